What follows belongs to an exercise in optimizing a design on an open flow for small area; a production flow would make more cautious choices.
At most, simulation tests tie the RTL to the original design; equivalence was not proved.
The runs stand in the order in which they began. Some may have run side by side, so a run need not build on the results above it, and the first need not be the original design.
Some runs may be left out. An edit can pass the tests and still lose a function that they never use.
Only the layout flow was run in runs 1 and 13; the RTL was not checked for function there.
The clock cells of runs 5 to 7 and 10 to 15 come from the design's own scripts or RTL, not from TritonCTS.
The flow treats the clock pin as an ideal source. Dropping or thinning the clock tree relies on that and would not hold on a real chip.
Power and IR drop assume default switching activity.

==> flow/config.mk <==
export PLATFORM = sky130hd
export DESIGN_NAME = block_break
export DESIGN_NICKNAME = block_break
export VERILOG_FILES = /design/flow/design.v
export SDC_FILE = /design/flow/constraint.sdc
export NUM_CORES = 4
export LEC_CHECK = 0
export CAP_MARGIN = 20
export CORE_MARGIN = 2
export CORE_UTILIZATION = 40
export SLEW_MARGIN = 20
==> flow/constraint.sdc <==
create_clock -name core_clock -period 20.0 [get_ports {CLOCK_50}]
set_input_delay 4.0000 -clock core_clock [delete_from_list [all_inputs] [get_ports {CLOCK_50}]]
set_output_delay 4.0000 -clock core_clock [all_outputs]
set_load 0.01 [all_outputs]
==> flow/design.v <==
module block_break (CLOCK_50, reset, SW, KEY,
 VGA_R, VGA_G, VGA_B, VGA_BLANK_N, VGA_CLK,
 VGA_HS, VGA_VS, VGA_SYNC_N);
	input CLOCK_50, reset;
	input [2:0] KEY, SW;
	output [7:0] VGA_R, VGA_G, VGA_B;
	output VGA_BLANK_N, VGA_CLK, VGA_HS, VGA_VS, VGA_SYNC_N;
	reg pe;           
	reg [9:0] h;      
	reg [8:0] v;      
	reg [9:0] apx;    
	reg [9:0] mpx;    
	reg [8:0] mpy;    
	reg [7:0] col;    
	wire h_end = h[9] & h[8] & (&h[4:0]);                  
	wire game_en = pe & h[9] & ~h[7] & (&h[6:1]) & ~h[0]   
	               & (&v[8:5]);                            
	wire idle = mpy[8] & mpy[7] & mpy[6];
	wire hit = (mpy == 9'd99) & (mpx <= 10'd600);
	always @(posedge CLOCK_50 or posedge reset)
		if (reset) pe <= 1'b1;
		else pe <= ~pe;
	always @(posedge CLOCK_50 or posedge reset)
		if (reset) h <= 10'd799;
		else if (pe) h <= h_end ? 10'd0 : h + 10'd1;
	always @(posedge CLOCK_50 or posedge reset)
		if (reset) v <= 9'd511;
		else if (pe & h_end) v <= v + 9'd1;
	always @(posedge CLOCK_50 or posedge reset)
		if (reset) apx <= 10'd340;
		else if (game_en) begin
			if (~KEY[0]) begin
				if (~(apx[9] & apx[7] & apx[4] & apx[1] & apx[0])) apx <= apx + 10'd1;
			end else if (~KEY[1]) begin
				if (apx != 10'd20) apx <= apx - 10'd1;
			end
		end
	always @(posedge CLOCK_50 or posedge reset)
		if (reset) mpy[8:6] <= 3'b111;
		else if (game_en) begin
			if (idle) begin
				if (~KEY[2]) mpy[8:6] <= 3'b110;
			end else mpy[8:6] <= mpy[8:6] - {2'b00, mpy[5:0] == 6'd0};
		end
	always @(posedge CLOCK_50)
		if (game_en) begin
			if (idle) begin
				if (~KEY[2]) begin mpy[5:0] <= 6'b010000; mpx <= apx; end
			end else mpy[5:0] <= mpy[5:0] - 6'd1;
		end
	always @(posedge CLOCK_50 or posedge reset)
		if (reset) col <= 8'hB0;
		else if (game_en & hit & (col != 8'h00)) col <= col - 8'h01;
	wire hvis = ~(h[9] & (h[8] | h[7]));                    
	wire [4:0] ad = v[5:0] - 6'd16;
	wire arow = (v >= 9'd400) & (v <= 9'd420);
	wire [10:0] adx = {1'b0, h} - {1'b0, apx};
	wire airplane = arow & ($signed(adx) <= $signed({6'd0, ad})) & ($signed(adx) >= -$signed({6'd0, ad}));
	wire [8:0] mdv = v - mpy;
	wire mrow = ~idle & (mdv <= 9'd6);
	wire [10:0] mdx = {1'b0, h} - {1'b0, mpx};
	wire missile = mrow & ($signed(mdx) <= $signed({8'd0, mdv[2:0]})) & ($signed(mdx) >= -$signed({8'd0, mdv[2:0]}));
	assign VGA_R = {{4{hvis & airplane}}, 4'h0};
	assign VGA_B = {{4{hvis & missile}}, 4'h0};
	assign VGA_G = (hvis & (v <= 9'd100)) ? col : 8'h00;
	assign VGA_HS = ~((h >= 10'd659) & (h <= 10'd755));
	assign VGA_VS = ~((v == 9'd493) | (v == 9'd494));
	assign VGA_BLANK_N = VGA_HS & VGA_VS;
	assign VGA_CLK = pe;
	assign VGA_SYNC_N = 1'b0;
endmodule
==> flow/run.sh <==
#!/bin/bash
# synth_recipe.tcl (not shown) runs the flow's synth.tcl, then flattens the netlist and writes it again
# the make line also repeats each setting of config.mk as NAME=value (left out here)
make -C /OpenROAD-flow-scripts/flow DESIGN_CONFIG=/design/flow/config.mk WORK_HOME=/design/flow/orfs CLKGATE_MAP_FILE= SYNTH_SCRIPT=/design/flow/synth_recipe.tcl finish
==> results.sh, run 1 <==
export IMPL_status="complete, no violations"
export IMPL_leakage_nw=2.514
export IMPL_max_stage_delay_ns=0.63
export IMPL_area_delta_synth_final_pct=12.15
export IMPL_ys_flop_type="dfstp_2"
export IMPL_peakVddDrop_v=0.00002706
export IMPL_num_antenna_cells=0
export IMPL_root_buffer="clkbuf_16"
export IMPL_r2r_start="v[5]"
export IMPL_r2r_cells=6
export IMPL_grt_use_met3_pct=3.620
export IMPL_rsz0062_at_grt="no"
export IMPL_worstSetupPathType="flop to primary output"
export IMPL_clk_latency_ns=0.33
export IMPL_cts_clk_slew_worst_paths_ns=0.06
export IMPL_powerDensity_nw_per_um2=51.52
export IMPL_grt_pass1_vias=4111
export IMPL_grt_pass1_wl_um=19890
export IMPL_cts_hold_buffers=0
export IMPL_timing_rr_end="apx[8]"
export IMPL_nFillCells=1260
export IMPL_hp_class="flop to flop"
export IMPL_ant_nets=0
export IMPL_finalSetupTns_ns=0
export IMPL_htree_levels=3
export IMPL_antenna_found_initial=0
export IMPL_fin_crit_ns=8.799
export IMPL_cp_end_kind="primary output"
export IMPL_fin_ws_ns=11.20
export IMPL_clock_sinks=57
export IMPL_crit_path_max_fanout=7
export IMPL_syn_area_per_cell_um2=8.845
export IMPL_fin_skew_ns=0.008567
export IMPL_vias_per_cell=5.392
export IMPL_use_met2_pct=30.89
export IMPL_ioPinCount=37
export IMPL_arrival_ns=4.80
export IMPL_grt_busiest_layer="met2"
export IMPL_tightest_slew_ns=0.7689
export IMPL_die_x_um=118.6
export IMPL_core_um2=12720
export IMPL_finalHoldViolCount=0
export IMPL_path_common_cell="inv_1"
export IMPL_synthTopCellsByCount="ha_1 (79), inv_1 (57), nor2_1 (46)"
export IMPL_yosysMostFrequentCell="ha_1"
export IMPL_drt_iter0_drc=194
export IMPL_async_flop_share_pct=71.93
export IMPL_yosys_area_top_type="ha_1"
export IMPL_slew_violations=0
export IMPL_synthTopCellsByArea="ha_1 (19%), dfstp_2 (14%), edfxtp_1 (9.1%)"
export IMPL_drtPass1Iterations=5
export IMPL_grt_overflow_total=0
export IMPL_wire_per_inst_um=15.03
export IMPL_routed_wl_um=11920
export IMPL_pre_cts_slack_ns=11.53
export IMPL_die_height_um=118.6
export IMPL_grt_util_met1_pct=21.62
export IMPL_port_buffers=24
export IMPL_initial_core_util_pct=41.30
export IMPL_cts_buffers=9
export IMPL_nNetsFinal=707
export IMPL_critPathCapture="VGA_B[4]"
export IMPL_r2r_slack_ns=17.39
export IMPL_slew_headroom_pct=48.74
export IMPL_period_share_pct=43.99
export IMPL_vias=4276
export IMPL_crit_path_cell_trace="inv_1, ha_1, inv_1, fa_1, inv_1, ha_1, nor2b_1, o21ai_0, a32oi_1, or3_1, or4_1, or3_1, a2111oi_2, clkdlybuf4s50_1"
export IMPL_grt_start_max_net_pins=42
export IMPL_ctsResizeCount=0
export IMPL_final_util_pct=46.31
export IMPL_synth_area_um2=5254
export IMPL_worst_ep_required_time_ns=16.00
export IMPL_startpoint_type="flop"
export IMPL_place_area_um2=5612
export IMPL_gp_congestion=0.8103
export IMPL_route_detailed_drc=0
export IMPL_synth_top_cell_area_share_pct=18.81
export IMPL_critical_path_top_delay_family="simple AND/OR/NAND/NOR gates"
export IMPL_rows=41
export IMPL_cts_tree="built"
export IMPL_drive_gt1_share_pct=8.696
export IMPL_synth_edf_count=16
export IMPL_grt_total_usage_pct=17.52
export IMPL_final_area_um2=5892
export IMPL_yosysUniqueCellTypes=63
export IMPL_postSynthCellCount=594
export IMPL_die_area_um2=14070
export IMPL_yosys_warnings=1
export IMPL_place_hpwl_um=9277
export IMPL_cp_num_cells=14
export IMPL_crit_start="v[0]"
export IMPL_clk_path_buf_depth=2
export IMPL_synth_seq_area_share_pct=29.32
export IMPL_ys_ff_latch=57
export IMPL_clock_fmax_ghz=0.1137
export IMPL_maxCapViolCount=0
export IMPL_setup_viol=0
export IMPL_post_cts_buffers=0
export IMPL_crit_buf_inv=4
export IMPL_crit_slowest_cell="clkdlybuf4s50_1"
export IMPL_hold_depth=1
[flip-flops by register name (all words and copies together), names as in the netlist]
register and count:
h 10, pe 1, mpy 9, v 9, mpx 10, apx 10, col 8
[layout by cell type, fill, tap and decap left out, types with 4 or more instances in the layout]
cell,count
ha_1,79
inv_1,57
nor2_1,46
nand2_1,40
o21ai_0,32
xnor2_1,29
dfstp_2,27
nor3_1,26
a21oi_1,25
clkdlybuf4s50_1,24
xor2_1,21
edfxtp_1,16
nand3_1,14
dfrtp_1,14
and2_1,13
and3_1,10
o21a_1,9
conb_1,9
clkbuf_16,9
nor2b_1,7
or3_1,7
nand4_1,6
nor4_1,6
a21o_1,6
nand2b_1,5
or2_2,5
o211ai_1,5
o2111ai_1,5
a31oi_1,5
o31ai_1,4
a211oi_1,4
fa_1,4
[how the worst min path moves through the flow]
stage | end | startpoint
after floorplan | col[6] | col[6]
final | col[6] | col[6]
after detailed placement | col[6] | col[6]
after CTS | col[6] | col[6]
after global placement | col[6] | col[6]
after global routing | col[7] | col[7]
[cells by family (layout without fill, tap and decap cells)]
| logic type | count (synthesis) | in the layout | synth area share, % |
|---|---|---|---|
| adder cells (fa/ha/maj) | 83 | 83 | 20.34 |
| AO/OA/AOI/OAI | 123 | 123 | 15.81 |
| buffers and inverters | 80 | 99 | 6.787 |
| flip-flops | 57 | 57 | 29.32 |
| XOR/XNOR | 50 | 50 | 8.335 |
| multiplexers | 2 | 2 | 0.4286 |
| AND/OR/NAND/NOR | 198 | 198 | 18.91 |
| other | 1 | 9 | 0.07138 |
[layout make-up]
class / count / area [µm²] / share of cell area (%)
multi-input combinational: 465 / 3387 / 57.49
sequential: 57 / 1540 / 26.14
timing repair buffer: 26 / 255.2 / 4.332
clock buffer: 11 / 232.7 / 3.950
tap: 172 / 215.2 / 3.653
inverter: 57 / 214.0 / 3.631
clock inverter: 5 / 47.55 / 0.8070
[metal layers]
| layer | vias to the layer above | wire length, µm |
|---|---|---|
| met1 | 2029 | 5378 |
| met4 | 0 | 174 |
| met5 | - | 0 |
| li1 | 2134 | - |
| met3 | 17 | 502 |
| met2 | 96 | 5864 |
[report_power, final]
part | switching (mW) | internal [mW] | total [mW]
logic | 0.0173 | 0.0126 | 0.0299
clock network | 0.0545 | 0.0951 | 0.150
registers | 0.00234 | 0.122 | 0.124
total | 0.0741 | 0.229 | 0.304
[metrics by stage]
step / hold WS (ns) / instances / total power, mW
2_1_floorplan: 0.4566 / 602 / 0.1493
3_3_place_gp: 0.4716 / 777 / 0.1548
3_5_place_dp: 0.4838 / 777 / 0.1559
4_1_cts: 0.4913 / 793 / 0.3058
5_1_grt: 0.5152 / 793 / 0.3151
6_report: 0.4855 / 793 / 0.3035
==> inputs of run 2 (changes only) <==
--- a/flow/design.v
+++ b/flow/design.v
@@ -9,6 +9,6 @@
 	reg [9:0] h;      
 	reg [8:0] v;      
-	reg [9:0] apx;    
-	reg [9:0] mpx;    
+	reg [9:0] ca;     
+	reg [9:0] cm;     
 	reg [8:0] mpy;    
 	reg [7:0] col;    
@@ -17,5 +17,11 @@
 	               & (&v[8:5]);                            
 	wire idle = mpy[8] & mpy[7] & mpy[6];
-	wire hit = (mpy == 9'd99) & (mpx <= 10'd600);
+	wire fire = game_en & idle & ~KEY[2];
+	wire at_right = ca[9] & ca[8] & ~ca[4] & ~ca[2];       
+	wire at_left = ca[9] & ca[6] & ca[5] & ca[3] & ca[1];  
+	wire mv_right = game_en & ~KEY[0] & ~at_right;
+	wire mv_left = game_en & KEY[0] & ~KEY[1] & ~at_left;
+	wire m_le600 = ~(cm[9] & cm[8]) & (cm >= 10'd37);      
+	wire hit = (mpy == 9'd99) & m_le600;
 	always @(posedge CLOCK_50 or posedge reset)
 		if (reset) pe <= 1'b1;
@@ -27,13 +33,14 @@
 		if (reset) v <= 9'd511;
 		else if (pe & h_end) v <= v + 9'd1;
+	wire [1:0] ca_k = mv_right ? 2'd0 : mv_left ? 2'd2 : 2'd1;
+	wire [10:0] ca_s = ca + ca_k;
+	wire ca_wrap = ca[9] & ca[8] & (&ca[4:1]) & (ca[0] ? ca_k != 2'd0 : ca_k == 2'd2);
 	always @(posedge CLOCK_50 or posedge reset)
-		if (reset) apx <= 10'd340;
-		else if (game_en) begin
-			if (~KEY[0]) begin
-				if (~(apx[9] & apx[7] & apx[4] & apx[1] & apx[0])) apx <= apx + 10'd1;
-			end else if (~KEY[1]) begin
-				if (apx != 10'd20) apx <= apx - 10'd1;
-			end
-		end
+		if (reset) ca <= 10'd459;
+		else if (pe) ca <= ca_wrap ? {9'd0, ca[0] & ca_k[1]} : ca_s[9:0];
+	wire cm_end = cm[9] & cm[8] & (&cm[4:0]);
+	always @(posedge CLOCK_50)
+		if (fire) cm <= ca;
+		else if (pe) cm <= cm_end ? 10'd0 : cm + 10'd1;
 	always @(posedge CLOCK_50 or posedge reset)
 		if (reset) mpy[8:6] <= 3'b111;
@@ -46,5 +53,5 @@
 		if (game_en) begin
 			if (idle) begin
-				if (~KEY[2]) begin mpy[5:0] <= 6'b010000; mpx <= apx; end
+				if (~KEY[2]) mpy[5:0] <= 6'b010000;
 			end else mpy[5:0] <= mpy[5:0] - 6'd1;
 		end
@@ -53,12 +60,13 @@
 		else if (game_en & hit & (col != 8'h00)) col <= col - 8'h01;
 	wire hvis = ~(h[9] & (h[8] | h[7]));                    
-	wire [4:0] ad = v[5:0] - 6'd16;
 	wire arow = (v >= 9'd400) & (v <= 9'd420);
-	wire [10:0] adx = {1'b0, h} - {1'b0, apx};
-	wire airplane = arow & ($signed(adx) <= $signed({6'd0, ad})) & ($signed(adx) >= -$signed({6'd0, ad}));
+	wire [4:0] ad = v[5:0] - 6'd16;                         
+	wire [5:0] ahs = ca[4:0] + ad;
+	wire airplane = arow & (((ca[9:5] == 5'd0) & (ca[4:0] <= ad)) | (ca[9] & ca[8] & ahs[5]));
 	wire [8:0] mdv = v - mpy;
-	wire mrow = ~idle & (mdv <= 9'd6);
-	wire [10:0] mdx = {1'b0, h} - {1'b0, mpx};
-	wire missile = mrow & ($signed(mdx) <= $signed({8'd0, mdv[2:0]})) & ($signed(mdx) >= -$signed({8'd0, mdv[2:0]}));
+	wire mrow = ~idle & (mdv <= 9'd6);                      
+	wire [2:0] md = mdv[2:0];
+	wire missile = mrow & (((cm[9:3] == 7'd0) & (cm[2:0] < md)) |
+	                       (cm[9] & cm[8] & cm[4] & cm[3] & (~cm[2:0] <= md)));
 	assign VGA_R = {{4{hvis & airplane}}, 4'h0};
 	assign VGA_B = {{4{hvis & missile}}, 4'h0};
--- a/flow/config.mk
+++ b/flow/config.mk
@@ -9,3 +9,6 @@
 export CORE_MARGIN = 2
 export CORE_UTILIZATION = 40
+export CTS_BUF_LIST = sky130_fd_sc_hd__clkbuf_4
+export CTS_CLUSTER_DIAMETER = 100
+export CTS_CLUSTER_SIZE = 30
 export SLEW_MARGIN = 20
==> results.sh, run 2 <==
export IMPL_powerDensity_nw_per_um2=56.24
export IMPL_yosysUniqueCellTypes=64
export IMPL_wl_met1_um=4329
export IMPL_fin_crit_ns=8.221
export IMPL_root_buffer="clkbuf_4"
export IMPL_port_buffers=24
export IMPL_grt_pass1_vias=3001
export IMPL_place_area_um2=4496
export IMPL_die_x_um=106.5
export IMPL_synthTopCellsByCount="nor2_1 (43), ha_1 (42), nand2_1 (32)"
export IMPL_vias=3201
export IMPL_final_util_pct=45.06
export IMPL_grt_overflow_total=0
export IMPL_die_area_um2=11350
export IMPL_highest_layer="met4"
export IMPL_slew_headroom_pct=55.78
export IMPL_worstSetupPathType="flop to primary output"
export IMPL_startpoint_type="flop"
export IMPL_yosysMostFrequentCell="nor2_1"
export IMPL_arrival_ns=4.22
export IMPL_peakVddDrop_v=0.00004770
export IMPL_period_share_pct=41.10
export IMPL_wl_met3_um=201
export IMPL_ys_ff_latch=57
export IMPL_finalHoldViolCount=0
export IMPL_final_common_cell="nor2_1"
export IMPL_r2r_cells=9
export IMPL_synth_area_um2=4204
export IMPL_tightest_slew_ns=0.6633
export IMPL_mostFrequentLayoutCells="nor2_1 (43), ha_1 (42), nand2_1 (32)"
export IMPL_cp_end_kind="primary output"
export IMPL_initial_core_util_pct=40.91
export IMPL_fin_skew_ns=0.01756
export IMPL_grt_total_usage_pct=16.19
export IMPL_grt_pass1_wl_um=14500
export IMPL_drt_iter0_drc=146
export IMPL_clock_sinks=57
export IMPL_cts_clk_slew_worst_paths_ns=0.11
export IMPL_num_antenna_cells=0
export IMPL_place_hpwl_um=6427
export IMPL_final_area_um2=4631
export IMPL_clock_fmax_ghz=0.1216
export IMPL_synth_edf_count=16
export IMPL_reg_top3="ca: 10 flops, cm: 10 flops, h: 10 flops"
export IMPL_async_flop_share_pct=71.93
export IMPL_grt_start_max_net_pins=42
export IMPL_synth_seq_area_share_pct=36.70
export IMPL_hp_class="flop to flop"
export IMPL_cts_tree="built"
export IMPL_finalSetupTns_ns=0
export IMPL_ioPinCount=37
export IMPL_area_delta_synth_final_pct=10.15
export IMPL_vias_per_cell=5.317
export IMPL_rsz0062_at_grt="no"
export IMPL_crit_path_max_fanout=8
export IMPL_syn_area_per_cell_um2=9.490
export IMPL_htree_levels=3
export IMPL_die_height_um=106.5
export IMPL_status="complete, no violations"
export IMPL_nNetsFinal=513
export IMPL_ys_flop_type="dfstp_2"
export IMPL_wire_per_inst_um=14.49
export IMPL_post_cts_buffers=0
export IMPL_cts_hold_buffers=0
export IMPL_slew_violations=0
export IMPL_ctsResizeCount=0
export IMPL_setup_viol=0
export IMPL_yosys_warnings=1
export IMPL_route_detailed_drc=0
export IMPL_worst_ep_required_time_ns=16.00
export IMPL_postSynthCellCount=443
export IMPL_drive_gt1_share_pct=12.23
export IMPL_met2RoutedLength_um=4010
export IMPL_rows=37
export IMPL_clk_latency_ns=0.41
export IMPL_synthTopCellsByArea="dfstp_2 (18%), ha_1 (13%), edfxtp_1 (11%)"
export IMPL_hold_depth=1
export IMPL_maxCapViolCount=0
export IMPL_ant_nets=0
export IMPL_r2r_slack_ns=16.48
export IMPL_drtPass1Iterations=4
export IMPL_cts_buffers=9
export IMPL_clk_path_buf_depth=2
export IMPL_yosys_area_top_type="dfstp_2"
export IMPL_leakage_nw=1.902
export IMPL_antenna_found_initial=0
export IMPL_routed_wl_um=8724
export IMPL_synth_top_cell_area_share_pct=18.13
export IMPL_gp_congestion=0.9348
export IMPL_core_um2=10280
## run 2: cell types whose count changed after synthesis, sizes merged, moves of 5 or more
| cell | previous run | this run |
|---|---|---|
| a21o | 8 | 1 |
| a21oi | 25 | 15 |
| ha | 79 | 42 |
| inv | 57 | 31 |
| nand2 | 40 | 32 |
| nand4 | 6 | 13 |
| nor3 | 26 | 11 |
| o2111ai | 5 | 0 |
| o21ai | 32 | 7 |
| or2 | 6 | 1 |
| or3 | 7 | 1 |
| xor2 | 21 | 15 |
## run 2: stage by stage
stage               std cells  total power, mW  hold WS, ns  setup slack, ns
CTS                       602           0.2635       0.5068            11.73
floorplan                 451           0.1691       0.4599            12.86
detailed placement        586           0.1801       0.4887            12.21
global route              602           0.2746       0.5141            11.51
finish                    602           0.2605       0.5045            11.78
global placement          586           0.1775       0.4854            12.34
## run 2: kinds of logic after synthesis
family / share of synthesized area (%)
compound gates: 11.40
xor+xnor: 8.750
fa+ha+maj: 13.45
buf+inv: 6.667
flops: 36.70
mux: 1.815
other cells: 0.08920
simple gates: 21.13
## run 2: power by group
group          internal [mW]  total (mW)  switching, mW
logic                 0.0165      0.0357         0.0192
registers              0.128       0.143         0.0150
clock network         0.0396      0.0819         0.0423
## run 2: critical path: stages, from the launching register on
cell and delay (ns):
dfstp_2 0.62, inv_1 0.13, ha_1 0.22, fa_1 0.41, xor2_1 0.26, ha_1 0.32, o22a_1 0.21, a211oi_1 0.27
o22ai_1 0.11, nor4_1 0.59, clkdlybuf4s50_1 0.66
## run 2: path summary, 6_finish.rpt
| kind | startpoint | endpoint |
|---|---|---|
| min reg2reg | col[7] | col[7] |
| max | v[0] | VGA_B[6] |
| min in group asynchronous | reset | h[5] |
| max reg2reg | pe | ca[6] |
| max in group asynchronous | reset | ca[3] |
| min | col[7] | col[7] |
## run 2: area by class of cell
class	count	area [µm²]
clock buffer	11	82.58
clock inverter	5	46.29
fill	983	5647
inverter	31	116.4
multi-input combinational	336	2417
sequential	57	1543
tap	136	170.2
timing repair buffer	26	255.2
## run 2: metal layers
metal	up-vias	GRT usage [%]
met5	-	0
met4	0	7.328
met3	13	2.759
met2	51	25.41
met1	1545	21.86
li1	1592	-
==> inputs of run 3 (changes only) <==
--- a/flow/config.mk
+++ b/flow/config.mk
@@ -9,6 +9,3 @@
 export CORE_MARGIN = 2
 export CORE_UTILIZATION = 40
-export CTS_BUF_LIST = sky130_fd_sc_hd__clkbuf_4
-export CTS_CLUSTER_DIAMETER = 100
-export CTS_CLUSTER_SIZE = 30
 export SLEW_MARGIN = 20
==> results.sh, run 3 <==
export IMPL_cts_tree="built"
export IMPL_port_buffers=24
export IMPL_seq_area_um2=1543
export IMPL_grt_pass1_wl_um=14520
export IMPL_clock_fmax_ghz=0.1227
export IMPL_clk_latency_ns=0.35
export IMPL_ioPinCount=37
export IMPL_place_hpwl_um=6427
export IMPL_synth_seq_area_share_pct=36.70
export IMPL_gp_congestion=0.9348
export IMPL_nFillCells=976
export IMPL_synthTopCellsByCount="nor2_1 (43), ha_1 (42), nand2_1 (32)"
export IMPL_fin_skew_ns=0.01027
export IMPL_clk_path_buf_depth=2
export IMPL_yosysUniqueCellTypes=64
export IMPL_grt_util_met1_pct=21.85
export IMPL_synth_edf_count=16
export IMPL_synth_area_um2=4204
export IMPL_die_area_um2=11350
export IMPL_wire_per_inst_um=14.51
export IMPL_route_detailed_drc=0
export IMPL_yosys_area_top_type="dfstp_2"
export IMPL_clock_sinks=57
export IMPL_grt_busiest_layer="met2"
export IMPL_worst_ep_required_time_ns=16.00
export IMPL_powerDensity_nw_per_um2=60.57
export IMPL_grt_overflow_total=0
export IMPL_die_height_um=106.5
export IMPL_yosysMostFrequentCell="nor2_1"
export IMPL_multi_input_area_um2=2417
export IMPL_yosys_warnings=1
export IMPL_num_antenna_cells=0
export IMPL_nNetsFinal=513
export IMPL_grt_pass1_vias=2991
export IMPL_async_flop_share_pct=71.93
export IMPL_routed_wl_um=8737
export IMPL_drive_gt1_share_pct=12.02
export IMPL_use_met2_pct=25.46
export IMPL_tightest_slew_ns=0.6618
export IMPL_final_area_um2=4690
export IMPL_finalHoldWorstSlack_ns=0.5000
export IMPL_synthTopCellsByArea="dfstp_2 (18%), ha_1 (13%), edfxtp_1 (11%)"
export IMPL_area_delta_synth_final_pct=11.55
export IMPL_initial_core_util_pct=40.91
export IMPL_slew_violations=0
export IMPL_grt_start_max_net_pins=42
export IMPL_cp_end_kind="primary output"
export IMPL_leakage_nw=1.924
export IMPL_final_util_pct=45.63
export IMPL_period_share_pct=40.74
export IMPL_peakVddDrop_v=0.00004952
export IMPL_post_cts_buffers=0
export IMPL_worstSetupPathType="flop to primary output"
export IMPL_antenna_found_initial=0
export IMPL_crit_path_max_fanout=8
export IMPL_final_common_cell="nor2_1"
export IMPL_ys_ff_latch=57
export IMPL_status="complete, no violations"
export IMPL_maxCapViolCount=0
export IMPL_hp_class="flop to flop"
export IMPL_postSynthCellCount=443
export IMPL_setup_viol=0
export IMPL_fin_crit_ns=8.148
export IMPL_core_um2=10280
export IMPL_power_uw=284.0
export IMPL_reg_top3="ca: 10 flops, cm: 10 flops, h: 10 flops"
export IMPL_die_x_um=106.5
export IMPL_ys_flop_type="dfstp_2"
export IMPL_root_buffer="clkbuf_8"
export IMPL_finalHoldViolCount=0
export IMPL_vias=3183
export IMPL_cts_clk_slew_worst_paths_ns=0.07
export IMPL_grt_total_usage_pct=16.20
export IMPL_syn_area_per_cell_um2=9.490
export IMPL_rows=37
export IMPL_cts_buffers=9
export IMPL_drt_iter0_drc=180
export IMPL_synth_top_cell_area_share_pct=18.13
export IMPL_finalSetupTns_ns=0
export IMPL_mostFrequentLayoutCells="nor2_1 (43), ha_1 (42), nand2_1 (32)"
export IMPL_vias_per_cell=5.287
export IMPL_htree_levels=3
export IMPL_drtPass1Iterations=4
export IMPL_startpoint_type="flop"
export IMPL_slew_headroom_pct=55.88
export IMPL_arrival_ns=4.15
export IMPL_cts_hold_buffers=0
export IMPL_ctsResizeCount=0
export IMPL_rsz0062_at_grt="no"
export IMPL_place_area_um2=4496
export IMPL_ant_nets=0
export IMPL_grt_use_met3_pct=2.575
## run 3: cell counts after synthesis
No cell type changed its count.
## run 3: kinds of logic (layout without fill, tap and decap cells)
logic type	Yosys count	after routing	synth area share [%]
flops	57	57	36.70
mux	7	7	1.815
other cells	1	9	0.08920
compound gates	68	68	11.40
xor+xnor	42	42	8.750
fa+ha+maj	44	44	13.45
simple gates	166	166	21.13
buf+inv	58	73	6.667
## run 3: power by group
part,leakage (nW),internal [mW],switching (mW)
Sequential,0.638,0.128,0.0150
Clock,0.0954,0.0599,0.0452
Combinational,1.19,0.0166,0.0193
Total,1.92,0.205,0.0795
## run 3: per-layer routing
metal	wire [µm]	vias up
met2	3990	54
met3	213	15
li1	-	1590
met5	0	-
met4	198	0
met1	4334	1524
## run 3: layout make-up
class	instances	share of cell area, %
sequential	57	32.90
clock buffer	12	3.095
inverter	31	2.481
clock inverter	4	0.9072
tap	136	3.629
multi-input combinational	336	51.55
timing repair buffer	26	5.443
## run 3: critical path: stages (launching register included)
cell and delay (ns):
dfstp_2 0.61, inv_1 0.13, ha_1 0.22, fa_1 0.41, xor2_1 0.26, ha_1 0.32
o22a_1 0.21, a211oi_1 0.27, o22ai_1 0.11, nor4_1 0.59, clkdlybuf4s50_1 0.66
## run 3: through the flow
step	worst slack [ns]	cells
5_1_grt	11.60	602
4_1_cts	11.82	602
2_1_floorplan	12.86	451
3_5_place_dp	12.21	586
6_report	11.85	602
3_3_place_gp	12.34	586
## run 3: worst paths after layout
| kind | from | endpoint | slack [ns] | depth (start not counted) |
|---|---|---|---|---|
| max | v[0] | VGA_B[6] | 11.85 | 10 |
| max reg2reg | pe | ca[6] | 16.48 | 9 |
| min in group asynchronous | reset | col[3] | 4.09 | 3 |
| max in group asynchronous | reset | ca[1] | 15.53 | 3 |
| min | col[7] | col[7] | 0.50 | 1 |
| min reg2reg | col[7] | col[7] | 0.50 | 1 |
==> inputs of run 4 (changes only) <==
==> flow/flow/run.sh (new file) <==
#!/bin/bash
# Layout flow: the standard flow (standard.sh), with three changes:
#  - synthesis maps the logic with an area-oriented ABC script (flow/area.abc)
#    and without Yosys's full/half-adder extraction; everything else in the
#    synthesis (synth_recipe.tcl, ORFS synth.tcl, flip-flop mapping) is unchanged;
#  - the port buffers are buf_1 cells;
#  - CTS uses a few clkbuf_8 cells and no dummy loads.
set -euo pipefail
F=$(pwd)
rm -rf "$F/scr"
cp -r "$FLOW_HOME/scripts" "$F/scr"
cp "$F/flow/area.abc" "$F/scr/abc_speed.script"
# same synthesis script as the standard flow's, pointed at the copied scripts folder
{
  echo "set ::env(SCRIPTS_DIR) $F/scr"
  echo "set ::env(ADDER_MAP_FILE) {}"
  sed -e "s|\$::env(SCRIPTS_DIR)/synth.tcl|$F/scr/synth.tcl|" synth_recipe.tcl
} > "$F/my_synth.tcl"
sed -e "s|SYNTH_SCRIPT=[^ ]*|SYNTH_SCRIPT=$F/my_synth.tcl|" standard.sh > "$F/my_standard.sh"
bash "$F/my_standard.sh" synth > "$F/synth.log" 2>&1
export BUFFER_PORTS_ARGS="-buffer_cell sky130_fd_sc_hd__buf_1"
export CTS_ARGS="-sink_clustering_enable -repair_clock_nets -dont_use_dummy_load -buf_list sky130_fd_sc_hd__clkbuf_8 -sink_clustering_size 30 -sink_clustering_max_diameter 100"
bash standard.sh > "$F/layout.log" 2>&1
==> flow/flow/area.abc (new file) <==
strash
&get -n
&deepsyn -I 8 -J 50
&put
dch -f
amap
topo
==> flow/standard.sh (new file) <==
#!/bin/bash
# synth_recipe.tcl (not shown) runs the flow's synth.tcl, then flattens the netlist and writes it again
# the make line also repeats each setting of config.mk as NAME=value (left out here)
make -C /OpenROAD-flow-scripts/flow DESIGN_CONFIG=/design/flow/config.mk WORK_HOME=/design/flow/orfs CLKGATE_MAP_FILE= SYNTH_SCRIPT=/design/flow/synth_recipe.tcl "${@:-finish}"
removed: flow/run.sh
==> results.sh, run 4 <==
export IMPL_final_common_cell="nor2_1"
export IMPL_drt_iter0_drc=120
export IMPL_cts_tree="built"
export IMPL_maxCapViolCount=0
export IMPL_area_delta_synth_final_pct=8.258
export IMPL_synth_top_cell_area_share_pct=23.95
export IMPL_initial_core_util_pct=41.18
export IMPL_status="complete, no violations"
export IMPL_arrival_ns=2.92
export IMPL_min_from="col[7]"
export IMPL_crit_start="v[1]"
export IMPL_finalHoldViolCount=0
export IMPL_route_detailed_drc=0
export IMPL_synth_edf_count=16
export IMPL_instances_no_fill=517
export IMPL_cts_clk_slew_worst_paths_ns=0.07
export IMPL_yosysMostFrequentCell="nor2_1"
export IMPL_clock_fmax_ghz=0.1446
export IMPL_port_buffers=24
export IMPL_crit_path_cell_trace="nor2_1, a21oi_1, clkinv_1, nor3_1, nor2_1, o21ai_0, nor2_1, a221oi_1, a211oi_1, a31oi_1, nor3_1, buf_1"
export IMPL_core_um2=7727
export IMPL_async_flop_share_pct=71.93
export IMPL_gp_congestion=0.8291
export IMPL_finalSetupTns_ns=0
export IMPL_fin_ws_ns=13.08
export IMPL_ys_flop_type="dfstp_2"
export IMPL_wire_per_inst_um=12.92
export IMPL_reg_top3="ca: 10 flops, cm: 10 flops, h: 10 flops"
export IMPL_grt_overflow_total=0
export IMPL_cp_end_kind="primary output"
export IMPL_fin_crit_ns=6.917
export IMPL_clock_sinks=57
export IMPL_setup_viol=0
export IMPL_die_area_um2=8684
export IMPL_worst_ep_required_time_ns=16.00
export IMPL_nNetsFinal=425
export IMPL_place_hpwl_um=5114
export IMPL_die_x_um=93.19
export IMPL_fin_skew_ns=0.01978
export IMPL_crit_slowest_cell="dfstp_2"
export IMPL_path_common_cell="nor2_1"
export IMPL_htree_levels=3
export IMPL_yosysUniqueCellTypes=35
export IMPL_grt_pass1_vias=2485
export IMPL_tightest_slew_ns=0.8745
export IMPL_vias=2661
export IMPL_hp_class="flop to flop"
export IMPL_num_antenna_cells=0
export IMPL_rsz0062_at_grt="no"
export IMPL_clk_latency_ns=0.34
export IMPL_finalHoldWorstSlack_ns=0.4569
export IMPL_ys_ff_latch=57
export IMPL_yosys_warnings=1
export IMPL_grt_total_usage_pct=17.20
export IMPL_postSynthCellCount=389
export IMPL_drtPass1Iterations=6
export IMPL_root_buffer="clkbuf_8"
export IMPL_die_height_um=93.19
export IMPL_max_stage_delay_ns=0.61
export IMPL_drive_gt1_share_pct=9.398
export IMPL_post_cts_buffers=0
export IMPL_grt_pass1_wl_um=11580
export IMPL_syn_area_per_cell_um2=8.179
export IMPL_antenna_found_initial=0
export IMPL_worstSetupPathType="flop to primary output"
export IMPL_r2r_start="pe"
export IMPL_ant_nets=0
export IMPL_period_share_pct=34.59
export IMPL_synthTopCellsByArea="dfstp_2 (24%), edfxtp_1 (15%), dfrtp_1 (9.4%)"
export IMPL_ctsResizeCount=0
export IMPL_synthTopCellsByCount="nor2_1 (76), clkinv_1 (65), nand2_1 (34)"
export IMPL_grt_start_max_net_pins=42
export IMPL_mostFrequentLayoutCells="nor2_1 (76), clkinv_1 (65), nand2_1 (34)"
export IMPL_cts_buffers=9
export IMPL_ioPinCount=37
export IMPL_synth_seq_area_share_pct=48.49
export IMPL_startpoint_type="flop"
export IMPL_slew_headroom_pct=41.25
export IMPL_cts_hold_buffers=0
export IMPL_pre_cts_slack_ns=13.46
export IMPL_routed_wl_um=6682
export IMPL_vias_per_cell=5.147
export IMPL_crit_path_max_fanout=8
export IMPL_yosys_area_top_type="dfstp_2"
export IMPL_synth_area_um2=3182
export IMPL_rows=32
export IMPL_dp_cells=508
export IMPL_clk_path_buf_depth=2
export IMPL_slew_violations=0
run 4: cell count changes after synthesis, sizes merged, moves of 15 or more:
cell,delta
xnor2,-27
ha,-42
nor2,+33
xor2,-15
clkinv,+65
inv,-31
o21ai,+20
run 4: path summary, 6_finish.rpt:
check | endpoint | slack [ns] | cells past startpoint
max in group asynchronous | ca[8] | 15.87 | 3
min in group asynchronous | h[7] | 3.74 | 3
setup reg to reg | cm[7] | 16.20 | 9
hold reg to reg | col[7] | 0.46 | 2
hold / removal | col[7] | 0.46 | 2
setup / recovery | VGA_B[5] | 13.08 | 12
run 4: per-stage QoR:
step	utilization, %	cell area (µm²)
global placement	42.97	3321
detailed placement	42.97	3321
finish	44.58	3445
CTS	44.58	3445
global route	44.58	3445
floorplan	-	3212
run 4: routing by layer:
layer  wire, µm  share of wire [%]  GRT usage, %
met1       3340                 50         23.37
met2       2944                 44         26.15
met3        255                3.8         4.674
met4        141                2.1         6.863
met5          0                  0             0
run 4: area by class of cell:
type / count / area, µm²
Inverter: 65 / 244.0
Tap cell: 102 / 127.6
Fill cell: 762 / 4283
Multi-Input combinational cell: 259 / 1309
Sequential cell: 57 / 1543
Clock buffer: 9 / 123.9
Timing Repair Buffer: 25 / 97.59
run 4: critical path: cells and delay by family (launching register included):
| kind | cells | cell delay (ns) |
|---|---|---|
| buffers and inverters | 2 | 0.26 |
| and+or+nand+nor | 5 | 0.56 |
| AOI/OAI and AO/OA | 5 | 1.15 |
| DFF | 1 | 0.61 |
run 4: logic make-up after synthesis:
logic type             Yosys count  share of synthesized area [%]
buffers and inverters           81                          11.33
AND/OR/NAND/NOR                145                          19.15
flip-flops                      57                          48.49
other                            1                         0.1179
AO/OA/AOI/OAI                  105                          20.92
Power of run 4 is not shown: the default activity estimate is doubtful for this run.
==> inputs of run 5 (changes only) <==
--- a/flow/flow/run.sh
+++ b/flow/flow/run.sh
@@ -5,5 +5,6 @@
 #    synthesis (synth_recipe.tcl, ORFS synth.tcl, flip-flop mapping) is unchanged;
 #  - the port buffers are buf_1 cells;
-#  - CTS uses a few clkbuf_8 cells and no dummy loads.
+#  - instead of a CTS tree, the clock port drives one clkbuf_8 per quadrant of
+#    flip-flops (flow/cts_pre.tcl, flow/clkbuf.tcl).
 set -euo pipefail
 F=$(pwd)
@@ -20,4 +21,4 @@
 bash "$F/my_standard.sh" synth > "$F/synth.log" 2>&1
 export BUFFER_PORTS_ARGS="-buffer_cell sky130_fd_sc_hd__buf_1"
-export CTS_ARGS="-sink_clustering_enable -repair_clock_nets -dont_use_dummy_load -buf_list sky130_fd_sc_hd__clkbuf_8 -sink_clustering_size 30 -sink_clustering_max_diameter 100"
+export PRE_CTS_TCL="$F/flow/cts_pre.tcl"
 bash standard.sh > "$F/layout.log" 2>&1
==> flow/flow/clkbuf.tcl (new file) <==
# Clock distribution without CTS: the flip-flops are split into up to four
# groups by quadrant around their centre, and each group gets one clock
# buffer, driven by the clock port.
proc my_clock_buffers { buf_cell } {
  set block [ord::get_db_block]
  set clknet [$block findNet CLOCK_50]
  set sinks {}
  foreach it [$clknet getITerms] { lappend sinks $it }
  set xs 0; set ys 0
  foreach it $sinks {
    set b [[$it getInst] getBBox]
    set xs [expr {$xs + ([$b xMin] + [$b xMax]) / 2}]
    set ys [expr {$ys + ([$b yMin] + [$b yMax]) / 2}]
  }
  set n [llength $sinks]
  set cx [expr {$xs / $n}]; set cy [expr {$ys / $n}]
  array set grp {}
  foreach it $sinks {
    set b [[$it getInst] getBBox]
    set q [expr {(([$b xMin] + [$b xMax]) / 2 >= $cx) + 2 * ((([$b yMin] + [$b yMax]) / 2) >= $cy)}]
    lappend grp($q) $it
  }
  set master [[ord::get_db] findMaster $buf_cell]
  foreach q [lsort [array names grp]] {
    set xs 0; set ys 0
    foreach it $grp($q) {
      set b [[$it getInst] getBBox]
      set xs [expr {$xs + ([$b xMin] + [$b xMax]) / 2}]
      set ys [expr {$ys + ([$b yMin] + [$b yMax]) / 2}]
    }
    set m [llength $grp($q)]
    set inst [odb::dbInst_create $block $master clkbuf_q$q]
    set net [odb::dbNet_create $block clknet_q$q]
    $net setSigType CLOCK
    foreach it $grp($q) { $it disconnect; $it connect $net }
    [$inst findITerm A] connect $clknet
    [$inst findITerm X] connect $net
    $inst setLocation [expr {$xs / $m}] [expr {$ys / $m}]
    $inst setPlacementStatus PLACED
    puts "clock buffer clkbuf_q$q drives $m flip-flops"
  }
}
==> flow/flow/cts_pre.tcl (new file) <==
# Runs in ORFS's cts.tcl just before clock_tree_synthesis: the clock gets one
# clkbuf_8 per quadrant of flip-flops instead of a CTS tree, and the CTS call
# that follows is skipped.
source [file dirname [info script]]/clkbuf.tcl
my_clock_buffers sky130_fd_sc_hd__clkbuf_8
detailed_placement
set_propagated_clock [all_clocks]
rename clock_tree_synthesis {}
proc clock_tree_synthesis { args } { puts "clock_tree_synthesis skipped: clock buffers placed by cts_pre.tcl" }
==> results.sh, run 5 <==
export IMPL_arrival_ns=2.74
export IMPL_ys_ff_latch=57
export IMPL_initial_core_util_pct=41.18
export IMPL_final_common_cell="nor2_1"
export IMPL_tightest_slew_ns=0.8910
export IMPL_synthTopCellsByArea="dfstp_2 (24%), edfxtp_1 (15%), dfrtp_1 (9.4%)"
export IMPL_yosys_warnings=1
export IMPL_area_delta_synth_final_pct=6.095
export IMPL_antenna_found_initial=0
export IMPL_status="complete, no violations"
export IMPL_worstSetupPathType="flop to primary output"
export IMPL_ant_nets=0
export IMPL_die_area_um2=8684
export IMPL_setup_viol=0
export IMPL_min_from="col[7]"
export IMPL_maxCapViolCount=0
export IMPL_synth_seq_area_share_pct=48.49
export IMPL_yosysMostFrequentCell="nor2_1"
export IMPL_ioPinCount=37
export IMPL_slew_headroom_pct=40.14
export IMPL_vias=2611
export IMPL_nNetsFinal=420
export IMPL_place_hpwl_um=5114
export IMPL_drive_gt1_share_pct=8.293
export IMPL_drt_iter0_drc=143
export IMPL_grt_overflow_total=0
export IMPL_reg_top3="ca: 10 flops, cm: 10 flops, h: 10 flops"
export IMPL_nFillCells=774
export IMPL_synth_edf_count=16
export IMPL_grt_total_usage_pct=15.51
export IMPL_synth_area_um2=3182
export IMPL_yosys_area_top_type="dfstp_2"
export IMPL_hp_class="flop to flop"
export IMPL_core_um2=7727
export IMPL_rows=32
export IMPL_clk_latency_ns=0.15
export IMPL_die_x_um=93.19
export IMPL_r2r_start="pe"
export IMPL_post_cts_buffers=0
export IMPL_finalSetupTns_ns=0
export IMPL_syn_area_per_cell_um2=8.179
export IMPL_synth_top_cell_area_share_pct=23.95
export IMPL_fin_crit_ns=6.742
export IMPL_mostFrequentLayoutCells="nor2_1 (76), clkinv_1 (65), nand2_1 (34)"
export IMPL_worst_ep_required_time_ns=16.00
export IMPL_cp_end_kind="primary output"
export IMPL_crit_path_max_fanout=8
export IMPL_cts_hold_buffers=0
export IMPL_grt_pass1_wl_um=11250
export IMPL_startpoint_type="flop"
export IMPL_rsz0062_at_grt="no"
export IMPL_routed_wl_um=6515
export IMPL_die_height_um=93.19
export IMPL_fin_skew_ns=0.01548
export IMPL_clock_fmax_ghz=0.1483
export IMPL_ys_flop_type="dfstp_2"
export IMPL_postSynthCellCount=389
export IMPL_final_util_pct=43.69
export IMPL_gp_congestion=0.8291
export IMPL_vias_per_cell=5.100
export IMPL_async_flop_share_pct=71.93
export IMPL_slew_violations=0
export IMPL_finalHoldViolCount=0
export IMPL_num_antenna_cells=0
export IMPL_grt_pass1_vias=2431
export IMPL_wire_per_inst_um=12.72
export IMPL_crit_start="v[1]"
export IMPL_ctsResizeCount=0
export IMPL_synthTopCellsByCount="nor2_1 (76), clkinv_1 (65), nand2_1 (34)"
export IMPL_drtPass1Iterations=4
export IMPL_grt_start_max_net_pins=42
export IMPL_route_detailed_drc=0
export IMPL_cts_clk_slew_worst_paths_ns=0.10
export IMPL_port_buffers=24
export IMPL_yosysUniqueCellTypes=35
export IMPL_period_share_pct=33.71
## run 5: cell counts after synthesis
Identical to the previous run, type by type.
## run 5: final timing paths
path                            cells after the start  slack, ns        to
worst max-delay path                               12      13.26  VGA_B[5]
worst min-delay path                                2       0.46    col[7]
worst max register to register                      9      16.18     cm[7]
worst min register to register                      2       0.46    col[7]
max in group asynchronous                           3      15.70    mpy[6]
min in group asynchronous                           3       3.91      h[6]
## run 5: routing by layer
layer,GRT usage (%),vias up,wire [µm]
li1,-,1367,-
met1,22.80,1194,3296
met2,25.72,44,2911
met3,1.209,6,203
met4,2.328,0,104
met5,0,-,0
## run 5: cells by family after synthesis
group | Yosys count | synth area share, %
other | 1 | 0.1179
buffers and inverters | 81 | 11.33
AND/OR/NAND/NOR | 145 | 19.15
AO/OA/AOI/OAI | 105 | 20.92
flip-flops | 57 | 48.49
## run 5: critical path, stage by stage, from the launching register on
cell      delay (ns)
dfstp_2         0.63
nor2_1          0.09
a21oi_1         0.20
clkinv_1        0.11
nor3_1          0.22
nor2_1          0.08
o21ai_0         0.46
nor2_1          0.07
a221oi_1        0.22
a211oi_1        0.08
a31oi_1         0.18
nor3_1          0.10
buf_1           0.15
## run 5: final cells by class
type	count	area (µm²)	area share, %
Inverter	65	244.0	7.228
Buffer	4	55.05	1.631
Timing Repair Buffer	25	97.59	2.891
Tap cell	102	127.6	3.781
Multi-Input combinational cell	259	1309	38.77
Sequential cell	57	1543	45.70
## run 5: per-stage QoR
step	hold slack, ns	instances	cell area (µm²)	setup WS [ns]
3_5_place_dp	0.4455	508	3321	13.46
4_1_cts	0.4627	512	3376	13.26
6_report	0.4615	512	3376	13.26
3_3_place_gp	0.4432	508	3321	13.54
5_1_grt	0.4848	512	3376	12.90
2_1_floorplan	0.4283	397	3212	13.63
Power of run 5 is not shown: the default activity estimate is doubtful for this run.
==> inputs of run 6 (changes only) <==
--- a/flow/config.mk
+++ b/flow/config.mk
@@ -8,4 +8,4 @@
 export CAP_MARGIN = 20
 export CORE_MARGIN = 2
-export CORE_UTILIZATION = 40
+export CORE_UTILIZATION = 65
 export SLEW_MARGIN = 20
==> results.sh, run 6 <==
export IMPL_grt_pass1_wl_um=10810
export IMPL_synth_edf_count=16
export IMPL_cp_num_cells=12
export IMPL_grt_pass1_vias=2435
export IMPL_rows=25
export IMPL_timing_rr_end="v[8]"
export IMPL_r2r_cells=18
export IMPL_die_x_um=73.97
export IMPL_grt_overflow_total=0
export IMPL_grt_start_max_net_pins=42
export IMPL_syn_area_per_cell_um2=8.179
export IMPL_r2r_start="pe"
export IMPL_vias=2698
export IMPL_reg_top3="ca: 10 flops, cm: 10 flops, h: 10 flops"
export IMPL_place_hpwl_um=4896
export IMPL_rsz0062_at_grt="no"
export IMPL_slew_headroom_pct=42.05
export IMPL_yosys_warnings=1
export IMPL_synth_xor_area_share_pct=0
export IMPL_gp_congestion=0.8674
export IMPL_arrival_ns=2.73
export IMPL_port_buffers=24
export IMPL_crit_path_max_fanout=8
export IMPL_vias_per_cell=5.656
export IMPL_clk_latency_ns=0.15
export IMPL_ys_ff_latch=57
export IMPL_post_cts_buffers=0
export IMPL_startpoint_type="flop"
export IMPL_ioPinCount=37
export IMPL_finalSetupTns_ns=0
export IMPL_mostFrequentLayoutCells="nor2_1 (76), clkinv_1 (65), nand2_1 (34)"
export IMPL_yosysMostFrequentCell="nor2_1"
export IMPL_synthAdderAreaFrac_pct=0
export IMPL_min_from="col[7]"
export IMPL_final_common_cell="nor2_1"
export IMPL_fin_skew_ns=0.005481
export IMPL_instances_no_fill=477
export IMPL_drive_gt1_share_pct=8.293
export IMPL_status="complete, no violations"
export IMPL_maxCapViolCount=0
export IMPL_period_share_pct=33.65
export IMPL_grt_total_usage_pct=24.64
export IMPL_synthMuxAreaShare_pct=0
export IMPL_crit_buf_inv=2
export IMPL_r2r_slack_ns=16.22
export IMPL_synthSimpleGateAreaFrac_pct=19.15
export IMPL_setup_viol=0
export IMPL_worst_ep_required_time_ns=16.00
export IMPL_dp_cells=473
export IMPL_yosysUniqueCellTypes=35
export IMPL_worstSetupPathType="flop to primary output"
export IMPL_die_area_um2=5471
export IMPL_yosys_area_top_type="dfstp_2"
export IMPL_synthTopCellsByCount="nor2_1 (76), clkinv_1 (65), nand2_1 (34)"
export IMPL_synth_compound_area_share_pct=20.92
export IMPL_crit_path_cell_trace="nor2_1, a21oi_1, clkinv_1, nor3_1, nor2_1, o21ai_0, nor2_1, a221oi_1, a211oi_1, a31oi_1, nor3_1, buf_1"
export IMPL_nNetsFinal=420
export IMPL_crit_start="v[1]"
export IMPL_postSynthCellCount=389
export IMPL_synth_area_um2=3182
export IMPL_cp_end_kind="primary output"
export IMPL_core_um2=4723
export IMPL_async_flop_share_pct=71.93
export IMPL_path_common_cell="nor2_1"
export IMPL_finalHoldWorstSlack_ns=0.4567
export IMPL_num_antenna_cells=0
export IMPL_slew_violations=0
export IMPL_synthTopCellsByArea="dfstp_2 (24%), edfxtp_1 (15%), dfrtp_1 (9.4%)"
export IMPL_clock_fmax_ghz=0.1486
export IMPL_initial_core_util_pct=67.36
export IMPL_drt_iter0_drc=147
export IMPL_ys_flop_type="dfstp_2"
export IMPL_critPathCapture="VGA_B[7]"
export IMPL_route_detailed_drc=0
export IMPL_synth_top_cell_area_share_pct=23.95
export IMPL_area_delta_synth_final_pct=4.719
export IMPL_finalHoldViolCount=0
export IMPL_die_height_um=73.97
export IMPL_ctsResizeCount=0
export IMPL_wire_per_inst_um=13.15
export IMPL_drtPass1Iterations=4
export IMPL_crit_slowest_cell="dfstp_2"
export IMPL_cts_hold_buffers=0
export IMPL_synth_top_family_by_area="compound AO/OA/AOI/OAI gates"
export IMPL_max_stage_delay_ns=0.62
export IMPL_critical_path_top_delay_family="compound AO/OA/AOI/OAI gates"
export IMPL_ant_nets=0
export IMPL_synth_seq_area_share_pct=48.49
export IMPL_fin_crit_ns=6.730
export IMPL_routed_wl_um=6274
export IMPL_hp_class="flop to flop"
export IMPL_cts_clk_slew_worst_paths_ns=0.09
export IMPL_tightest_slew_ns=0.8626
export IMPL_antenna_found_initial=0
-- run 6: worst min-delay path by stage --
stage / end / slack, ns / cells after the start
final: col[7] / 0.46 / 2
after global routing: col[7] / 0.48 / 2
after CTS: col[7] / 0.46 / 2
after detailed placement: col[7] / 0.44 / 2
after global placement: col[7] / 0.44 / 2
after floorplan: col[7] / 0.43 / 2
-- run 6: cells by family after synthesis --
kind of cell,Yosys count
AND/OR/NAND/NOR,145
other,1
buffers and inverters,81
AO/OA/AOI/OAI,105
flip-flops,57
-- run 6: per-stage QoR --
stage               util (%)  instance area (µm²)  setup slack, ns
detailed placement     69.38                 3277            13.48
global placement       69.38                 3277            13.52
CTS                    70.54                 3332            13.29
finish                 70.54                 3332            13.27
global route           70.54                 3332            12.93
floorplan                  -                 3212            13.63
-- run 6: final cells by class --
cell class | instances | area [µm²]
sequential | 57 | 1543
tap | 67 | 83.83
multi-input combinational | 259 | 1309
buffer | 4 | 55.05
fill | 384 | 1391
timing repair buffer | 25 | 97.59
inverter | 65 | 244.0
-- run 6: layer usage --
layer | global-route usage, % | vias to the layer above | routed length, µm
met1 | 36.07 | 1258 | 2983
li1 | - | 1366 | -
met3 | 0.9485 | 8 | 255
met4 | 4.646 | 0 | 120
met5 | 0 | - | 0
met2 | 41.87 | 66 | 2915
-- run 6: worst reg2reg max path, stage by stage (launching register included) --
cell	delay, ns
dfstp_2	0.74
clkinv_1	0.19
nor2_1	0.18
clkinv_1	0.10
nor2_1	0.14
clkinv_1	0.09
nor2_1	0.17
nand2_1	0.15
nor3_1	0.42
nand2_1	0.19
nor2_1	0.17
clkinv_1	0.10
nor2_1	0.15
clkinv_1	0.10
nor2_1	0.23
clkinv_1	0.16
nor2_1	0.18
nand2_1	0.09
a21oi_1	0.15
Power of run 6 is not shown: the default activity estimate is doubtful for this run.
==> inputs of run 7 (changes only) <==
==> flow/design.v (replaced) <==
module block_break (CLOCK_50, reset, SW, KEY,
 VGA_R, VGA_G, VGA_B, VGA_BLANK_N, VGA_CLK,
 VGA_HS, VGA_VS, VGA_SYNC_N);
	input CLOCK_50, reset;
	input [2:0] KEY, SW;
	output [7:0] VGA_R, VGA_G, VGA_B;
	output VGA_BLANK_N, VGA_CLK, VGA_HS, VGA_VS, VGA_SYNC_N;
	localparam [9:0] H0 = 10'd799, CA0 = 10'd459;
	localparam [8:0] V0 = 9'd511;
	localparam [7:0] COL0 = 8'hB0;
	reg pe_q;          
	reg [9:0] h_q;     
	reg [8:0] v_q;     
	reg [9:0] ca_q;    
	reg [9:0] cm;      
	reg mst;           
	reg [8:0] mv;      
	reg [7:0] col_q;   
	wire pe = ~pe_q;
	wire [9:0] h = h_q ^ H0;
	wire [8:0] v = v_q ^ V0;
	wire [9:0] ca = ca_q ^ CA0;
	wire [7:0] col = col_q ^ COL0;
	wire h_end = h[9] & h[8] & (&h[4:0]);                  
	wire line_end = pe & h_end;
	wire game_en = pe & h[9] & ~h[7] & (&h[6:1]) & ~h[0]   
	               & (&v[8:5]);                            
	wire fire = game_en & ~mst & ~KEY[2];
	wire land = game_en & (mv == v);                       
	wire at_right = ca[9] & ca[8] & ~ca[4] & ~ca[2];       
	wire at_left = ca[9] & ca[6] & ca[5] & ca[3] & ca[1];  
	wire mv_right = game_en & ~KEY[0] & ~at_right;
	wire mv_left = game_en & KEY[0] & ~KEY[1] & ~at_left;
	wire hit = pe & (h == 10'd729) & (&v) & mst & (mv >= 9'd413) & (mv <= 9'd444) & (|cm[9:7]);
	always @(posedge CLOCK_50 or posedge reset)
		if (reset) pe_q <= 1'b0;
		else pe_q <= pe;
	always @(posedge CLOCK_50 or posedge reset)
		if (reset) h_q <= 10'd0;
		else h_q <= (line_end ? 10'd0 : h + {9'd0, pe}) ^ H0;
	always @(posedge CLOCK_50 or posedge reset)
		if (reset) v_q <= 9'd0;
		else v_q <= (v + {8'd0, line_end}) ^ V0;
	wire [1:0] ca_k = mv_right ? 2'd0 : mv_left ? 2'd2 : {1'b0, pe};
	wire [10:0] ca_s = ca + ca_k;
	wire ca_wrap = ca[9] & ca[8] & (&ca[4:1]) & (ca[0] ? ca_k != 2'd0 : ca_k == 2'd2);
	always @(posedge CLOCK_50 or posedge reset)
		if (reset) ca_q <= 10'd0;
		else ca_q <= (ca_wrap ? {9'd0, ca[0] & ca_k[1]} : ca_s[9:0]) ^ CA0;
	wire cm_end = cm[9] & cm[8] & (&cm[4:0]);
	always @(posedge CLOCK_50)
		if (fire) cm <= ca;
		else cm <= (pe & cm_end) ? 10'd0 : cm + {9'd0, pe};
	always @(posedge CLOCK_50 or posedge reset)
		if (reset) mst <= 1'b0;
		else if (fire) mst <= 1'b1;
		else if (land) mst <= 1'b0;
	always @(posedge CLOCK_50)
		if (fire) mv <= {3'b001, v[4], ~v[4], v[3:0]};
		else mv <= mv + {8'd0, line_end | game_en};
	always @(posedge CLOCK_50 or posedge reset)
		if (reset) col_q <= 8'd0;
		else col_q <= (col - {7'd0, hit & (col != 8'h00)}) ^ COL0;
	wire hvis = ~(h[9] & (h[8] | h[7]));                    
	wire arow = (v >= 9'd400) & (v <= 9'd420);
	wire [5:0] a_lo = {ca[4], ~ca[4], ca[3:0]};             
	wire [5:0] a_hi = {~ca[4], ca[4], ~ca[3:0]};            
	wire airplane = arow & (((ca[9:5] == 5'd0) & (a_lo <= v[5:0])) |
	                        (ca[9] & ca[8] & (a_hi < v[5:0])));
	wire mrow = mst & (mv[8:3] == 6'd0) & (mv[2:0] != 3'd7);
	wire [2:0] md = mv[2:0];
	wire missile = mrow & (((cm[9:3] == 7'd0) & (cm[2:0] < md)) |
	                       (cm[9] & cm[8] & cm[4] & cm[3] & (~cm[2:0] <= md)));
	assign VGA_R = {{4{hvis & airplane}}, 4'h0};
	assign VGA_B = {{4{hvis & missile}}, 4'h0};
	assign VGA_G = (hvis & (v <= 9'd100)) ? col : 8'h00;
	assign VGA_HS = ~(h[9] & h[7] & (h[6:0] >= 7'd19) & (h[6:0] <= 7'd115));
	assign VGA_VS = ~((v[8:2] == 7'b1111011) & (v[1] ^ v[0]));    
	assign VGA_BLANK_N = VGA_HS & VGA_VS;
	assign VGA_CLK = pe;
	assign VGA_SYNC_N = 1'b0;
endmodule
==> results.sh, run 7 <==
export IMPL_die_x_um=71.43
export IMPL_hold_end="mv[8]"
export IMPL_netSwitchingFraction_pct=26.20
export IMPL_switchingPower_uw=53.52
export IMPL_route_detailed_drc=0
export IMPL_core_um2=4354
export IMPL_mostFrequentLayoutCells="nor2_1 (68), clkinv_1 (65), dfrtp_1 (39)"
export IMPL_setup_viol=0
export IMPL_internal_power_uw=150.7
export IMPL_yosys_warnings=1
export IMPL_period_share_pct=30.87
export IMPL_fin_skew_ns=0.01640
export IMPL_nFillCells=373
export IMPL_hp_class="flop to flop"
export IMPL_syn_area_per_cell_um2=7.944
export IMPL_fin_crit_ns=6.175
export IMPL_pwr_share_seq_pct=65.2
export IMPL_vias_per_cell=5.899
export IMPL_async_flop_share_pct=67.24
export IMPL_cts_hold_buffers=0
export IMPL_grt_overflow_total=0
export IMPL_status="complete, no violations"
export IMPL_area_delta_synth_final_pct=4.572
export IMPL_hold_depth=1
export IMPL_cts_clk_slew_worst_paths_ns=0.09
export IMPL_gp_congestion=0.9113
export IMPL_post_cts_buffers=0
export IMPL_synthTopCellsByCount="nor2_1 (68), clkinv_1 (65), dfrtp_1 (39)"
export IMPL_ys_flop_type="dfrtp_1"
export IMPL_grt_pass1_vias=2280
export IMPL_arrival_ns=2.17
export IMPL_startpoint_type="flop"
export IMPL_wl_met3_um=421
export IMPL_grt_pass1_wl_um=10490
export IMPL_postSynthCellCount=372
export IMPL_leakage_nw=1.164
export IMPL_synth_area_um2=2955
export IMPL_rsz0062_at_grt="no"
export IMPL_peakVddDrop_v=0.00006213
export IMPL_port_buffers=24
export IMPL_r2r_start="h_q[0]"
export IMPL_met2RoutedLength_um=2728
export IMPL_synth_edf_count=0
export IMPL_clock_power_share_pct=23.2
export IMPL_wire_per_inst_um=13.92
export IMPL_yosysMostFrequentCell="nor2_1"
export IMPL_finalSetupTns_ns=0
export IMPL_ioPinCount=37
export IMPL_worstSetupPathType="flop to primary output"
export IMPL_yosys_area_top_type="dfrtp_1"
export IMPL_ctsResizeCount=0
export IMPL_ys_ff_latch=58
export IMPL_yosysUniqueCellTypes=41
export IMPL_maxCapViolCount=0
export IMPL_die_area_um2=5102
export IMPL_slew_violations=0
export IMPL_final_util_pct=70.98
export IMPL_routed_wl_um=6207
export IMPL_num_antenna_cells=0
export IMPL_vias=2631
export IMPL_antenna_found_initial=0
export IMPL_clock_fmax_ghz=0.1620
export IMPL_crit_path_max_fanout=8
export IMPL_cp_end_kind="primary output"
export IMPL_wl_met1_um=2998
export IMPL_tightest_slew_ns=0.7802
export IMPL_combPwrFrac_pct=11.6
export IMPL_synthTopCellsByArea="dfrtp_1 (33%), dfxtp_1 (13%), nor2_1 (8.6%)"
export IMPL_r2r_cells=25
export IMPL_highest_layer="met4"
export IMPL_powerDensity_nw_per_um2=66.08
export IMPL_rows=24
export IMPL_nNetsFinal=404
export IMPL_worst_ep_required_time_ns=16.00
export IMPL_drtPass1Iterations=5
export IMPL_die_height_um=71.43
export IMPL_place_hpwl_um=4780
export IMPL_grt_total_usage_pct=24.93
export IMPL_initial_core_util_pct=67.87
export IMPL_drt_iter0_drc=134
export IMPL_finalHoldViolCount=0
export IMPL_final_common_cell="nor2_1"
export IMPL_grt_start_max_net_pins=40
export IMPL_synth_top_cell_area_share_pct=33.02
export IMPL_clk_latency_ns=0.16
export IMPL_r2r_slack_ns=15.66
export IMPL_slew_headroom_pct=46.64
export IMPL_reg_top3="ca_q: 10 flops, cm: 10 flops, h_q: 10 flops"
export IMPL_timing_rr_end="v_q[8]"
export IMPL_ant_nets=0
export IMPL_synth_seq_area_share_pct=45.89
export IMPL_drive_gt1_share_pct=1.269
export IMPL_min_from="mv[8]"
==> run 7: how the worst max path moves through the flow <==
| stage | start | endpoint | slack [ns] | depth (start not counted) |
|---|---|---|---|---|
| 4_1_cts | ca_q[1] | VGA_R[5] | 13.81 | 8 |
| 3_5_place_dp | KEY[0] | ca_q[8] | 13.72 | 13 |
| 5_1_grt | KEY[0] | ca_q[8] | 13.60 | 13 |
| 2_1_floorplan | ca_q[1] | VGA_R[5] | 13.98 | 8 |
| 3_3_place_gp | KEY[0] | ca_q[8] | 13.85 | 13 |
| 6_report | ca_q[1] | VGA_R[4] | 13.83 | 8 |
==> run 7: cells by family (layout without fill, tap and decap cells) <==
group | after synthesis | after routing | synth area share [%]
AOI/OAI and AO/OA | 95 | 95 | 21.85
other | 1 | 9 | 0.1269
DFF | 58 | 58 | 45.89
buffers and inverters | 80 | 94 | 12.07
and+or+nand+nor | 138 | 138 | 20.07
==> run 7: power groups by stage <==
| stage | Sequential, mW | Combinational, mW | Clock, mW |
|---|---|---|---|
| floorplan | 0.132 | 0.0198 | 0 |
| global placement | 0.135 | 0.0234 | 0 |
| detailed placement | 0.135 | 0.0237 | 0 |
| CTS | 0.133 | 0.0237 | 0.0483 |
| global route | 0.134 | 0.0268 | 0.0518 |
| finish | 0.133 | 0.0238 | 0.0474 |
==> run 7: layer usage <==
| metal | GRT usage [%] | up-vias |
|---|---|---|
| met5 | 0 | - |
| met4 | 2.096 | 0 |
| met3 | 1.688 | 6 |
| met2 | 38.79 | 90 |
| met1 | 40.17 | 1201 |
| li1 | - | 1334 |
==> run 7: cell type report <==
class | instances | area [µm²] | area share, %
Sequential cell | 58 | 1356 | 43.89
Multi-Input combinational cell | 242 | 1272 | 41.17
Inverter | 65 | 244.0 | 7.895
Timing Repair Buffer | 25 | 97.59 | 3.158
Tap cell | 52 | 65.06 | 2.105
Buffer | 4 | 55.05 | 1.781
==> run 7: stage by stage <==
stage                     setup slack, ns  instances  instance area (µm²)  hold WS (ns)  power, mW
after CTS                           13.81        446                 3090        0.4977     0.2048
after detailed placement            13.72        442                 3035        0.4833     0.1589
final                               13.83        446                 3090        0.5003     0.2042
after global routing                13.60        446                 3090        0.5134     0.2127
after floorplan                     13.98        380                 2985        0.4476     0.1521
after global placement              13.85        442                 3035        0.4726     0.1583
==> run 7: critical path: stages (launching register included) <==
cell	delay, ns
dfrtp_1	0.46
a211oi_1	0.27
o22ai_1	0.10
o221ai_1	0.08
o221ai_1	0.14
o21a_1	0.13
o22a_1	0.20
nor4_1	0.44
buf_1	0.21
==> inputs of run 8 (changes only) <==
==> flow/flow/area.abc (replaced) <==
strash
&get -n
&deepsyn -I 8 -J 50
&put
dch -f
amap
mfs3 -a
topo
==> results.sh, run 8 <==
export IMPL_status="did not finish"
export IMPL_failed_stage="1_2_yosys"
export IMPL_firstError="ERROR: ABC failed with status 6"
export IMPL_yosys_warnings=1
==> inputs of run 9 (changes only) <==
--- a/flow/flow/run.sh
+++ b/flow/flow/run.sh
@@ -4,5 +4,6 @@
 #    and without Yosys's full/half-adder extraction; everything else in the
 #    synthesis (synth_recipe.tcl, ORFS synth.tcl, flip-flop mapping) is unchanged;
-#  - the port buffers are buf_1 cells;
+#  - the port buffers are buf_1 cells, and the one tie cell that synthesis
+#    makes drives all the constant outputs (no repair_tie_fanout);
 #  - instead of a CTS tree, the clock port drives one clkbuf_8 per quadrant of
 #    flip-flops (flow/cts_pre.tcl, flow/clkbuf.tcl).
@@ -21,4 +22,5 @@
 bash "$F/my_standard.sh" synth > "$F/synth.log" 2>&1
 export BUFFER_PORTS_ARGS="-buffer_cell sky130_fd_sc_hd__buf_1"
+export SKIP_REPAIR_TIE_FANOUT=1
 export PRE_CTS_TCL="$F/flow/cts_pre.tcl"
 bash standard.sh > "$F/layout.log" 2>&1
==> results.sh, run 9 <==
export IMPL_status="did not finish"
export IMPL_failed_stage="1_2_yosys"
export IMPL_firstError="ERROR: ABC failed with status 6"
export IMPL_yosys_warnings=1
==> inputs of run 10 (changes only) <==
--- a/flow/design.v
+++ b/flow/design.v
@@ -27,10 +27,12 @@
 	               & (&v[8:5]);                            
 	wire fire = game_en & ~mst & ~KEY[2];
-	wire land = game_en & (mv == v);                       
+	wire land = game_en & (mv[8:5] == 4'hF) & (mv[4:0] == v[4:0]);  
 	wire at_right = ca[9] & ca[8] & ~ca[4] & ~ca[2];       
 	wire at_left = ca[9] & ca[6] & ca[5] & ca[3] & ca[1];  
 	wire mv_right = game_en & ~KEY[0] & ~at_right;
 	wire mv_left = game_en & KEY[0] & ~KEY[1] & ~at_left;
-	wire hit = pe & (h == 10'd729) & (&v) & mst & (mv >= 9'd413) & (mv <= 9'd444) & (|cm[9:7]);
+	wire h793 = h[9] & h[8] & h[4] & h[3] & ~h[2] & ~h[1] & h[0];   
+	wire hit = pe & h793 & (&v) & mst & (mv >= 9'd413) & (mv <= 9'd444) &
+	           (cm[9] | cm[8] | (cm[7] & cm[6]));
 	always @(posedge CLOCK_50 or posedge reset)
 		if (reset) pe_q <= 1'b0;
==> flow/flow/area.abc (replaced) <==
strash
&get -n
&deepsyn -I 8 -J 50
&put
dch -f
amap
topo
==> results.sh, run 10 <==
export IMPL_rows=24
export IMPL_port_buffers=24
export IMPL_grt_pass1_wl_um=10720
export IMPL_vias_per_cell=5.791
export IMPL_initial_core_util_pct=67.81
export IMPL_grt_start_max_net_pins=40
export IMPL_antenna_found_initial=0
export IMPL_post_cts_buffers=0
export IMPL_grt_overflow_total=0
export IMPL_routed_wl_um=6248
export IMPL_maxCapViolCount=0
export IMPL_synth_seq_area_share_pct=45.62
export IMPL_grt_use_met3_pct=1.688
export IMPL_async_flop_share_pct=67.24
export IMPL_max_stage_delay_ns=0.37
export IMPL_seq_area_um2=1356
export IMPL_period_share_pct=30.77
export IMPL_multi_input_area_um2=1252
export IMPL_slew_headroom_pct=55.29
export IMPL_worstSetupPathType="flop to primary output"
export IMPL_slew_violations=0
export IMPL_ys_flop_type="dfrtp_1"
export IMPL_pre_cts_slack_ns=13.87
export IMPL_synth_area_um2=2973
export IMPL_area_delta_synth_final_pct=3.788
export IMPL_yosys_warnings=1
export IMPL_finalSetupTns_ns=0
export IMPL_finalHoldViolCount=0
export IMPL_crit_slowest_cell="dfrtp_1"
export IMPL_synth_top_cell_area_share_pct=32.83
export IMPL_fin_skew_ns=0.01845
export IMPL_syn_area_per_cell_um2=7.865
export IMPL_drive_gt1_share_pct=1.527
export IMPL_cts_hold_buffers=0
export IMPL_ys_ff_latch=58
export IMPL_die_x_um=71.63
export IMPL_grt_busiest_layer="met2"
export IMPL_worst_ep_required_time_ns=16.00
export IMPL_drtPass1Iterations=4
export IMPL_cts_clk_slew_worst_paths_ns=0.10
export IMPL_synthTopCellsByArea="dfrtp_1 (33%), dfxtp_1 (13%), clkinv_1 (8.5%)"
export IMPL_grt_pass1_vias=2350
export IMPL_hp_class="flop to flop"
export IMPL_final_util_pct=70.38
export IMPL_ant_nets=0
export IMPL_tightest_slew_ns=0.6690
export IMPL_arrival_ns=2.15
export IMPL_clk_latency_ns=0.15
export IMPL_vias=2577
export IMPL_wire_per_inst_um=14.04
export IMPL_grt_total_usage_pct=25.60
export IMPL_ioPinCount=37
export IMPL_die_area_um2=5131
export IMPL_critical_path_top_delay_family="compound AO/OA/AOI/OAI gates"
export IMPL_yosys_area_top_type="dfrtp_1"
export IMPL_startpoint_type="flop"
export IMPL_nFillCells=398
export IMPL_nNetsFinal=403
export IMPL_rsz0062_at_grt="no"
export IMPL_ctsResizeCount=0
export IMPL_core_um2=4384
export IMPL_crit_path_max_fanout=7
export IMPL_clock_fmax_ghz=0.1625
export IMPL_synthTopCellsByCount="clkinv_1 (67), nor2_1 (67), dfrtp_1 (39)"
export IMPL_fin_crit_ns=6.153
export IMPL_setup_viol=0
export IMPL_fin_ws_ns=13.85
export IMPL_die_height_um=71.63
export IMPL_place_hpwl_um=4800
export IMPL_status="complete, no violations"
export IMPL_crit_buf_inv=2
export IMPL_cp_end_kind="primary output"
export IMPL_postSynthCellCount=378
export IMPL_grt_util_met1_pct=38.02
export IMPL_gp_congestion=0.8939
export IMPL_drt_iter0_drc=196
export IMPL_use_met2_pct=43.11
export IMPL_crit_path_cell_trace="clkinv_1, o22ai_1, a31oi_1, a221oi_1, a221oi_1, a211oi_1, a31oi_1, nor3_1, buf_1"
export IMPL_reg_top3="ca_q: 10 flops, cm: 10 flops, h_q: 10 flops"
export IMPL_mostFrequentLayoutCells="clkinv_1 (67), nor2_1 (67), dfrtp_1 (39)"
export IMPL_route_detailed_drc=0
export IMPL_synth_edf_count=0
export IMPL_yosysUniqueCellTypes=37
export IMPL_num_antenna_cells=0
## run 10: layout make-up
| cell class | instances | share of cell area (%) |
|---|---|---|
| Sequential cell | 58 | 43.96 |
| Tap cell | 52 | 2.109 |
| Inverter | 67 | 8.151 |
| Multi-Input combinational cell | 238 | 40.59 |
| Buffer | 4 | 1.784 |
| Timing Repair Buffer | 26 | 3.406 |
## run 10: path summary, 6_finish.rpt
check	startpoint	endpoint	slack, ns	cells past startpoint
max in group asynchronous	reset	ca_q[0]	15.74	3
min in group asynchronous	reset	ca_q[9]	3.91	3
hold / removal	ca_q[6]	cm[6]	0.49	1
hold reg to reg	ca_q[6]	cm[6]	0.49	1
setup / recovery	ca_q[2]	VGA_R[6]	13.85	9
setup reg to reg	h_q[0]	v_q[8]	15.82	26
## run 10: cell families (layout without fill, tap and decap cells)
| logic type | count (synthesis) | after routing | share of synthesized area [%] |
|---|---|---|---|
| flops | 58 | 58 | 45.62 |
| simple gates | 142 | 142 | 20.62 |
| buf+inv | 82 | 97 | 12.25 |
| other cells | 1 | 1 | 0.1261 |
| compound gates | 95 | 95 | 21.38 |
## run 10: metrics by stage
step / hold WS [ns] / instances / area, µm²
6_report: 0.4862 / 445 / 3085
5_1_grt: 0.5270 / 445 / 3085
4_1_cts: 0.4888 / 445 / 3085
3_5_place_dp: 0.4734 / 441 / 3030
3_3_place_gp: 0.4670 / 441 / 3030
2_1_floorplan: 0.4508 / 378 / 2973
## run 10: worst register-to-register path, delay by kind of cell, from the launching register on
kind	cells	cell delay, ns
flops	1	0.43
buf+inv	11	1.32
compound gates	1	0.09
simple gates	14	2.23
## run 10: routing by layer
layer / wire length (µm) / vias to the layer above
met1: 3018 / 1175
met5: 0 / -
met4: 61 / 0
met3: 287 / 6
met2: 2880 / 56
li1: - / 1340
Power of run 10 is not shown: the default activity estimate is doubtful for this run.
==> inputs of run 11 (changes only) <==
--- a/flow/design.v
+++ b/flow/design.v
@@ -27,5 +27,5 @@
 	               & (&v[8:5]);                            
 	wire fire = game_en & ~mst & ~KEY[2];
-	wire land = game_en & (mv[8:5] == 4'hF) & (mv[4:0] == v[4:0]);  
+	wire land = game_en & (mv[3:0] == v[3:0]) & (v[4] ? (mv[8:4] == 5'd0) : (mv[8:4] == 5'h1F));
 	wire at_right = ca[9] & ca[8] & ~ca[4] & ~ca[2];       
 	wire at_left = ca[9] & ca[6] & ca[5] & ca[3] & ca[1];  
@@ -33,5 +33,5 @@
 	wire mv_left = game_en & KEY[0] & ~KEY[1] & ~at_left;
 	wire h793 = h[9] & h[8] & h[4] & h[3] & ~h[2] & ~h[1] & h[0];   
-	wire hit = pe & h793 & (&v) & mst & (mv >= 9'd413) & (mv <= 9'd444) &
+	wire hit = pe & h793 & (&v) & mst & (mv >= 9'd429) & (mv <= 9'd460) &
 	           (cm[9] | cm[8] | (cm[7] & cm[6]));
 	always @(posedge CLOCK_50 or posedge reset)
@@ -59,5 +59,5 @@
 		else if (land) mst <= 1'b0;
 	always @(posedge CLOCK_50)
-		if (fire) mv <= {3'b001, v[4], ~v[4], v[3:0]};
+		if (fire) mv <= {4'b0011, v[4:0]};
 		else mv <= mv + {8'd0, line_end | game_en};
 	always @(posedge CLOCK_50 or posedge reset)
@@ -70,5 +70,5 @@
 	wire airplane = arow & (((ca[9:5] == 5'd0) & (a_lo <= v[5:0])) |
 	                        (ca[9] & ca[8] & (a_hi < v[5:0])));
-	wire mrow = mst & (mv[8:3] == 6'd0) & (mv[2:0] != 3'd7);
+	wire mrow = mst & (mv[8:3] == 6'b000010) & (mv[2:0] != 3'd7);
 	wire [2:0] md = mv[2:0];
 	wire missile = mrow & (((cm[9:3] == 7'd0) & (cm[2:0] < md)) |
==> results.sh, run 11 <==
export IMPL_status="complete, no violations"
export IMPL_vias=2579
export IMPL_synth_seq_area_share_pct=45.91
export IMPL_synthMuxAreaShare_pct=0
export IMPL_core_um2=4354
export IMPL_grt_pass1_wl_um=10770
export IMPL_gp_congestion=0.8547
export IMPL_cts_hold_buffers=0
export IMPL_synth_top_cell_area_share_pct=33.04
export IMPL_slew_violations=0
export IMPL_reg_top3="ca_q: 10 flops, cm: 10 flops, h_q: 10 flops"
export IMPL_setup_viol=0
export IMPL_die_height_um=71.42
export IMPL_synth_area_um2=2954
export IMPL_tightest_slew_ns=0.6934
export IMPL_drtPass1Iterations=7
export IMPL_maxCapViolCount=0
export IMPL_antenna_found_initial=0
export IMPL_drive_gt1_share_pct=1.563
export IMPL_worst_ep_required_time_ns=16.00
export IMPL_ant_nets=0
export IMPL_slew_headroom_pct=53.29
export IMPL_postSynthCellCount=369
export IMPL_period_share_pct=30.54
export IMPL_synth_top_family_by_area="compound AO/OA/AOI/OAI gates"
export IMPL_startpoint_type="flop"
export IMPL_synth_compound_area_share_pct=22.87
export IMPL_die_x_um=71.42
export IMPL_place_hpwl_um=4799
export IMPL_wire_per_inst_um=14.29
export IMPL_worstSetupPathType="flop to primary output"
export IMPL_synthTopCellsByArea="dfrtp_1 (33%), dfxtp_1 (13%), nor2_1 (8.5%)"
export IMPL_grt_start_max_net_pins=40
export IMPL_finalHoldViolCount=0
export IMPL_cp_end_kind="primary output"
export IMPL_crit_path_max_fanout=7
export IMPL_yosysUniqueCellTypes=42
export IMPL_initial_core_util_pct=67.84
export IMPL_yosys_area_top_type="dfrtp_1"
export IMPL_nNetsFinal=394
export IMPL_yosysMostFrequentCell="nor2_1"
export IMPL_drt_iter0_drc=192
export IMPL_hp_class="flop to flop"
export IMPL_ys_flop_type="dfrtp_1"
export IMPL_die_area_um2=5100
export IMPL_instances_no_fill=436
export IMPL_final_util_pct=70.43
export IMPL_yosys_warnings=1
export IMPL_ioPinCount=37
export IMPL_ctsResizeCount=0
export IMPL_area_delta_synth_final_pct=3.812
export IMPL_fin_crit_ns=6.107
export IMPL_synthSimpleGateAreaFrac_pct=19.61
export IMPL_rows=24
export IMPL_cts_clk_slew_worst_paths_ns=0.09
export IMPL_final_area_um2=3067
export IMPL_post_cts_buffers=0
export IMPL_grt_pass1_vias=2295
export IMPL_multi_input_area_um2=1267
export IMPL_clock_fmax_ghz=0.1637
export IMPL_async_flop_share_pct=67.24
export IMPL_seq_area_um2=1356
export IMPL_arrival_ns=2.11
export IMPL_port_buffers=24
export IMPL_synthTopCellsByCount="nor2_1 (67), clkinv_1 (58), dfrtp_1 (39)"
export IMPL_place_area_um2=3012
export IMPL_rsz0062_at_grt="no"
export IMPL_mostFrequentLayoutCells="nor2_1 (67), clkinv_1 (58), dfrtp_1 (39)"
export IMPL_nFillCells=363
export IMPL_route_detailed_drc=0
export IMPL_num_antenna_cells=0
export IMPL_synth_xor_area_share_pct=0.2965
export IMPL_finalSetupTns_ns=0
export IMPL_grt_total_usage_pct=25.36
export IMPL_ys_ff_latch=58
export IMPL_grt_overflow_total=0
export IMPL_vias_per_cell=5.915
export IMPL_synth_edf_count=0
export IMPL_routed_wl_um=6230
export IMPL_clk_latency_ns=0.16
export IMPL_syn_area_per_cell_um2=8.006
export IMPL_dp_cells=432
export IMPL_final_common_cell="nor2_1"
export IMPL_fin_skew_ns=0.01842
export IMPL_synthAdderAreaFrac_pct=0
==> run 11: kinds of logic after synthesis <==
logic type,count (synthesis)
compound gates,103
simple gates,133
buf+inv,73
flops,58
xor+xnor,1
other cells,1
==> run 11: layout make-up <==
cell class                 count  share of cell area [%]
buffer                         4                   1.795
inverter                      58                   7.099
multi-input combinational    238                   41.33
sequential                    58                   44.23
tap                           52                   2.122
timing repair buffer          26                   3.427
==> run 11: per-layer routing <==
metal  GRT usage [%]  vias to the layer above  part of all wire (%)
li1                -                     1314                     -
met1           40.20                     1181                    49
met2           40.33                       77                    45
met3           1.266                        7                   4.8
met4           2.516                        0                   1.0
met5               0                        -                     0
==> run 11: final timing paths <==
path / start / end / slack (ns) / cells after the start
min in group asynchronous: reset / v_q[7] / 3.91 / 3
max in group asynchronous: reset / h_q[7] / 15.73 / 3
hold / removal: mv[8] / mv[8] / 0.48 / 1
setup reg to reg: h_q[0] / v_q[8] / 16.51 / 18
hold reg to reg: mv[8] / mv[8] / 0.48 / 1
setup / recovery: mv[2] / VGA_B[7] / 13.89 / 5
==> run 11: per-stage QoR <==
| stage | setup WS, ns | hold WS, ns |
|---|---|---|
| after global routing | 13.64 | 0.5257 |
| after detailed placement | 13.87 | 0.4724 |
| after CTS | 13.92 | 0.4871 |
| after global placement | 13.90 | 0.4606 |
| final | 13.89 | 0.4835 |
| after floorplan | 14.17 | 0.4439 |
==> run 11: critical path, cell delays in order, from the launching register on <==
cell	delay, ns
dfxtp_1	0.40
clkinv_1	0.21
a2111oi_0	0.46
a31oi_1	0.17
nor4_1	0.50
buf_1	0.21
Power of run 11 is not shown: the default activity estimate is doubtful for this run.
==> inputs of run 12 (changes only) <==
==> flow/flow/area.abc (replaced) <==
strash
&get -n
&deepsyn -I 8 -J 50
&put
dc2
dch -f
amap
topo
==> results.sh, run 12 <==
export IMPL_status="complete, no violations"
export IMPL_worstSetupPathType="flop to primary output"
export IMPL_yosysUniqueCellTypes=37
export IMPL_path_common_cell="a21oi_1"
export IMPL_ys_ff_latch=58
export IMPL_reg_top3="ca_q: 10 flops, cm: 10 flops, h_q: 10 flops"
export IMPL_tightest_slew_ns=0.8311
export IMPL_grt_pass1_vias=2380
export IMPL_maxCapViolCount=0
export IMPL_die_x_um=71.32
export IMPL_vias=2601
export IMPL_internal_power_uw=149.4
export IMPL_ant_nets=0
export IMPL_arrival_ns=2.16
export IMPL_ioPinCount=37
export IMPL_nNetsFinal=394
export IMPL_grt_overflow_total=0
export IMPL_r2r_slack_ns=16.03
export IMPL_nFillCells=366
export IMPL_combPwrFrac_pct=11.2
export IMPL_max_stage_delay_ns=0.47
export IMPL_synth_top_cell_area_share_pct=33.14
export IMPL_startpoint_type="flop"
export IMPL_cp_end_kind="primary output"
export IMPL_netSwitchingFraction_pct=25.93
export IMPL_ctsResizeCount=0
export IMPL_initial_core_util_pct=67.64
export IMPL_worst_ep_required_time_ns=16.00
export IMPL_die_height_um=71.32
export IMPL_synth_edf_count=0
export IMPL_drive_gt1_share_pct=1.563
export IMPL_core_um2=4354
export IMPL_grt_start_max_net_pins=40
export IMPL_crit_path_max_fanout=7
export IMPL_cts_hold_buffers=0
export IMPL_finalHoldWorstSlack_ns=0.4975
export IMPL_final_common_cell="nor2_1"
export IMPL_hold_end="cm[0]"
export IMPL_synthTopCellsByArea="dfrtp_1 (33%), dfxtp_1 (13%), nor2_1 (7.8%)"
export IMPL_powerDensity_nw_per_um2=65.97
export IMPL_syn_area_per_cell_um2=7.982
export IMPL_hp_class="flop to flop"
export IMPL_instances_no_fill=436
export IMPL_slew_headroom_pct=44.08
export IMPL_rows=24
export IMPL_synthTopCellsByCount="nor2_1 (61), clkinv_1 (54), dfrtp_1 (39)"
export IMPL_routed_wl_um=6126
export IMPL_async_flop_share_pct=67.24
export IMPL_slew_violations=0
export IMPL_postSynthCellCount=369
export IMPL_peakVddDrop_v=0.00005606
export IMPL_port_buffers=24
export IMPL_num_antenna_cells=0
export IMPL_clk_latency_ns=0.16
export IMPL_ys_flop_type="dfrtp_1"
export IMPL_drtPass1Iterations=5
export IMPL_yosys_warnings=1
export IMPL_period_share_pct=30.80
export IMPL_antenna_found_initial=0
export IMPL_drt_iter0_drc=193
export IMPL_timing_rr_end="ca_q[9]"
export IMPL_r2r_cells=17
export IMPL_crit_path_cell_trace="clkinv_1, nor2_1, a21oi_1, a21oi_1, a222oi_1, a221oi_1, nor4_1, a31oi_1, nor3_1, buf_1"
export IMPL_r2r_start="v_q[5]"
export IMPL_route_detailed_drc=0
export IMPL_post_cts_buffers=0
export IMPL_leakage_nw=1.067
export IMPL_vias_per_cell=5.966
export IMPL_yosys_area_top_type="dfrtp_1"
export IMPL_setup_viol=0
export IMPL_clock_fmax_ghz=0.1624
export IMPL_grt_pass1_wl_um=10700
export IMPL_dp_cells=432
export IMPL_fin_crit_ns=6.159
export IMPL_die_area_um2=5086
export IMPL_min_from="ca_q[0]"
export IMPL_synth_area_um2=2945
export IMPL_switchingPower_uw=52.31
export IMPL_finalSetupTns_ns=0
export IMPL_synth_seq_area_share_pct=46.05
export IMPL_hold_depth=1
export IMPL_fin_skew_ns=0.01449
export IMPL_crit_slowest_cell="dfrtp_1"
export IMPL_cts_clk_slew_worst_paths_ns=0.08
export IMPL_area_delta_synth_final_pct=3.823
export IMPL_gp_congestion=0.9038
export IMPL_finalHoldViolCount=0
export IMPL_yosysMostFrequentCell="nor2_1"
export IMPL_mostFrequentLayoutCells="nor2_1 (61), clkinv_1 (54), dfrtp_1 (39)"
export IMPL_pwr_share_seq_pct=65.6
export IMPL_clock_power_share_pct=23.2
export IMPL_place_hpwl_um=4719
export IMPL_grt_total_usage_pct=25.28
export IMPL_wire_per_inst_um=14.05
export IMPL_rsz0062_at_grt="no"
## run 12: per-stage QoR
| stage | worst slack (ns) | area (µm²) | power, mW | utilization, % |
|---|---|---|---|---|
| after CTS | 13.82 | 3058 | 0.2027 | 70.23 |
| final | 13.84 | 3058 | 0.2017 | 70.23 |
| after detailed placement | 13.77 | 3003 | 0.1570 | 68.97 |
| after global placement | 13.83 | 3003 | 0.1554 | 68.97 |
| after floorplan | 14.11 | 2945 | 0.1500 | - |
| after global routing | 13.51 | 3058 | 0.2109 | 70.23 |
## run 12: worst max-delay path by stage
| stage | start | endpoint | slack, ns | cells past startpoint |
|---|---|---|---|---|
| after floorplan | KEY[0] | ca_q[9] | 14.11 | 14 |
| after detailed placement | KEY[0] | ca_q[9] | 13.77 | 15 |
| after global placement | KEY[0] | ca_q[9] | 13.83 | 15 |
| after global routing | KEY[0] | ca_q[9] | 13.51 | 14 |
| after CTS | v_q[1] | VGA_R[5] | 13.82 | 10 |
| final | v_q[1] | VGA_R[5] | 13.84 | 10 |
## run 12: cells by family after synthesis
logic type,after synthesis,share of synthesized area (%)
other cells,1,0.1273
flops,58,46.05
compound gates,97,21.28
simple gates,144,21.84
buf+inv,69,10.71
## run 12: final cells by class
| type | instances | area, µm² | share of cell area, % |
|---|---|---|---|
| flip-flops and latches | 58 | 1356 | 44.35 |
| inverters | 54 | 202.7 | 6.628 |
| plain buffers | 4 | 55.05 | 1.800 |
| multi-input cells | 242 | 1274 | 41.65 |
| repair buffers | 26 | 105.1 | 3.437 |
| well taps | 52 | 65.06 | 2.128 |
## run 12: worst max-delay path, delay by kind of cell, from the launching register on
family,cells,cell delay [ns]
AO/OA/AOI/OAI,5,0.67
AND/OR/NAND/NOR,3,0.54
flip-flops,1,0.47
buffers and inverters,2,0.34
## run 12: power by group through the flow
stage               Sequential, mW  Clock [mW]  Combinational, mW
floorplan                    0.132           0             0.0184
global route                 0.133      0.0516             0.0258
CTS                          0.132      0.0481             0.0225
global placement             0.134           0             0.0217
finish                       0.132      0.0468             0.0227
detailed placement           0.135           0             0.0224
## run 12: per-layer routing
layer	GRT usage, %	wire length, µm	vias to the layer above
met2	41.26	2747	77
met3	1.266	357	9
met5	0	0	-
met1	39.02	2940	1193
met4	2.725	80	0
li1	-	-	1322
==> inputs of run 13 (changes only) <==
--- a/flow/design.v
+++ b/flow/design.v
@@ -6,5 +6,5 @@
 	output [7:0] VGA_R, VGA_G, VGA_B;
 	output VGA_BLANK_N, VGA_CLK, VGA_HS, VGA_VS, VGA_SYNC_N;
-	localparam [9:0] H0 = 10'd799, CA0 = 10'd459;
+	localparam [9:0] H0 = 10'd799, CA0 = 10'd491;
 	localparam [8:0] V0 = 9'd511;
 	localparam [7:0] COL0 = 8'hB0;
@@ -28,11 +28,10 @@
 	wire fire = game_en & ~mst & ~KEY[2];
 	wire land = game_en & (mv[3:0] == v[3:0]) & (v[4] ? (mv[8:4] == 5'd0) : (mv[8:4] == 5'h1F));
-	wire at_right = ca[9] & ca[8] & ~ca[4] & ~ca[2];       
-	wire at_left = ca[9] & ca[6] & ca[5] & ca[3] & ca[1];  
+	wire at_right = (ca[9:4] == 6'd0) & ~ca[2];            
+	wire at_left = ca[9] & ca[7] & ca[3] & ca[1];          
 	wire mv_right = game_en & ~KEY[0] & ~at_right;
 	wire mv_left = game_en & KEY[0] & ~KEY[1] & ~at_left;
-	wire h793 = h[9] & h[8] & h[4] & h[3] & ~h[2] & ~h[1] & h[0];   
-	wire hit = pe & h793 & (&v) & mst & (mv >= 9'd429) & (mv <= 9'd460) &
-	           (cm[9] | cm[8] | (cm[7] & cm[6]));
+	wire h697 = h[9] & h[7] & ~h[6] & h[5] & h[4] & h[3] & ~h[2] & ~h[1] & h[0];
+	wire hit = pe & h697 & (&v) & mst & (mv >= 9'd429) & (mv <= 9'd460) & (|cm[9:7]);
 	always @(posedge CLOCK_50 or posedge reset)
 		if (reset) pe_q <= 1'b0;
@@ -45,9 +44,8 @@
 		else v_q <= (v + {8'd0, line_end}) ^ V0;
 	wire [1:0] ca_k = mv_right ? 2'd0 : mv_left ? 2'd2 : {1'b0, pe};
-	wire [10:0] ca_s = ca + ca_k;
-	wire ca_wrap = ca[9] & ca[8] & (&ca[4:1]) & (ca[0] ? ca_k != 2'd0 : ca_k == 2'd2);
+	wire ca_end = ca[9] & ca[8] & (&ca[4:0]);
 	always @(posedge CLOCK_50 or posedge reset)
 		if (reset) ca_q <= 10'd0;
-		else ca_q <= (ca_wrap ? {9'd0, ca[0] & ca_k[1]} : ca_s[9:0]) ^ CA0;
+		else ca_q <= ((pe & ca_end) ? 10'd0 : ca + ca_k) ^ CA0;
 	wire cm_end = cm[9] & cm[8] & (&cm[4:0]);
 	always @(posedge CLOCK_50)
@@ -66,12 +64,11 @@
 	wire hvis = ~(h[9] & (h[8] | h[7]));                    
 	wire arow = (v >= 9'd400) & (v <= 9'd420);
-	wire [5:0] a_lo = {ca[4], ~ca[4], ca[3:0]};             
-	wire [5:0] a_hi = {~ca[4], ca[4], ~ca[3:0]};            
-	wire airplane = arow & (((ca[9:5] == 5'd0) & (a_lo <= v[5:0])) |
-	                        (ca[9] & ca[8] & (a_hi < v[5:0])));
+	wire [4:0] ay = ca[4:0] ^ {5{~ca[5]}};
+	wire [5:0] a16 = {ay[4], ~ay[4], ay[3:0]};              
+	wire airplane = arow & (ca[9:6] == 4'd0) & ((a16 < v[5:0]) | (ca[5] & (a16 == v[5:0])));
 	wire mrow = mst & (mv[8:3] == 6'b000010) & (mv[2:0] != 3'd7);
 	wire [2:0] md = mv[2:0];
-	wire missile = mrow & (((cm[9:3] == 7'd0) & (cm[2:0] < md)) |
-	                       (cm[9] & cm[8] & cm[4] & cm[3] & (~cm[2:0] <= md)));
+	wire missile = mrow & (cm[9:6] == 4'd0) &
+	               (cm[5] ? (cm[4:3] == 2'd0) & (cm[2:0] < md) : (cm[4:3] == 2'd3) & (~cm[2:0] <= md));
 	assign VGA_R = {{4{hvis & airplane}}, 4'h0};
 	assign VGA_B = {{4{hvis & missile}}, 4'h0};
==> results.sh, run 13 <==
export IMPL_setup_viol=0
export IMPL_port_buffers=24
export IMPL_crit_path_cell_trace="clkinv_1, nand2_1, o21ai_0, nor2_1, nand3_1, a2111oi_0, buf_1"
export IMPL_crit_start="h_q[9]"
export IMPL_die_height_um=72.49
export IMPL_power_uw=202.7
export IMPL_die_x_um=72.49
export IMPL_grt_start_max_net_pins=40
export IMPL_drtPass1Iterations=4
export IMPL_yosys_warnings=1
export IMPL_fin_crit_ns=6.257
export IMPL_crit_slowest_cell="a2111oi_0"
export IMPL_synthTopCellsByArea="dfrtp_1 (32%), dfxtp_1 (12%), clkinv_1 (8.6%)"
export IMPL_clk_latency_ns=0.15
export IMPL_finalHoldViolCount=0
export IMPL_post_cts_buffers=0
export IMPL_synth_edf_count=0
export IMPL_clock_fmax_ghz=0.1598
export IMPL_synthTopCellsByCount="clkinv_1 (70), nor2_1 (63), dfrtp_1 (39)"
export IMPL_yosys_area_top_type="dfrtp_1"
export IMPL_worst_ep_required_time_ns=16.00
export IMPL_rsz0062_at_grt="no"
export IMPL_route_detailed_drc=0
export IMPL_grt_total_usage_pct=25.35
export IMPL_vias=2721
export IMPL_drt_iter0_drc=142
export IMPL_arrival_ns=2.26
export IMPL_ant_nets=0
export IMPL_tightest_slew_ns=0.8274
export IMPL_pre_cts_slack_ns=13.85
export IMPL_nFillCells=373
export IMPL_die_area_um2=5255
export IMPL_final_common_cell="clkinv_1"
export IMPL_crit_path_max_fanout=4
export IMPL_routed_wl_um=6480
export IMPL_mostFrequentLayoutCells="clkinv_1 (70), nor2_1 (63), dfrtp_1 (39)"
export IMPL_grt_pass1_vias=2420
export IMPL_drive_gt1_share_pct=1.467
export IMPL_ys_flop_type="dfrtp_1"
export IMPL_status="complete, no violations"
export IMPL_place_hpwl_um=5003
export IMPL_instances_no_fill=461
export IMPL_place_area_um2=3099
export IMPL_num_antenna_cells=0
export IMPL_async_flop_share_pct=67.24
export IMPL_nNetsFinal=419
export IMPL_peakVddDrop_v=0.00004751
export IMPL_finalHoldWorstSlack_ns=0.4629
export IMPL_postSynthCellCount=395
export IMPL_reg_top3="ca_q: 10 flops, cm: 10 flops, h_q: 10 flops"
export IMPL_final_area_um2=3162
export IMPL_powerDensity_nw_per_um2=64.12
export IMPL_ys_ff_latch=58
export IMPL_cp_end_kind="primary output"
export IMPL_area_delta_synth_final_pct=3.693
export IMPL_leakage_nw=1.148
export IMPL_seq_area_um2=1356
export IMPL_r2r_start="h_q[0]"
export IMPL_initial_core_util_pct=68.61
export IMPL_gp_congestion=0.8888
export IMPL_fin_skew_ns=0.01109
export IMPL_synth_seq_area_share_pct=44.48
export IMPL_synth_top_cell_area_share_pct=32.01
export IMPL_worstSetupPathType="flop to primary output"
export IMPL_core_um2=4444
export IMPL_multi_input_area_um2=1325
export IMPL_vias_per_cell=5.902
export IMPL_synth_area_um2=3049
export IMPL_syn_area_per_cell_um2=7.719
export IMPL_antenna_found_initial=0
export IMPL_finalSetupTns_ns=0
export IMPL_ioPinCount=37
export IMPL_grt_pass1_wl_um=10920
export IMPL_rows=24
export IMPL_wire_per_inst_um=14.06
export IMPL_cts_hold_buffers=0
export IMPL_yosysMostFrequentCell="clkinv_1"
export IMPL_startpoint_type="flop"
export IMPL_hp_class="flop to flop"
export IMPL_grt_overflow_total=0
export IMPL_slew_violations=0
export IMPL_fin_ws_ns=13.74
export IMPL_ctsResizeCount=0
export IMPL_yosysUniqueCellTypes=34
export IMPL_maxCapViolCount=0
export IMPL_dp_cells=457
export IMPL_final_util_pct=71.14
export IMPL_max_stage_delay_ns=0.73
export IMPL_min_from="ca_q[1]"
export IMPL_cts_clk_slew_worst_paths_ns=0.09
export IMPL_period_share_pct=31.28
export IMPL_slew_headroom_pct=43.41
==> run 13: worst max-delay path: cells and delay by family (launching register included) <==
family | cells | cell delay [ns]
and+or+nand+nor | 3 | 0.39
DFF | 1 | 0.41
AOI/OAI and AO/OA | 2 | 0.96
buffers and inverters | 2 | 0.34
==> run 13: final timing paths <==
| check | depth (start not counted) | slack, ns | to |
|---|---|---|---|
| hold reg to reg | 1 | 0.46 | cm[1] |
| hold / removal | 1 | 0.46 | cm[1] |
| setup reg to reg | 18 | 16.05 | mv[8] |
| min in group asynchronous | 3 | 3.92 | h_q[5] |
| setup / recovery | 7 | 13.74 | VGA_B[7] |
| max in group asynchronous | 3 | 15.73 | ca_q[5] |
==> run 13: cells by family (layout without fill, tap and decap cells) <==
| family | after synthesis | count (layout) | share of synthesized area (%) |
|---|---|---|---|
| buf+inv | 85 | 99 | 12.31 |
| compound gates | 102 | 102 | 20.93 |
| flops | 58 | 58 | 44.48 |
| other cells | 1 | 1 | 0.1230 |
| simple gates | 149 | 149 | 22.16 |
==> run 13: cell type report <==
class | instances | share of cell area (%)
Multi-Input combinational cell | 252 | 41.91
Buffer | 4 | 1.741
Sequential cell | 58 | 42.90
Tap cell | 52 | 2.058
Timing Repair Buffer | 25 | 3.087
Inverter | 70 | 8.310
==> run 13: routing by layer <==
layer | routed length, µm | track usage, %
met1 | 3237 | 39.80
met2 | 2802 | 40.06
met3 | 362 | 1.944
met4 | 77 | 2.675
met5 | 0 | 0
==> run 13: where the power goes <==
part	switching (mW)	internal, mW
registers	0.00758	0.126
logic	0.0122	0.00991
clock network	0.0289	0.0185
==> inputs of run 14 (changes only) <==
==> flow/design.v: back to that of run 11 <==
--- a/flow/config.mk
+++ b/flow/config.mk
@@ -6,6 +6,7 @@
 export NUM_CORES = 4
 export LEC_CHECK = 0
-export CAP_MARGIN = 20
+export CAP_MARGIN = 0
 export CORE_MARGIN = 2
 export CORE_UTILIZATION = 65
-export SLEW_MARGIN = 20
+export GPL_TIMING_DRIVEN = 0
+export SLEW_MARGIN = 0
==> results.sh, run 14 <==
export IMPL_status="complete, no violations"
export IMPL_leakage_nw=1.153
export IMPL_fin_crit_ns=6.381
export IMPL_power_uw=203.3
export IMPL_multi_input_area_um2=1274
export IMPL_finalSetupTns_ns=0
export IMPL_vias=2690
export IMPL_grt_overflow_total=0
export IMPL_die_height_um=71.32
export IMPL_rsz0062_at_grt="no"
export IMPL_die_area_um2=5086
export IMPL_setup_viol=0
export IMPL_synth_top_cell_area_share_pct=33.14
export IMPL_syn_area_per_cell_um2=7.982
export IMPL_async_flop_share_pct=67.24
export IMPL_finalHoldWorstSlack_ns=0.4978
export IMPL_place_hpwl_um=4899
export IMPL_yosysUniqueCellTypes=37
export IMPL_final_common_cell="nor2_1"
export IMPL_crit_path_max_fanout=7
export IMPL_crit_path_cell_trace="clkinv_1, a2111oi_0, a31oi_1, nor4_1, buf_4, buf_1"
export IMPL_finalHoldViolCount=0
export IMPL_hp_class="flop to flop"
export IMPL_worstSetupPathType="flop to primary output"
export IMPL_peakVddDrop_v=0.00008268
export IMPL_routed_wl_um=6480
export IMPL_yosys_area_top_type="dfrtp_1"
export IMPL_powerDensity_nw_per_um2=63.88
export IMPL_nFillCells=360
export IMPL_ctsResizeCount=0
export IMPL_period_share_pct=31.91
export IMPL_min_from="v_q[7]"
export IMPL_drtPass1Iterations=4
export IMPL_initial_core_util_pct=67.64
export IMPL_grt_pass1_vias=2504
export IMPL_r2r_start="v_q[5]"
export IMPL_r2r_slack_ns=15.94
export IMPL_ioPinCount=37
export IMPL_fin_skew_ns=0.01227
export IMPL_synth_seq_area_share_pct=46.05
export IMPL_drive_gt1_share_pct=5.025
export IMPL_yosys_warnings=1
export IMPL_cts_hold_buffers=0
export IMPL_grt_total_usage_pct=26.72
export IMPL_yosysMostFrequentCell="nor2_1"
export IMPL_hold_end="v_q[7]"
export IMPL_seq_area_um2=1356
export IMPL_postSynthCellCount=369
export IMPL_area_delta_synth_final_pct=8.071
export IMPL_timing_rr_end="ca_q[9]"
export IMPL_clk_latency_ns=0.16
export IMPL_ant_nets=0
export IMPL_vias_per_cell=5.978
export IMPL_post_cts_buffers=0
export IMPL_maxCapViolCount=0
export IMPL_synthTopCellsByArea="dfrtp_1 (33%), dfxtp_1 (13%), nor2_1 (7.8%)"
export IMPL_place_area_um2=3128
export IMPL_cts_clk_slew_worst_paths_ns=0.10
export IMPL_num_antenna_cells=0
export IMPL_port_buffers=24
export IMPL_antenna_found_initial=0
export IMPL_cp_end_kind="primary output"
export IMPL_startpoint_type="flop"
export IMPL_die_x_um=71.32
export IMPL_clock_fmax_ghz=0.1567
export IMPL_reg_top3="ca_q: 10 flops, cm: 10 flops, h_q: 10 flops"
export IMPL_tightest_slew_ns=1.006
export IMPL_slew_violations=0
export IMPL_core_um2=4354
export IMPL_grt_pass1_wl_um=11340
export IMPL_ys_flop_type="dfrtp_1"
export IMPL_arrival_ns=2.38
export IMPL_synth_edf_count=0
export IMPL_max_stage_delay_ns=0.56
export IMPL_slew_headroom_pct=31.84
export IMPL_route_detailed_drc=0
export IMPL_synth_area_um2=2945
export IMPL_ys_ff_latch=58
export IMPL_r2r_cells=17
export IMPL_wire_per_inst_um=14.40
export IMPL_mostFrequentLayoutCells="nor2_1 (61), clkinv_1 (54), dfrtp_1 (39)"
export IMPL_crit_slowest_cell="a2111oi_0"
export IMPL_worst_ep_required_time_ns=16.00
export IMPL_synthTopCellsByCount="nor2_1 (61), clkinv_1 (54), dfrtp_1 (39)"
export IMPL_drt_iter0_drc=197
export IMPL_nNetsFinal=408
export IMPL_gp_congestion=0.9120
export IMPL_final_area_um2=3183
export IMPL_rows=24
export IMPL_grt_start_max_net_pins=22
export IMPL_hold_depth=1
run 14: cell count changes after synthesis, moves of 5 or more:
cell	delta
clkinv_1	-16
o21ai_0	-10
o32ai_1	+5
or3_1	-5
run 14: area by class of cell:
cell class,count,share of cell area [%]
multi-input combinational,242,40.02
tap,52,2.044
buffer,19,5.267
sequential,58,42.61
timing repair buffer,25,3.695
inverter,54,6.368
run 14: routing by layer:
layer,routed length (µm),global-route usage [%],vias to the layer above,share of wire (%)
met3,457,1.969,8,7.1
met4,89,3.983,0,1.4
met2,2882,43.42,74,44
met1,3050,40.56,1249,47
li1,-,-,1359,-
met5,0,0,-,0
run 14: report_power, final:
group	switching, mW	internal [mW]	total, mW
combinational	0.0156	0.00879	0.0244
clock	0.0288	0.0185	0.0473
sequential	0.00796	0.124	0.132
run 14: worst max-delay path by stage:
stage                      start  endpoint  cells past startpoint
final                      mv[2]  VGA_B[6]                      6
after global routing      v_q[1]  VGA_R[5]                     11
after CTS                 v_q[1]  VGA_G[0]                      7
after detailed placement  KEY[0]   ca_q[9]                     15
after global placement    v_q[1]  VGA_G[0]                      7
after floorplan           KEY[0]   ca_q[9]                     14
run 14: cells by family (layout without fill, tap and decap cells):
group | Yosys count | in the layout | share of synthesized area, %
other | 1 | 1 | 0.1273
flip-flops | 58 | 58 | 46.05
buffers and inverters | 69 | 98 | 10.71
AND/OR/NAND/NOR | 144 | 144 | 21.84
AO/OA/AOI/OAI | 97 | 97 | 21.28
run 14: metrics by stage:
| step | instances | worst slack, ns | utilization [%] |
|---|---|---|---|
| after floorplan | 369 | 14.11 | - |
| after CTS | 450 | 13.59 | 73.10 |
| after global placement | 445 | 13.82 | 71.21 |
| after detailed placement | 446 | 13.70 | 71.84 |
| after global routing | 450 | 13.33 | 73.10 |
| final | 450 | 13.62 | 73.10 |
run 14: critical path, delay by kind of cell (launching register included):
kind / cells / cell delay, ns
flip-flops: 1 / 0.41
AND/OR/NAND/NOR: 1 / 0.48
buffers and inverters: 3 / 0.58
AO/OA/AOI/OAI: 2 / 0.76
==> inputs of run 15 (changes only) <==
--- a/flow/config.mk
+++ b/flow/config.mk
@@ -9,4 +9,3 @@
 export CORE_MARGIN = 2
 export CORE_UTILIZATION = 65
-export GPL_TIMING_DRIVEN = 0
 export SLEW_MARGIN = 0
==> results.sh, run 15 <==
export IMPL_status="complete, no violations"
export IMPL_antenna_found_initial=0
export IMPL_rows=24
export IMPL_rsz0062_at_grt="no"
export IMPL_mostFrequentLayoutCells="nor2_1 (61), clkinv_1 (54), dfrtp_1 (39)"
export IMPL_slew_headroom_pct=44.08
export IMPL_crit_slowest_cell="dfrtp_1"
export IMPL_grt_use_met3_pct=1.266
export IMPL_route_detailed_drc=0
export IMPL_synth_seq_area_share_pct=46.05
export IMPL_die_area_um2=5086
export IMPL_maxCapViolCount=0
export IMPL_arrival_ns=2.16
export IMPL_place_hpwl_um=4719
export IMPL_drt_iter0_drc=193
export IMPL_async_flop_share_pct=67.24
export IMPL_num_antenna_cells=0
export IMPL_ant_nets=0
export IMPL_synthTopCellsByCount="nor2_1 (61), clkinv_1 (54), dfrtp_1 (39)"
export IMPL_synth_edf_count=0
export IMPL_area_delta_synth_final_pct=3.823
export IMPL_port_buffers=24
export IMPL_grt_busiest_layer="met2"
export IMPL_ioPinCount=37
export IMPL_die_x_um=71.32
export IMPL_timing_rr_end="ca_q[9]"
export IMPL_r2r_slack_ns=16.03
export IMPL_grt_pass1_vias=2380
export IMPL_routed_wl_um=6126
export IMPL_r2r_cells=17
export IMPL_cts_clk_slew_worst_paths_ns=0.08
export IMPL_yosys_area_top_type="dfrtp_1"
export IMPL_r2r_start="v_q[5]"
export IMPL_grt_total_usage_pct=25.28
export IMPL_finalSetupTns_ns=0
export IMPL_cts_hold_buffers=0
export IMPL_vias=2601
export IMPL_period_share_pct=30.80
export IMPL_vias_per_cell=5.966
export IMPL_crit_path_cell_trace="clkinv_1, nor2_1, a21oi_1, a21oi_1, a222oi_1, a221oi_1, nor4_1, a31oi_1, nor3_1, buf_1"
export IMPL_wire_per_inst_um=14.05
export IMPL_grt_overflow_total=0
export IMPL_postSynthCellCount=369
export IMPL_clock_fmax_ghz=0.1624
export IMPL_grt_pass1_wl_um=10700
export IMPL_yosysMostFrequentCell="nor2_1"
export IMPL_post_cts_buffers=0
export IMPL_fin_skew_ns=0.01449
export IMPL_grt_start_max_net_pins=40
export IMPL_tightest_slew_ns=0.8311
export IMPL_drtPass1Iterations=5
export IMPL_final_common_cell="nor2_1"
export IMPL_ys_flop_type="dfrtp_1"
export IMPL_synthTopCellsByArea="dfrtp_1 (33%), dfxtp_1 (13%), nor2_1 (7.8%)"
export IMPL_syn_area_per_cell_um2=7.982
export IMPL_powerDensity_nw_per_um2=65.97
export IMPL_use_met2_pct=41.26
export IMPL_synth_area_um2=2945
export IMPL_gp_congestion=0.9038
export IMPL_ys_ff_latch=58
export IMPL_path_common_cell="a21oi_1"
export IMPL_core_um2=4354
export IMPL_clk_latency_ns=0.16
export IMPL_cp_end_kind="primary output"
export IMPL_crit_path_max_fanout=7
export IMPL_crit_start="v_q[1]"
export IMPL_max_stage_delay_ns=0.47
export IMPL_worstSetupPathType="flop to primary output"
export IMPL_final_util_pct=70.23
export IMPL_nNetsFinal=394
export IMPL_drive_gt1_share_pct=1.563
export IMPL_ctsResizeCount=0
export IMPL_synth_top_cell_area_share_pct=33.14
export IMPL_worst_ep_required_time_ns=16.00
export IMPL_hp_class="flop to flop"
export IMPL_grt_util_met1_pct=39.02
export IMPL_power_uw=201.7
export IMPL_fin_crit_ns=6.159
export IMPL_startpoint_type="flop"
export IMPL_leakage_nw=1.067
export IMPL_finalHoldViolCount=0
export IMPL_critPathCapture="VGA_R[5]"
export IMPL_yosys_warnings=1
export IMPL_yosysUniqueCellTypes=37
export IMPL_slew_violations=0
export IMPL_peakVddDrop_v=0.00005606
export IMPL_reg_top3="ca_q: 10 flops, cm: 10 flops, h_q: 10 flops"
export IMPL_setup_viol=0
export IMPL_die_height_um=71.32
export IMPL_initial_core_util_pct=67.64
## run 15: cell types whose count changed in the layout (fill, tap and decap cells not counted), sizes merged
| cell | delta |
|---|---|
| buf | -14 |
## run 15: where the power goes
part / switching, mW / internal (mW)
logic: 0.0154 / 0.00724
clock network: 0.0284 / 0.0185
registers: 0.00852 / 0.124
## run 15: layout make-up
| class | count | area [µm²] |
|---|---|---|
| Sequential cell | 58 | 1356 |
| Tap cell | 52 | 65.06 |
| Multi-Input combinational cell | 242 | 1274 |
| Buffer | 4 | 55.05 |
| Timing Repair Buffer | 26 | 105.1 |
| Inverter | 54 | 202.7 |
| Fill cell | 366 | 1296 |
## run 15: worst min path at each step
stage	from	end	slack, ns	depth (start not counted)
global route	ca_q[0]	cm[0]	0.52	1
detailed placement	ca_q[0]	cm[0]	0.49	1
floorplan	ca_q[0]	cm[0]	0.45	1
finish	ca_q[0]	cm[0]	0.50	1
global placement	ca_q[0]	cm[0]	0.48	1
CTS	ca_q[0]	cm[0]	0.50	1
## run 15: logic make-up (layout without fill, tap and decap cells)
kind of cell,count (synthesis),count (layout),share of synthesized area (%)
buf+inv,69,84,10.71
other cells,1,1,0.1273
simple gates,144,144,21.84
compound gates,97,97,21.28
flops,58,58,46.05
## run 15: worst max-delay path, delay by kind of cell (launching register included)
kind,cells,cell delay (ns)
simple gates,3,0.54
flops,1,0.47
buf+inv,2,0.34
compound gates,5,0.67
## run 15: routing by layer
metal | wire, µm | share of wire, %
met1 | 2940 | 48
met2 | 2747 | 45
met4 | 80 | 1.3
met5 | 0 | 0
met3 | 357 | 5.8
## run 15: per-stage QoR
| step | cells | area (µm²) | setup slack (ns) | hold WS [ns] |
|---|---|---|---|---|
| 6_report | 436 | 3058 | 13.84 | 0.4975 |
| 5_1_grt | 436 | 3058 | 13.51 | 0.5210 |
| 4_1_cts | 436 | 3058 | 13.82 | 0.4993 |
| 3_5_place_dp | 432 | 3003 | 13.77 | 0.4871 |
| 3_3_place_gp | 432 | 3003 | 13.83 | 0.4781 |
| 2_1_floorplan | 369 | 2945 | 14.11 | 0.4538 |

-- re-timing with driven ports --
No port has a modelled driver above. Below, the same layouts with a new extraction and two added sets of constraints.
Step 1: set_driving_cell puts a clkbuf_16 on CLOCK_50 and a buf_2 on each other input, an assumption about the parent block.
Step 2 also shifts input and output timing later by t, the mid clock arrival at the registers, as if the neighbouring blocks saw the same clock.
Three values: no drivers, after step 1, after step 2; two values: the first two.
| run | t, ns | setup slack, ns | hold WS [ns] | worst data-port slew with drivers (ns) |
|---|---|---|---|---|
| run 1 | 0.366 | 11.201 / 11.165 / 11.531 | 0.486 / 0.486 / 0.486 | 0.03 |
| run 2 | 0.435 | 11.779 / 11.749 / 12.184 | 0.505 / 0.505 / 0.505 | 0.03 |
| run 3 | 0.374 | 11.853 / 11.823 / 12.197 | 0.500 / 0.500 / 0.500 | 0.03 |
| run 4 | 0.361 | 13.083 / 13.051 / 13.412 | 0.457 / 0.457 / 0.457 | 0.03 |
| run 5 | 0.208 | 13.258 / 13.197 / 13.405 | 0.462 / 0.462 / 0.462 | 0.03 |
| run 6 | 0.204 | 13.270 / 13.212 / 13.416 | 0.457 / 0.457 / 0.457 | 0.03 |
| run 7 | 0.209 | 13.825 / 13.766 / 13.689 | 0.500 / 0.500 / 0.500 | 0.03 |
| run 10 | 0.206 | 13.847 / 13.786 / 13.826 | 0.486 / 0.486 / 0.486 | 0.03 |
| run 11 | 0.200 | 13.893 / 13.839 / 13.833 | 0.483 / 0.483 / 0.483 | 0.03 |
| run 12 | 0.204 | 13.841 / 13.785 / 13.759 | 0.498 / 0.498 / 0.498 | 0.03 |
| run 13 | 0.206 | 13.743 / 13.683 / 13.786 | 0.463 / 0.463 / 0.463 | 0.03 |
| run 14 | 0.208 | 13.619 / 13.560 / 13.685 | 0.498 / 0.498 / 0.498 | 0.03 |
| run 15 | 0.204 | 13.841 / 13.785 / 13.759 | 0.498 / 0.498 / 0.498 | 0.03 |
After both steps setup and hold are still met in every run listed. For run 7, which loses most, drivers alone change the setup slack by -0.059 ns; drivers and shift together by -0.136 ns.
